What follows belongs to an exercise in optimizing a design on an open flow for small area; a production flow would make more cautious choices. Only simulation tests tie the RTL to the original design; equivalence was not proved. The runs stand in the order in which they began. Some may have run side by side, so a run need not build on the results above it, and the first need not be the original design. The series may have gaps, and a smaller design here may also do less where the tests do not look. The flow treats the clock pin as an ideal source, which a real chip does not have.

==> flow/design.v <==
`timescale 1ps/1ps
module lcd114_test(
	input clk,  
	input resetn,
	output lcd_resetn,
	output lcd_cs,
	output lcd_rs,
	output lcd_data,
	output lcd_bl
);
assign lcd_bl =1'b1;
localparam MAX_CMDS = 69;
wire [8:0] init_cmd[MAX_CMDS:0];
assign init_cmd[ 0] = 9'h036;
assign init_cmd[ 1] = 9'h170;
assign init_cmd[ 2] = 9'h03A;
assign init_cmd[ 3] = 9'h105;
assign init_cmd[ 4] = 9'h0B2;
assign init_cmd[ 5] = 9'h10C;
assign init_cmd[ 6] = 9'h10C;
assign init_cmd[ 7] = 9'h100;
assign init_cmd[ 8] = 9'h133;
assign init_cmd[ 9] = 9'h133;
assign init_cmd[10] = 9'h0B7;
assign init_cmd[11] = 9'h135;
assign init_cmd[12] = 9'h0BB;
assign init_cmd[13] = 9'h119;
assign init_cmd[14] = 9'h0C0;
assign init_cmd[15] = 9'h12C;
assign init_cmd[16] = 9'h0C2;
assign init_cmd[17] = 9'h101;
assign init_cmd[18] = 9'h0C3;
assign init_cmd[19] = 9'h112;
assign init_cmd[20] = 9'h0C4;
assign init_cmd[21] = 9'h120;
assign init_cmd[22] = 9'h0C6;
assign init_cmd[23] = 9'h10F;
assign init_cmd[24] = 9'h0D0;
assign init_cmd[25] = 9'h1A4;
assign init_cmd[26] = 9'h1A1;
assign init_cmd[27] = 9'h0E0;
assign init_cmd[28] = 9'h1D0;
assign init_cmd[29] = 9'h104;
assign init_cmd[30] = 9'h10D;
assign init_cmd[31] = 9'h111;
assign init_cmd[32] = 9'h113;
assign init_cmd[33] = 9'h12B;
assign init_cmd[34] = 9'h13F;
assign init_cmd[35] = 9'h154;
assign init_cmd[36] = 9'h14C;
assign init_cmd[37] = 9'h118;
assign init_cmd[38] = 9'h10D;
assign init_cmd[39] = 9'h10B;
assign init_cmd[40] = 9'h11F;
assign init_cmd[41] = 9'h123;
assign init_cmd[42] = 9'h0E1;
assign init_cmd[43] = 9'h1D0;
assign init_cmd[44] = 9'h104;
assign init_cmd[45] = 9'h10C;
assign init_cmd[46] = 9'h111;
assign init_cmd[47] = 9'h113;
assign init_cmd[48] = 9'h12C;
assign init_cmd[49] = 9'h13F;
assign init_cmd[50] = 9'h144;
assign init_cmd[51] = 9'h151;
assign init_cmd[52] = 9'h12F;
assign init_cmd[53] = 9'h11F;
assign init_cmd[54] = 9'h11F;
assign init_cmd[55] = 9'h120;
assign init_cmd[56] = 9'h123;
assign init_cmd[57] = 9'h021;
assign init_cmd[58] = 9'h029;
assign init_cmd[59] = 9'h02A;  
assign init_cmd[60] = 9'h100;
assign init_cmd[61] = 9'h128;
assign init_cmd[62] = 9'h101;
assign init_cmd[63] = 9'h117;
assign init_cmd[64] = 9'h02B;  
assign init_cmd[65] = 9'h100;
assign init_cmd[66] = 9'h135;
assign init_cmd[67] = 9'h100;
assign init_cmd[68] = 9'h1BB;
assign init_cmd[69] = 9'h02C;  
localparam INIT_RESET   = 4'b0000;  
localparam INIT_PREPARE = 4'b0001;  
localparam INIT_WAKEUP  = 4'b0010;  
localparam INIT_SNOOZE  = 4'b0011;  
localparam INIT_WORKING = 4'b0100;  
localparam INIT_DONE    = 4'b0101;  
localparam CNT_100MS = 32'd27;
localparam CNT_120MS = 32'd32;
localparam CNT_200MS = 32'd54;
reg [ 3:0] init_state;
reg [ 6:0] cmd_index;
reg [31:0] clk_cnt;
reg [ 4:0] bit_loop;
reg [15:0] pixel_cnt;
reg lcd_cs_r;
reg lcd_rs_r;
reg lcd_reset_r;
reg [7:0] spi_data;
assign lcd_resetn = lcd_reset_r;
assign lcd_cs     = lcd_cs_r;
assign lcd_rs     = lcd_rs_r;
assign lcd_data   = spi_data[7];  
wire [15:0] pixel = (pixel_cnt >= 21600) ? 16'hF800 :
					(pixel_cnt >= 10800) ? 16'h07E0 : 16'h001F;
always@(posedge clk or negedge resetn) begin
	if (~resetn) begin
		clk_cnt <= 0;
		cmd_index <= 0;
		init_state <= INIT_RESET;
		lcd_cs_r <= 1;
		lcd_rs_r <= 1;
		lcd_reset_r <= 0;
		spi_data <= 8'hFF;
		bit_loop <= 0;
		pixel_cnt <= 0;
	end else begin
		case (init_state)
			INIT_RESET : begin
				if (clk_cnt == CNT_100MS) begin
					clk_cnt <= 0;
					init_state <= INIT_PREPARE;
					lcd_reset_r <= 1;
				end else begin
					clk_cnt <= clk_cnt + 1;
				end
			end
			INIT_PREPARE : begin
				if (clk_cnt == CNT_200MS) begin
					clk_cnt <= 0;
					init_state <= INIT_WAKEUP;
				end else begin
					clk_cnt <= clk_cnt + 1;
				end
			end
			INIT_WAKEUP : begin
				if (bit_loop == 0) begin
					lcd_cs_r <= 0;
					lcd_rs_r <= 0;
					spi_data <= 8'h11;  
					bit_loop <= bit_loop + 1;
				end else if (bit_loop == 8) begin
					lcd_cs_r <= 1;
					lcd_rs_r <= 1;
					bit_loop <= 0;
					init_state <= INIT_SNOOZE;
				end else begin
					spi_data <= { spi_data[6:0], 1'b1 };
					bit_loop <= bit_loop + 1;
				end
			end
			INIT_SNOOZE : begin
				if (clk_cnt == CNT_120MS) begin
					clk_cnt <= 0;
					init_state <= INIT_WORKING;
				end else begin
					clk_cnt <= clk_cnt + 1;
				end
			end
			INIT_WORKING : begin
				if (cmd_index == MAX_CMDS + 1) begin
					init_state <= INIT_DONE;
				end else begin
					if (bit_loop == 0) begin
						lcd_cs_r <= 0;
						lcd_rs_r <= init_cmd[cmd_index][8];
						spi_data <= init_cmd[cmd_index][7:0];
						bit_loop <= bit_loop + 1;
					end else if (bit_loop == 8) begin
						lcd_cs_r <= 1;
						lcd_rs_r <= 1;
						bit_loop <= 0;
						cmd_index <= cmd_index + 1;  
					end else begin
						spi_data <= { spi_data[6:0], 1'b1 };
						bit_loop <= bit_loop + 1;
					end
				end
			end
			INIT_DONE : begin
				if (pixel_cnt == 32400) begin
					;  
				end else begin
					if (bit_loop == 0) begin
						lcd_cs_r <= 0;
						lcd_rs_r <= 1;
						spi_data <= pixel[15:8];
						bit_loop <= bit_loop + 1;
					end else if (bit_loop == 8) begin
						spi_data <= pixel[7:0];
						bit_loop <= bit_loop + 1;
					end else if (bit_loop == 16) begin
						lcd_cs_r <= 1;
						lcd_rs_r <= 1;
						bit_loop <= 0;
						pixel_cnt <= pixel_cnt + 1;  
					end else begin
						spi_data <= { spi_data[6:0], 1'b1 };
						bit_loop <= bit_loop + 1;
					end
				end
			end
		endcase
	end
end
endmodule
==> flow/run.sh <==
#!/bin/bash
# synth_recipe.tcl (not shown) runs the flow's synth.tcl, then flattens the netlist and writes it again
# the make line also repeats each setting of config.mk as NAME=value (left out here)
make -C /OpenROAD-flow-scripts/flow DESIGN_CONFIG=/design/flow/config.mk WORK_HOME=/design/flow/orfs CLKGATE_MAP_FILE= SYNTH_SCRIPT=/design/flow/synth_recipe.tcl finish
==> flow/config.mk <==
export PLATFORM = sky130hd
export DESIGN_NAME = lcd114_test
export DESIGN_NICKNAME = lcd114_test
export VERILOG_FILES = /design/flow/design.v
export SDC_FILE = /design/flow/constraint.sdc
export NUM_CORES = 4
export LEC_CHECK = 0
export CAP_MARGIN = 20
export CORE_MARGIN = 2
export CORE_UTILIZATION = 40
export PLACE_DENSITY = 0.6
export SLEW_MARGIN = 20
==> flow/constraint.sdc <==
create_clock -name core_clock -period 10.0 [get_ports {clk}]
set_input_delay 2.0000 -clock core_clock [delete_from_list [all_inputs] [get_ports {clk}]]
set_output_delay 2.0000 -clock core_clock [all_outputs]
set_load 0.01 [all_outputs]
==> impl_metrics.env, run 1 <==
export IMPL_run_status="finished clean"
export IMPL_drv_slew=0
export IMPL_numCtsBuffers=9
export IMPL_min_period_ns=3.440
export IMPL_drt_iter0_markers=733
export IMPL_clock_path_buffers=2
export IMPL_crit_chain="clkdlybuf4s50_1"
export IMPL_io_buffers=5
export IMPL_ys_ff_latch=74
export IMPL_cp_arrival_ns=1.44
export IMPL_critPathMaxFanout=3
export IMPL_worstPathRequired_ns=8.00
export IMPL_drc_errors=0
export IMPL_yosys_warnings=1
export IMPL_cp_top_family="flip-flops"
export IMPL_final_nets=642
export IMPL_clk_latency_ns=0.34
export IMPL_worst_slew_pin_slew_ns=1.041
export IMPL_multiInputGateArea_sq_um=3442
export IMPL_startpoint="spi_data[7]"
export IMPL_synth_nets=668
export IMPL_ios=7
export IMPL_cp_num_buf_inv=1
export IMPL_holdWs_ns=0.4602
export IMPL_grt_overflow=0
export IMPL_final_common_cell="dfrtp_1"
export IMPL_path_clk_slew_ns=0.06
export IMPL_place_congestion=0.9686
export IMPL_max_slew_margin_pct=30.60
export IMPL_grt_max_degree=75
export IMPL_ant_nets=0
export IMPL_end_kind="output pin"
export IMPL_synthFlopType="dfrtp_1"
export IMPL_ys_seq_area_share_pct=32.94
export IMPL_syn_instance_count=654
export IMPL_drive_gt1_share_pct=9.163
export IMPL_yosysTopAreaCell="dfrtp_1"
export IMPL_layoutNonFillerInstCount=813
export IMPL_start_util_pct=40.93
export IMPL_cts_setup_buffers=0
export IMPL_ctsResizeCount=0
export IMPL_netlist_area_sq_um=5659
export IMPL_vias_per_cell=6.316
export IMPL_tns_ns=0
export IMPL_avgSynthCellArea_sq_um=8.653
export IMPL_dp_hpwl_microns=10170
export IMPL_synth_area_leaders="dfrtp_1, xnor2_1, dfstp_2, nand2_1, nand3_1"
export IMPL_timing_clock_skew_ns=0.008213
export IMPL_die_area_sq_um=15120
export IMPL_die_y_microns=122.9
export IMPL_track_usage_pct=20.47
export IMPL_crit_type="reg -> out"
export IMPL_root_buffer="clkbuf_16"
export IMPL_clock_sinks=74
export IMPL_fin_crit_sh_pct=34.40
export IMPL_wirelength_microns=14920
export IMPL_final_hold_violation_count=0
export IMPL_rows=43
export IMPL_chipWidth_microns=122.9
export IMPL_n_fill_cell=1301
export IMPL_routed_via_count=5135
export IMPL_clock_fmax_mhz=290.7
export IMPL_cap_violations=0
export IMPL_rsz0062_at_grt="no"
export IMPL_first_pass_iters=5
export IMPL_setup_violations=0
export IMPL_async_flop_share_pct=100.0
export IMPL_synth_distinct_cells=86
export IMPL_antenna_cells=0
export IMPL_cpPeakStageDelay_ns=0.56
export IMPL_dp_cells=797
export IMPL_syn2layout_area_growth_pct=6.478
export IMPL_avgRoutedWirePerCell_microns=18.36
export IMPL_reg2reg_from="cmd_index[5]"
export IMPL_core_area_sq_um=13830
export IMPL_startpoint_type="flop"
export IMPL_cts_tree="yes"
export IMPL_postCtsHoldBufs=0
export IMPL_layout_common_cells="dfrtp_1, nand2_1, nor2_1, xnor2_1, nand3_1"
export IMPL_synth_edff_count=0
export IMPL_register_area_sq_um=1864
export IMPL_slowest_stage="dfstp_2"
export IMPL_hold_start="lcd_reset_r"
export IMPL_grt_pass1_wl_microns=24700
export IMPL_grt_pass1_vias=4879
export IMPL_htreeDepth=3
export IMPL_antenna_found_initial=0
export IMPL_synth_top_area_share_pct=28.30
export IMPL_hp_class="reg -> reg"
==> worst paths after layout <==
| kind | end | slack [ns] | cells past startpoint |
|---|---|---|---|
| min reg2reg | lcd_reset_r | 0.46 | 1 |
| max in group asynchronous | clk_cnt[26] | 7.56 | 1 |
| max reg2reg | spi_data[5] | 6.85 | 6 |
| max | lcd_data | 6.56 | 1 |
| min in group asynchronous | cmd_index[3] | 1.81 | 1 |
| min | lcd_reset_r | 0.46 | 1 |
==> kinds of logic after synthesis <==
group	after synthesis	share of synthesized area (%)
XOR/XNOR	52	8.180
adder cells (fa/ha/maj)	12	2.653
AND/OR/NAND/NOR	273	28.19
flip-flops	74	32.94
AO/OA/AOI/OAI	163	20.85
multiplexers	5	0.8844
buffers and inverters	74	6.234
other	1	0.06626
==> metrics by stage <==
step / setup slack [ns] / area, sq um / util, %
floorplan: 7.463 / 5659 / -
global placement: 6.905 / 5722 / 41.38
detailed placement: 6.911 / 5722 / 41.38
CTS: 6.541 / 6026 / 43.58
global route: 6.528 / 6026 / 43.58
finish: 6.560 / 6026 / 43.58
==> registers in the layout (all words and copies together) (netlist names) <==
signal and count:
bit_loop 5, lcd_rs_r 1, init_state 3, clk_cnt 32
spi_data 8, lcd_cs_r 1, lcd_reset_r 1, cmd_index 7
pixel_cnt 16
==> cells in the mapped netlist (4+ instances only) <==
cell,n
nand4_1,21
a21oi_1,22
buf_2,20
nand3b_1,11
o21ai_0,28
xor2_1,10
inv_1,26
nor4_1,12
nand2_1,47
nor2b_1,8
nor3b_1,10
or4b_1,4
nand3_1,32
nor3_1,20
ha_1,12
buf_6,5
o211ai_1,6
and3_1,10
dfstp_2,10
a211oi_1,10
o21a_1,4
xnor2_1,41
or3b_2,5
and4_1,5
o32ai_1,4
a31oi_1,13
dfrtp_1,64
clkbuf_1,15
o22ai_1,8
o2bb2ai_1,4
nor2_1,42
mux2i_1,5
nand2b_1,14
buf_1,4
a21o_1,9
a311oi_1,5
==> layout make-up <==
cell class	count	area share, %
Tap cell	180	3.738
Timing Repair Buffer	11	1.537
Clock inverter	6	1.080
Clock buffer	10	3.966
Inverter	26	1.620
Sequential cell	74	30.94
Multi-Input combinational cell	506	57.12
==> layer usage <==
metal | up-vias | track usage (%) | share of wire, %
li1 | 2388 | - | -
met1 | 2494 | 29.32 | 47
met2 | 211 | 29.25 | 43
met3 | 42 | 4.566 | 6.4
met4 | 0 | 9.267 | 2.9
met5 | - | 0 | 0
Power of run 1 is not shown: the default activity estimate is doubtful for this run.
==> run 2: changes to the inputs <==
==> flow/design.v (replaced) <==
module lcd114_test(
	input clk,
	input resetn,
	output lcd_resetn,
	output lcd_cs,
	output lcd_rs,
	output lcd_data,
	output lcd_bl
);
assign lcd_bl = 1'b1;
reg [4:0] b;
reg [14:0] n;
wire [6:0] a = n[6:0];
reg [8:0] ent;
always @* begin
	case (a)
		7'd18: ent = 9'h036;
		7'd19: ent = 9'h170;
		7'd20: ent = 9'h03a;
		7'd21: ent = 9'h105;
		7'd22: ent = 9'h0b2;
		7'd23: ent = 9'h10c;
		7'd24: ent = 9'h10c;
		7'd25: ent = 9'h100;
		7'd26: ent = 9'h133;
		7'd27: ent = 9'h133;
		7'd28: ent = 9'h0b7;
		7'd29: ent = 9'h135;
		7'd30: ent = 9'h0bb;
		7'd31: ent = 9'h119;
		7'd32: ent = 9'h0c0;
		7'd33: ent = 9'h12c;
		7'd34: ent = 9'h0c2;
		7'd35: ent = 9'h101;
		7'd36: ent = 9'h0c3;
		7'd37: ent = 9'h112;
		7'd38: ent = 9'h0c4;
		7'd39: ent = 9'h120;
		7'd40: ent = 9'h0c6;
		7'd41: ent = 9'h10f;
		7'd42: ent = 9'h0d0;
		7'd43: ent = 9'h1a4;
		7'd44: ent = 9'h1a1;
		7'd45: ent = 9'h0e0;
		7'd46: ent = 9'h1d0;
		7'd47: ent = 9'h104;
		7'd48: ent = 9'h10d;
		7'd49: ent = 9'h111;
		7'd50: ent = 9'h113;
		7'd51: ent = 9'h12b;
		7'd52: ent = 9'h13f;
		7'd53: ent = 9'h154;
		7'd54: ent = 9'h14c;
		7'd55: ent = 9'h118;
		7'd56: ent = 9'h10d;
		7'd57: ent = 9'h10b;
		7'd58: ent = 9'h11f;
		7'd59: ent = 9'h123;
		7'd60: ent = 9'h0e1;
		7'd61: ent = 9'h1d0;
		7'd62: ent = 9'h104;
		7'd63: ent = 9'h10c;
		7'd64: ent = 9'h111;
		7'd65: ent = 9'h113;
		7'd66: ent = 9'h12c;
		7'd67: ent = 9'h13f;
		7'd68: ent = 9'h144;
		7'd69: ent = 9'h151;
		7'd70: ent = 9'h12f;
		7'd71: ent = 9'h11f;
		7'd72: ent = 9'h11f;
		7'd73: ent = 9'h120;
		7'd74: ent = 9'h123;
		7'd75: ent = 9'h021;
		7'd76: ent = 9'h029;
		7'd77: ent = 9'h02a;
		7'd78: ent = 9'h100;
		7'd79: ent = 9'h128;
		7'd80: ent = 9'h101;
		7'd81: ent = 9'h117;
		7'd82: ent = 9'h02b;
		7'd83: ent = 9'h100;
		7'd84: ent = 9'h135;
		7'd85: ent = 9'h100;
		7'd86: ent = 9'h1bb;
		7'd87: ent = 9'h02c;
		7'd13: ent = 9'h002;
		7'd14: ent = 9'h040;
		default: ent = 9'h000;
	endcase
end
wire pix = (n >= 15'd88);
wire wake = (a == 7'd13 && b >= 5'd3) || (a == 7'd14 && b <= 5'd1);
wire cmd = (a >= 7'd18) && !b[3];
wire done = (n == 15'd32488);
wire blue = (n < 15'd10888);
wire red = (n >= 15'd21688);
wire pdat = blue ? (b >= 5'd12) : red ? (b <= 5'd5) : (b >= 5'd6 && b <= 5'd11);
assign lcd_cs = pix ? (b == 5'd0 || done) : !(wake | cmd);
assign lcd_rs = pix | ent[8];
assign lcd_data = pix ? pdat : ent[~b[2:0]];
assign lcd_resetn = pix | (a > 7'd7) | (a == 7'd7 && b != 5'd0);
wire wrap = pix ? b[4] : b[3];
always @(posedge clk or negedge resetn) begin
	if (!resetn) begin
		b <= 5'd0;
		n <= 15'd4;
	end else begin
		if (wrap) b <= 5'd0;
		else b <= b + 5'd1;
		if (wrap && !done) n <= n + 15'd1;
	end
end
endmodule
==> run 2 against run 1 <==
  * Still clean on timing, DRC and antenna
  * Non-clock buffer count is 6 lower
  * Die area is 56% lower
  * Cell area down 59%
  * Sequential share of layout area down 11 points
  * Global-route usage grew 1.5 points
  * First-iteration DRC count decreased by 78%
  * Fmax is 38% lower
  * Via count down 54%
  * Sequential cell count fell by 54
  * Area after synthesis down 58%
  * Cell count fell by 54%
  * Critical path type unchanged
  * Highest routed layer unchanged
==> impl_metrics.env, run 2 <==
export IMPL_run_status="finished clean"
export IMPL_min_period_ns=5.525
export IMPL_track_usage_pct=21.98
export IMPL_final_hold_violation_count=0
export IMPL_routed_via_count=2382
export IMPL_cts_tree="yes"
export IMPL_register_area_sq_um=503.0
export IMPL_critPathMaxFanout=50
export IMPL_synthSimpleGateAreaFrac_pct=28.83
export IMPL_crit_type="reg -> out"
export IMPL_ios=7
export IMPL_ant_nets=0
export IMPL_chipWidth_microns=81.32
export IMPL_largest_register="n"
export IMPL_yosys_warnings=1
export IMPL_netlist_area_sq_um=2391
export IMPL_clk_latency_ns=0.26
export IMPL_synthMuxAreaShare_pct=5.861
export IMPL_synthMostInstantiatedCell="nand2_1"
export IMPL_fin_crit_sh_pct=55.25
export IMPL_cp_num_buf_inv=1
export IMPL_startpoint_type="flop"
export IMPL_wirelength_microns=7004
export IMPL_grt_max_degree=51
export IMPL_max_slew_margin_pct=32.32
export IMPL_crit_path_frequent_cell="a32oi_1"
export IMPL_grt_pass1_vias=2204
export IMPL_top_regs="n: 15 flops, b: 5 flops"
export IMPL_synth_top_area_share_pct=19.88
export IMPL_worstPathRequired_ns=8.00
export IMPL_synth_distinct_cells=62
export IMPL_root_buffer="clkbuf_8"
export IMPL_synth_nets=328
export IMPL_vias_per_cell=6.403
export IMPL_io_buffers=5
export IMPL_r2r_slack_ns=6.90
export IMPL_tns_ns=0
export IMPL_clock_path_buffers=2
export IMPL_place_congestion=0.9583
export IMPL_start_util_pct=40.87
export IMPL_avgSynthCellArea_sq_um=7.591
export IMPL_cap_violations=0
export IMPL_drc_errors=0
export IMPL_multiInputGateArea_sq_um=1714
export IMPL_clock_sinks=20
export IMPL_final_common_cell="nand2_1"
export IMPL_postCtsHoldBufs=0
export IMPL_synth_xor_area_share_pct=5.861
export IMPL_antenna_cells=0
export IMPL_final_nets=311
export IMPL_grt_pass1_wl_microns=11300
export IMPL_synth_area_leaders="dfrtp_1, ha_1, xnor2_1, a21oi_1, nand2b_1"
export IMPL_synthAdderAreaFrac_pct=5.756
export IMPL_ys_seq_area_share_pct=20.98
export IMPL_rows=28
export IMPL_drv_slew=0
export IMPL_end_kind="output pin"
export IMPL_ctsResizeCount=0
export IMPL_antenna_found_initial=0
export IMPL_drive_gt1_share_pct=6.734
export IMPL_die_area_sq_um=6612
export IMPL_async_flop_share_pct=100.0
export IMPL_path_clk_slew_ns=0.09
export IMPL_synth_edff_count=0
export IMPL_timing_clock_skew_ns=0.009426
export IMPL_htreeDepth=1
export IMPL_crit_chain="and3b_1 -> a2111oi_0 -> a31oi_1 -> o2111ai_1 -> a32oi_1 -> a32oi_1 -> clkdlybuf4s50_1"
export IMPL_dp_hpwl_microns=4865
export IMPL_yosysTopAreaCell="dfrtp_1"
export IMPL_numCtsBuffers=3
export IMPL_cp_top_family="compound AO/OA/AOI/OAI gates"
export IMPL_clock_fmax_mhz=181.0
export IMPL_drt_iter0_markers=164
export IMPL_ys_ff_latch=20
export IMPL_synth_top_family_by_area="simple AND/OR/NAND/NOR gates"
export IMPL_first_pass_iters=5
export IMPL_core_area_sq_um=5851
export IMPL_cp_arrival_ns=3.53
export IMPL_worst_slew_pin_slew_ns=1.015
export IMPL_synth_compound_area_share_pct=25.22
export IMPL_slowest_stage="dfstp_2"
export IMPL_syn_instance_count=315
export IMPL_yosys_top_cells_count="nand2_1, a21oi_1, nor2_1"
export IMPL_layout_common_cells="nand2_1, a21oi_1, nor2_1, dfrtp_1, nand2b_1"
export IMPL_rsz0062_at_grt="no"
export IMPL_setup_violations=0
export IMPL_n_fill_cell=569
export IMPL_synthFlopType="dfrtp_1"
export IMPL_cts_setup_buffers=0
export IMPL_avgRoutedWirePerCell_microns=18.83
export IMPL_die_y_microns=81.32
export IMPL_largest_reg_flops=15
export IMPL_syn2layout_area_growth_pct=3.925
export IMPL_grt_overflow=0
export IMPL_cpPeakStageDelay_ns=1.09
export IMPL_hp_class="reg -> reg"
[run 2: per-layer routing]
| layer | share of wire, % | wire, microns | GRT usage [%] |
|---|---|---|---|
| met4 | 2.7 | 186 | 9.831 |
| met1 | 42 | 2976 | 30.18 |
| met3 | 9.3 | 654 | 3.444 |
| met5 | 0 | 0 | 0 |
| met2 | 45 | 3186 | 33.77 |
[run 2: worst paths after layout]
check	from	cells past startpoint	endpoint
setup / recovery	n[2]	7	lcd_data
min in group asynchronous	resetn	1	n[9]
hold / removal	n[13]	1	n[13]
setup reg to reg	n[1]	8	n[3]
hold reg to reg	n[13]	1	n[13]
max in group asynchronous	resetn	1	n[3]
[run 2: area by class of cell]
cell class / count / share of cell area [%]
clock buffer: 3 / 1.662
clock inverter: 1 / 1.208
inverter: 14 / 2.115
multi-input combinational: 254 / 68.98
sequential: 20 / 20.24
tap: 75 / 3.776
timing repair buffer: 5 / 2.014
[run 2: kinds of logic (layout without fill, tap and decap cells)]
kind of cell | Yosys count | after routing
AO/OA/AOI/OAI | 88 | 88
XOR/XNOR | 16 | 16
adder cells (fa/ha/maj) | 11 | 11
buffers and inverters | 41 | 23
flip-flops | 20 | 20
multiplexers | 11 | 11
other | 1 | 1
AND/OR/NAND/NOR | 127 | 127
[run 2: stage by stage]
step                std cells  utilization, %  worst slack [ns]  instance area [sq um]  hold slack [ns]
finish                    372           42.47             4.475                   2485           0.5982
detailed placement        368           41.23             4.763                   2412           0.5879
floorplan                 315               -             5.758                   2391           0.5136
global route              372           42.47             4.327                   2485           0.6232
global placement          368           41.23             4.767                   2412           0.5695
CTS                       372           42.45             4.455                   2484           0.5985
Power of run 2 is not shown: the default activity estimate is doubtful for this run.
==> run 3: changes to the inputs <==
==> flow/design.v (replaced) <==
module lcd114_test(
	input clk,
	input resetn,
	output lcd_resetn,
	output lcd_cs,
	output lcd_rs,
	output lcd_data,
	output lcd_bl
);
assign lcd_bl = 1'b1;
reg [4:0] b;
reg [14:0] n;
wire [6:0] a = n[6:0];
reg [8:0] ent;
always @* begin
	case (a)
		7'd42: ent = 9'h036;
		7'd43: ent = 9'h170;
		7'd44: ent = 9'h03a;
		7'd45: ent = 9'h105;
		7'd46: ent = 9'h0b2;
		7'd47: ent = 9'h10c;
		7'd48: ent = 9'h10c;
		7'd49: ent = 9'h100;
		7'd50: ent = 9'h133;
		7'd51: ent = 9'h133;
		7'd52: ent = 9'h0b7;
		7'd53: ent = 9'h135;
		7'd54: ent = 9'h0bb;
		7'd55: ent = 9'h119;
		7'd56: ent = 9'h0c0;
		7'd57: ent = 9'h12c;
		7'd58: ent = 9'h0c2;
		7'd59: ent = 9'h101;
		7'd60: ent = 9'h0c3;
		7'd61: ent = 9'h112;
		7'd62: ent = 9'h0c4;
		7'd63: ent = 9'h120;
		7'd64: ent = 9'h0c6;
		7'd65: ent = 9'h10f;
		7'd66: ent = 9'h0d0;
		7'd67: ent = 9'h1a4;
		7'd68: ent = 9'h1a1;
		7'd69: ent = 9'h0e0;
		7'd70: ent = 9'h1d0;
		7'd71: ent = 9'h104;
		7'd72: ent = 9'h10d;
		7'd73: ent = 9'h111;
		7'd74: ent = 9'h113;
		7'd75: ent = 9'h12b;
		7'd76: ent = 9'h13f;
		7'd77: ent = 9'h154;
		7'd78: ent = 9'h14c;
		7'd79: ent = 9'h118;
		7'd80: ent = 9'h10d;
		7'd81: ent = 9'h10b;
		7'd82: ent = 9'h11f;
		7'd83: ent = 9'h123;
		7'd84: ent = 9'h0e1;
		7'd85: ent = 9'h1d0;
		7'd86: ent = 9'h104;
		7'd87: ent = 9'h10c;
		7'd88: ent = 9'h111;
		7'd89: ent = 9'h113;
		7'd90: ent = 9'h12c;
		7'd91: ent = 9'h13f;
		7'd92: ent = 9'h144;
		7'd93: ent = 9'h151;
		7'd94: ent = 9'h12f;
		7'd95: ent = 9'h11f;
		7'd96: ent = 9'h11f;
		7'd97: ent = 9'h120;
		7'd98: ent = 9'h123;
		7'd99: ent = 9'h021;
		7'd100: ent = 9'h029;
		7'd101: ent = 9'h02a;
		7'd102: ent = 9'h100;
		7'd103: ent = 9'h128;
		7'd104: ent = 9'h101;
		7'd105: ent = 9'h117;
		7'd106: ent = 9'h02b;
		7'd107: ent = 9'h100;
		7'd108: ent = 9'h135;
		7'd109: ent = 9'h100;
		7'd110: ent = 9'h1bb;
		7'd111: ent = 9'h02c;
		7'd37: ent = 9'h002;
		7'd38: ent = 9'h040;
		default: ent = 9'h000;
	endcase
end
wire pix = (n >= 15'd112);
wire wake = (a == 7'd37 && b >= 5'd3) || (a == 7'd38 && b <= 5'd1);
wire cmd = (a >= 7'd42) && !b[3];
wire done = (n == 15'd32512);
wire blue = (n < 15'd10912);
wire red = (n >= 15'd21712);
wire pdat = blue ? (b >= 5'd12) : red ? (b <= 5'd5) : (b >= 5'd6 && b <= 5'd11);
assign lcd_cs = pix ? (b == 5'd0 || done) : !(wake | cmd);
assign lcd_rs = pix | ent[8];
assign lcd_data = pix ? pdat : ent[~b[2:0]];
assign lcd_resetn = pix | (a > 7'd31) | (a == 7'd31 && b != 5'd0);
wire wrap = pix ? b[4] : b[3];
always @(posedge clk or negedge resetn) begin
	if (!resetn) begin
		b <= 5'd0;
		n <= 15'd28;
	end else begin
		if (wrap) b <= 5'd0;
		else b <= b + 5'd1;
		if (wrap && !done) n <= n + 15'd1;
	end
end
endmodule
==> flow/flow/run.sh (new file) <==
#!/bin/bash
# Own flow: the standard synthesis, then an area-oriented re-synthesis of the
# combinational logic only (registers kept as they are, same names and cells), then
# the standard layout from floorplan to finish.
set -euo pipefail
W=$PWD
R=$W/orfs/results/$FLOW_PLATFORM/lcd114_test/base
LIB=$FLOW_HOME/platforms/$FLOW_PLATFORM/lib/sky130_fd_sc_hd__tt_025C_1v80.lib
YOSYS=$(command -v yosys || echo $FLOW_HOME/../tools/install/yosys/bin/yosys)

bash standard.sh synth > $W/log_1_synth_std.txt 2>&1
cp $R/1_2_yosys.v $W/netlist_std.v

sed -e "s#@LIB@#$LIB#g" -e "s#@IN@#$W/netlist_std.v#" -e "s#@OUT@#$W/netlist_reopt.v#" \
    -e "s#@SCRIPT@#$W/flow/reopt.abc#" -e "s#@STAT@#$W/reopt_stat.txt#" \
    flow/reopt.ys > $W/reopt_run.ys
$YOSYS -s $W/reopt_run.ys > $W/log_1_reopt_yosys.txt 2>&1

cp $W/netlist_reopt.v $R/1_2_yosys.v
rm -f $R/1_synth.odb $R/1_synth.sdc
bash standard.sh > $W/log_2_layout.txt 2>&1
==> flow/flow/reopt.abc (new file) <==
&get -n
&st
&deepsyn -T 60
&put
dch
map -a
topo
==> flow/flow/reopt.ys (new file) <==
# comb cells become logic, registers and tie cells stay as they are
read_liberty -ignore_miss_func @LIB@
blackbox sky130_fd_sc_hd__df* sky130_fd_sc_hd__conb_1
read_verilog @IN@
hierarchy -top lcd114_test
flatten
opt_clean -purge
stat
abc -script @SCRIPT@ -liberty @LIB@ -dont_use *lpflow* -dont_use *probe* -D 10000
opt_clean -purge
splitnets
opt_clean -purge
tee -o @STAT@ stat -liberty @LIB@
check
write_verilog -noattr -nohex -nodec @OUT@
==> flow/standard.sh (new file) <==
#!/bin/bash
# synth_recipe.tcl (not shown) runs the flow's synth.tcl, then flattens the netlist and writes it again
# the make line also repeats each setting of config.mk as NAME=value (left out here)
make -C /OpenROAD-flow-scripts/flow DESIGN_CONFIG=/design/flow/config.mk WORK_HOME=/design/flow/orfs CLKGATE_MAP_FILE= SYNTH_SCRIPT=/design/flow/synth_recipe.tcl "${@:-finish}"
removed: flow/run.sh
==> run 3 against run 2 <==
  * Area after synthesis decreased by 28%
  * Worst setup slack got worse by 0.30 ns
  * Critical path depth increased by 6
  * Die area down 27%
  * Clock skew down 0.0053 ns
  * First-iteration DRC count grew 98%
  * Cell area decreased by 24%
  * Via count down 16%
  * Wire length decreased by 17%
  * Utilization grew 4.4 points
  * Critical path type unchanged
  * Critical endpoint unchanged
==> impl_metrics.env, run 3 <==
export IMPL_netlist_area_sq_um=1717
export IMPL_cp_arrival_ns=3.82
export IMPL_slowest_stage="dfstp_2"
export IMPL_routed_via_count=2009
export IMPL_final_nets=292
export IMPL_postCtsHoldBufs=0
export IMPL_hp_class="reg -> reg"
export IMPL_fin_crit_sh_pct=58.23
export IMPL_register_area_sq_um=504.2
export IMPL_cp_num_buf_inv=3
export IMPL_root_buffer="clkbuf_8"
export IMPL_syn2layout_area_growth_pct=10.71
export IMPL_grt_pass1_vias=1912
export IMPL_reg2reg_from="n[2]"
export IMPL_largest_register="n"
export IMPL_cap_violations=0
export IMPL_drv_slew=0
export IMPL_max_slew_margin_pct=43.07
export IMPL_die_area_sq_um=4832
export IMPL_min_period_ns=5.823
export IMPL_worst_slew_pin_slew_ns=0.8513
export IMPL_clk_latency_ns=0.26
export IMPL_antenna_found_initial=0
export IMPL_drive_gt1_share_pct=3.114
export IMPL_layout_common_cells="nor2_1, clkinv_1, nand2_1, nor3_1"
export IMPL_core_area_sq_um=4058
export IMPL_io_buffers=5
export IMPL_worstPathRequired_ns=8.00
export IMPL_crit_cells=13
export IMPL_place_congestion=1.022
export IMPL_end_kind="output pin"
export IMPL_synth_nets=282
export IMPL_startpoint="n[2]"
export IMPL_run_status="finished clean"
export IMPL_avgSynthCellArea_sq_um=6.131
export IMPL_grt_pass1_wl_microns=9411
export IMPL_drc_errors=0
export IMPL_crit_chain="clkinv_1 -> nor2_1 -> nor2_1 -> clkinv_1 -> nor2_1 -> a2111oi_0 -> a22oi_1 -> nor2_1 -> o2111ai_1 -> a41oi_1 -> o2111ai_1 -> a21oi_1 -> clkdlybuf4s50_1"
export IMPL_cts_setup_buffers=0
export IMPL_wirelength_microns=5781
export IMPL_critPathMaxFanout=11
export IMPL_antenna_cells=0
export IMPL_grt_overflow=0
export IMPL_setup_violations=0
export IMPL_startpoint_type="flop"
export IMPL_ant_nets=0
export IMPL_largest_reg_flops=15
export IMPL_timing_clock_skew_ns=0.004081
export IMPL_avgRoutedWirePerCell_microns=17.05
export IMPL_vias_per_cell=5.926
export IMPL_clock_fmax_mhz=171.7
export IMPL_multiInputGateArea_sq_um=1017
export IMPL_first_pass_iters=5
export IMPL_rsz0062_at_grt="no"
export IMPL_reg2reg_depth=12
export IMPL_die_y_microns=69.51
export IMPL_path_clk_slew_ns=0.08
export IMPL_cp_endpoint="lcd_data"
export IMPL_track_usage_pct=24.74
export IMPL_numCtsBuffers=3
export IMPL_start_util_pct=42.31
export IMPL_ctsResizeCount=0
export IMPL_chipWidth_microns=69.51
export IMPL_n_fill_cell=417
export IMPL_clock_path_buffers=2
export IMPL_final_common_cell="nor2_1"
export IMPL_grt_max_degree=21
export IMPL_cts_tree="yes"
export IMPL_dp_hpwl_microns=4599
export IMPL_rows=23
export IMPL_htreeDepth=1
export IMPL_top_regs="n: 15 flops, b: 5 flops"
export IMPL_final_hold_violation_count=0
export IMPL_r2r_end="n[14]"
export IMPL_syn_instance_count=280
export IMPL_crit_type="reg -> out"
export IMPL_ios=7
export IMPL_crit_path_frequent_cell="nor2_1"
export IMPL_drt_iter0_markers=325
export IMPL_cpPeakStageDelay_ns=0.67
export IMPL_clock_sinks=20
export IMPL_yosys_warnings=1
export IMPL_r2r_slack_ns=6.93
export IMPL_cp_top_family="compound AO/OA/AOI/OAI gates"
export IMPL_tns_ns=0
run 3: cell type report:
type	count	share of cell area, %
inverter	52	10.27
tap	50	3.292
multi-input combinational	208	53.52
sequential	20	26.53
clock buffer	3	2.172
timing repair buffer	5	2.633
clock inverter	1	1.580
run 3: through the flow:
step / utilization, % / setup WS, ns / instances / cell area [sq um] / hold WS, ns
3_3_place_gp: 45.08 / 4.372 / 335 / 1829 / 0.4528
6_report: 46.84 / 4.177 / 339 / 1901 / 0.4613
3_5_place_dp: 45.08 / 4.561 / 335 / 1829 / 0.4553
2_1_floorplan: - / 5.463 / 280 / 1717 / 0.4327
4_1_cts: 46.84 / 4.262 / 339 / 1901 / 0.4656
5_1_grt: 46.84 / 3.913 / 339 / 1901 / 0.4923
run 3: layer usage:
metal	vias to the layer above	part of all wire, %	GRT usage (%)	wire length (microns)
li1	969	-	-	-
met5	-	0	0	0
met2	114	48	42.41	2799
met4	0	6.8	15.90	395
met1	888	39	29.32	2236
met3	38	6.0	2.471	349
run 3: worst min path at each step:
| stage | from | to | slack (ns) | cells after the start |
|---|---|---|---|---|
| 3_3_place_gp | b[0] | b[0] | 0.45 | 1 |
| 2_1_floorplan | b[0] | b[0] | 0.43 | 1 |
| 4_1_cts | b[0] | b[0] | 0.47 | 1 |
| 6_report | b[0] | b[0] | 0.46 | 1 |
| 3_5_place_dp | b[0] | b[0] | 0.46 | 1 |
| 5_1_grt | b[0] | b[0] | 0.49 | 1 |
Power of run 3 is not shown: the default activity estimate is doubtful for this run.
==> run 4: changes to the inputs <==
--- a/flow/flow/run.sh
+++ b/flow/flow/run.sh
@@ -18,4 +18,4 @@
 
 cp $W/netlist_reopt.v $R/1_2_yosys.v
 rm -f $R/1_synth.odb $R/1_synth.sdc
-bash standard.sh > $W/log_2_layout.txt 2>&1
+bash standard.sh "BUFFER_PORTS_ARGS=-buffer_cell sky130_fd_sc_hd__buf_1" finish > $W/log_2_layout.txt 2>&1
--- a/flow/config.mk
+++ b/flow/config.mk
@@ -8,5 +8,8 @@
 export CAP_MARGIN = 20
 export CORE_MARGIN = 2
 export CORE_UTILIZATION = 40
+export CTS_BUF_LIST = sky130_fd_sc_hd__clkbuf_4
+export CTS_CLUSTER_DIAMETER = 100
+export CTS_CLUSTER_SIZE = 30
 export PLACE_DENSITY = 0.6
 export SLEW_MARGIN = 20
==> run 4 against run 3 <==
  * Area after synthesis fell by 1.4%
  * Worst setup slack got worse by 0.12 ns
  * Fmax fell by 2.0%
  * Synthesized cell count fell by 1.8%
  * Worst hold slack improved by 0.072 ns
  * Non-clock buffer count did not move
  * Sequential share of layout area rose by 1.1 points
  * Clock skew rose by 0.0010 ns
  * Critical endpoint unchanged
==> impl_metrics.env, run 4 <==
export IMPL_fin_crit_sh_pct=59.38
export IMPL_io_buffers=5
export IMPL_root_buffer="clkbuf_4"
export IMPL_grt_pass1_wl_microns=9052
export IMPL_run_status="finished clean"
export IMPL_rsz0062_at_grt="no"
export IMPL_htreeDepth=1
export IMPL_final_hold_violation_count=0
export IMPL_max_slew_margin_pct=56.40
export IMPL_avgRoutedWirePerCell_microns=15.85
export IMPL_antenna_found_initial=0
export IMPL_die_y_microns=69.06
export IMPL_chipWidth_microns=69.06
export IMPL_worstPathRequired_ns=8.00
export IMPL_r2r_slack_ns=6.93
export IMPL_routed_via_count=2032
export IMPL_clock_fmax_mhz=168.4
export IMPL_postCtsHoldBufs=0
export IMPL_cap_violations=0
export IMPL_register_area_sq_um=504.2
export IMPL_drt_iter0_markers=386
export IMPL_grt_overflow=0
export IMPL_crit_type="reg -> out"
export IMPL_end_kind="output pin"
export IMPL_largest_reg_flops=15
export IMPL_numCtsBuffers=3
export IMPL_syn_instance_count=275
export IMPL_critPathMaxFanout=14
export IMPL_first_pass_iters=6
export IMPL_cts_tree="yes"
export IMPL_cts_setup_buffers=0
export IMPL_hp_class="reg -> reg"
export IMPL_yosys_warnings=1
export IMPL_clock_path_buffers=2
export IMPL_startpoint_type="flop"
export IMPL_drv_slew=0
export IMPL_hold_start="b[0]"
export IMPL_core_area_sq_um=4029
export IMPL_cp_arrival_ns=3.94
export IMPL_syn2layout_area_growth_pct=7.982
export IMPL_min_period_ns=5.938
export IMPL_clock_sinks=20
export IMPL_final_nets=287
export IMPL_path_clk_slew_ns=0.12
export IMPL_hold_depth=1
export IMPL_avgSynthCellArea_sq_um=6.156
export IMPL_grt_pass1_vias=1924
export IMPL_r2r_end="n[14]"
export IMPL_reg2reg_from="n[1]"
export IMPL_worst_slew_pin_slew_ns=0.6497
export IMPL_synth_nets=277
export IMPL_ant_nets=0
export IMPL_track_usage_pct=23.11
export IMPL_drc_errors=0
export IMPL_rows=23
export IMPL_die_area_sq_um=4769
export IMPL_hold_end="b[0]"
export IMPL_timing_clock_skew_ns=0.005111
export IMPL_setup_violations=0
export IMPL_grt_max_degree=21
export IMPL_reg2reg_depth=15
export IMPL_clk_latency_ns=0.31
export IMPL_tns_ns=0
export IMPL_place_congestion=1.020
export IMPL_vias_per_cell=6.084
export IMPL_ios=7
export IMPL_layout_common_cells="nor2_1, clkinv_1, nand2_1, dfrtp_1, nor3_1"
export IMPL_netlist_area_sq_um=1693
export IMPL_drive_gt1_share_pct=2.817
export IMPL_largest_register="n"
export IMPL_start_util_pct=42.02
export IMPL_ctsResizeCount=0
export IMPL_top_regs="n: 15 flops, b: 5 flops"
export IMPL_antenna_cells=0
export IMPL_wirelength_microns=5293
export IMPL_multiInputGateArea_sq_um=1046
export IMPL_final_common_cell="nor2_1"
export IMPL_n_fill_cell=436
export IMPL_dp_hpwl_microns=4042
-- run 4: per-layer routing --
metal  vias to the layer above  track usage, %  wire length, microns
met1                       880           30.78                  2179
met3                        37           3.655                   550
met4                         0           15.03                   282
met2                       138           34.51                  2282
li1                        977               -                     -
met5                         -               0                     0
-- run 4: worst max-delay path, cell delays in order (launching register included) --
cell and delay (ns):
dfrtp_1 0.68, clkinv_1 0.37, nor2_1 0.29, clkinv_1 0.20
a311oi_1 0.63, nand2_1 0.18, o211a_1 0.20, o21ai_0 0.17
o2111ai_1 0.12, a32oi_1 0.21, o2111ai_1 0.12, a221oi_1 0.27
buf_1 0.19
-- run 4: how the worst max path moves through the flow --
stage                     from        to  slack (ns)
after floorplan           n[3]  lcd_data        5.25
after global placement    n[1]  lcd_data        4.46
after detailed placement  n[1]  lcd_data        4.58
after CTS                 n[1]  lcd_data        4.20
after global routing      n[1]  lcd_data        3.73
final                     n[1]  lcd_data        4.06
-- run 4: cell type report --
cell class              instances  area share (%)
clock buffers                   3           1.232
repair buffers                  5           1.095
clock inverters                 1           1.643
inverters                      38           7.803
multi-input cells             217           57.22
well taps                      50           3.422
flip-flops and latches         20           27.58
-- run 4: per-stage QoR --
| stage | utilization, % | hold WS [ns] | cells | instance area, sq um | worst slack, ns |
|---|---|---|---|---|---|
| 3_5_place_dp | 44.04 | 0.5134 | 330 | 1774 | 4.585 |
| 4_1_cts | 45.34 | 0.5308 | 334 | 1827 | 4.200 |
| 2_1_floorplan | - | 0.4725 | 275 | 1693 | 5.252 |
| 5_1_grt | 45.37 | 0.5534 | 334 | 1828 | 3.733 |
| 3_3_place_gp | 44.04 | 0.5230 | 330 | 1774 | 4.459 |
| 6_report | 45.37 | 0.5333 | 334 | 1828 | 4.062 |
Power of run 4 is not shown: the default activity estimate is doubtful for this run.
==> run 5: changes to the inputs <==
--- a/flow/flow/run.sh
+++ b/flow/flow/run.sh
@@ -18,4 +18,8 @@
 
 cp $W/netlist_reopt.v $R/1_2_yosys.v
 rm -f $R/1_synth.odb $R/1_synth.sdc
-bash standard.sh "BUFFER_PORTS_ARGS=-buffer_cell sky130_fd_sc_hd__buf_1" finish > $W/log_2_layout.txt 2>&1
+# port buffers: the smallest buffer (repair may still upsize it)
+EXTRA=("BUFFER_PORTS_ARGS=-buffer_cell sky130_fd_sc_hd__buf_1")
+# clock tree: settings in flow/cts_args.txt when present
+if [[ -s flow/cts_args.txt ]]; then EXTRA+=("CTS_ARGS=$(tr '\n' ' ' < flow/cts_args.txt)"); fi
+bash standard.sh "${EXTRA[@]}" finish > $W/log_2_layout.txt 2>&1
==> flow/flow/cts_args.txt (new file) <==
-sink_clustering_enable -repair_clock_nets -dont_use_dummy_load -sink_clustering_size 30 -sink_clustering_max_diameter 500 -root_buf sky130_fd_sc_hd__clkbuf_8 -buf_list sky130_fd_sc_hd__clkbuf_8
--- a/flow/config.mk
+++ b/flow/config.mk
@@ -8,8 +8,5 @@
 export CAP_MARGIN = 20
 export CORE_MARGIN = 2
 export CORE_UTILIZATION = 40
-export CTS_BUF_LIST = sky130_fd_sc_hd__clkbuf_4
-export CTS_CLUSTER_DIAMETER = 100
-export CTS_CLUSTER_SIZE = 30
 export PLACE_DENSITY = 0.6
 export SLEW_MARGIN = 20
==> run 5 against run 4 <==
  * Worst hold slack worse by 0.071 ns
  * Critical path depth up 1
  * First-iteration DRC count down 24%
  * Worst setup slack better by 0.43 ns
  * Register-to-register slack worse by 0.14 ns
  * Wire length up 11%
  * Still clean
  * Synthesized cell count up 1.8%
  * Cell area up 0.68%
  * Global-route usage up 1.8 points
  * Utilization about the same
==> impl_metrics.env, run 5 <==
export IMPL_io_buffers=5
export IMPL_crit_type="reg -> out"
export IMPL_rsz0062_at_grt="no"
export IMPL_syn2layout_area_growth_pct=7.216
export IMPL_timing_clock_skew_ns=0.01774
export IMPL_clock_path_buffers=2
export IMPL_final_common_cell="nor2_1"
export IMPL_ios=7
export IMPL_clock_sinks=20
export IMPL_avgSynthCellArea_sq_um=6.131
export IMPL_htreeDepth=1
export IMPL_grt_overflow=0
export IMPL_hp_class="reg -> reg"
export IMPL_yosys_warnings=1
export IMPL_clk_latency_ns=0.27
export IMPL_min_period_ns=5.505
export IMPL_fin_crit_sh_pct=55.05
export IMPL_routed_via_count=2056
export IMPL_drt_iter0_markers=294
export IMPL_core_area_sq_um=4058
export IMPL_critPathMaxFanout=11
export IMPL_path_clk_slew_ns=0.08
export IMPL_grt_max_degree=21
export IMPL_antenna_found_initial=0
export IMPL_vias_per_cell=6.083
export IMPL_setup_violations=0
export IMPL_cp_top_family="compound AO/OA/AOI/OAI gates"
export IMPL_wirelength_microns=5873
export IMPL_largest_reg_flops=15
export IMPL_cts_setup_buffers=0
export IMPL_top_regs="n: 15 flops, b: 5 flops"
export IMPL_startpoint_type="flop"
export IMPL_avgRoutedWirePerCell_microns=17.38
export IMPL_cpPeakStageDelay_ns=0.68
export IMPL_drc_errors=0
export IMPL_track_usage_pct=24.93
export IMPL_end_kind="output pin"
export IMPL_layout_common_cells="nor2_1, clkinv_1, nand2_1, nor3_1"
export IMPL_drive_gt1_share_pct=3.125
export IMPL_cp_num_buf_inv=3
export IMPL_grt_pass1_vias=2009
export IMPL_slowest_stage="dfstp_2"
export IMPL_clock_fmax_mhz=181.7
export IMPL_rows=23
export IMPL_first_pass_iters=5
export IMPL_cts_tree="yes"
export IMPL_drv_slew=0
export IMPL_die_area_sq_um=4832
export IMPL_tns_ns=0
export IMPL_worstPathRequired_ns=8.00
export IMPL_crit_chain="clkinv_1 -> nor2_1 -> nor2_1 -> clkinv_1 -> nor2_1 -> a2111oi_0 -> a22oi_1 -> nor2_1 -> o2111ai_1 -> a41oi_1 -> o2111ai_1 -> a21oi_1 -> buf_1"
export IMPL_dp_hpwl_microns=4733
export IMPL_place_congestion=0.9874
export IMPL_run_status="finished clean"
export IMPL_worst_slew_pin_slew_ns=0.6547
export IMPL_netlist_area_sq_um=1717
export IMPL_numCtsBuffers=3
export IMPL_chipWidth_microns=69.51
export IMPL_cap_violations=0
export IMPL_final_hold_violation_count=0
export IMPL_max_slew_margin_pct=55.95
export IMPL_ctsResizeCount=0
export IMPL_start_util_pct=42.31
export IMPL_syn_instance_count=280
export IMPL_die_y_microns=69.51
export IMPL_cp_arrival_ns=3.50
export IMPL_root_buffer="clkbuf_8"
export IMPL_crit_path_frequent_cell="nor2_1"
export IMPL_postCtsHoldBufs=0
export IMPL_antenna_cells=0
export IMPL_largest_register="n"
export IMPL_grt_pass1_wl_microns=9515
export IMPL_final_nets=292
export IMPL_synth_nets=282
export IMPL_ant_nets=0
run 5: path summary, 6_finish.rpt:
path / startpoint / end / slack [ns] / cells past startpoint
max: n[2] / lcd_data / 4.50 / 13
min: b[0] / b[0] / 0.46 / 1
max reg2reg: n[2] / n[14] / 6.79 / 12
min reg2reg: b[0] / b[0] / 0.46 / 1
max in group asynchronous: resetn / b[2] / 7.94 / 1
min in group asynchronous: resetn / n[8] / 1.69 / 1
run 5: stage by stage:
| step | instances | hold slack, ns | area [sq um] | util (%) | worst slack [ns] |
|---|---|---|---|---|---|
| after floorplan | 280 | 0.4327 | 1717 | - | 5.463 |
| after global placement | 335 | 0.4518 | 1798 | 44.31 | 4.745 |
| after detailed placement | 335 | 0.4544 | 1798 | 44.31 | 4.872 |
| after CTS | 338 | 0.4623 | 1839 | 45.33 | 4.565 |
| after global routing | 338 | 0.4943 | 1841 | 45.36 | 4.046 |
| final | 338 | 0.4625 | 1841 | 45.36 | 4.495 |
run 5: layer usage:
metal | GRT usage, % | vias up | routed length [microns]
li1 | - | 977 | -
met1 | 27.64 | 907 | 2207
met2 | 43.06 | 126 | 2773
met3 | 3.343 | 46 | 389
met4 | 18.74 | 0 | 503
met5 | 0 | - | 0
run 5: final cells by class:
cell class	instances	area (sq um)
fill	441	2217
multi-input combinational	208	1017
sequential	20	504.2
inverter	52	195.2
tap	50	62.56
clock buffer	3	41.29
timing repair buffer	5	20.02
run 5: worst reg2reg max path, cell delays in order, from the launching register on:
cell      delay (ns)
dfstp_2         0.68
clkinv_1        0.34
nor2_1          0.39
clkinv_1        0.15
nor2_1          0.28
nand3_1         0.19
nor2_1          0.20
nand2_1         0.10
nor2_1          0.24
nand2_1         0.12
nor2_1          0.22
a21oi_1         0.10
a21oi_1         0.11
Power of run 5 is not shown: the default activity estimate is doubtful for this run.
==> run 6: changes to the inputs <==
==> flow/flow/run.sh (replaced) <==
#!/bin/bash
# Own flow: the standard synthesis, then an area-oriented re-synthesis of the
# combinational logic only (registers kept as they are: same names, same cells),
# then the standard layout from floorplan to finish.
set -euo pipefail
W=$PWD
R=$W/orfs/results/$FLOW_PLATFORM/lcd114_test/base
LIB=$FLOW_HOME/platforms/$FLOW_PLATFORM/lib/sky130_fd_sc_hd__tt_025C_1v80.lib
YOSYS=$(command -v yosys || echo $FLOW_HOME/../tools/install/yosys/bin/yosys)
NJ=${NUM_CORES:-4}

bash standard.sh synth > $W/log_1_synth_std.txt 2>&1
cp $R/1_2_yosys.v $W/netlist_std.v

# re-synthesis: ABC's deepsyn with several seeds, keep the smallest netlist
mkdir -p $W/reopt
run_seed() {
  local s=$1
  sed -e "s#@SEED@#$s#" flow/reopt.abc > $W/reopt/s$s.abc
  sed -e "s#@LIB@#$LIB#g" -e "s#@IN@#$W/netlist_std.v#" -e "s#@OUT@#$W/reopt/s$s.v#" \
      -e "s#@SCRIPT@#$W/reopt/s$s.abc#" -e "s#@STAT@#$W/reopt/s$s.stat#" \
      flow/reopt.ys > $W/reopt/s$s.ys
  $YOSYS -s $W/reopt/s$s.ys > $W/reopt/log_yosys_s$s.txt 2>&1 || true
}
SEEDS=$(cat flow/seeds.txt)
i=0
for s in $SEEDS; do
  run_seed $s &
  i=$((i+1))
  if (( i % NJ == 0 )); then wait; fi
done
wait
best=""; barea=""
for s in $SEEDS; do
  a=$(grep -s "Chip area" $W/reopt/s$s.stat | awk '{print $NF}' || true)
  [[ -n "$a" && -s $W/reopt/s$s.v ]] || continue
  echo "seed $s area $a" >> $W/reopt/areas.txt
  if [[ -z "$best" ]] || awk "BEGIN{exit !($a < $barea)}"; then best=$s; barea=$a; fi
done
echo "best seed $best area $barea" >> $W/reopt/areas.txt
if [[ -n "$best" ]]; then
  cp $W/reopt/s$best.v $R/1_2_yosys.v
  rm -f $R/1_synth.odb $R/1_synth.sdc
fi

# port buffers: the smallest buffer (repair may still upsize it)
EXTRA=("BUFFER_PORTS_ARGS=-buffer_cell sky130_fd_sc_hd__buf_1")
# clock tree: settings in flow/cts_args.txt when present
if [[ -s flow/cts_args.txt ]]; then EXTRA+=("CTS_ARGS=$(tr '\n' ' ' < flow/cts_args.txt)"); fi
bash standard.sh "${EXTRA[@]}" finish > $W/log_2_layout.txt 2>&1
==> flow/flow/reopt.abc (replaced) <==
&get -n
&st
&deepsyn -T 60 -S @SEED@
&put
dch
map -a
topo
==> flow/flow/seeds.txt (new file) <==
0 13 21 89 7 3 42 77
==> run 6 against run 5 <==
  * Wire length is 11% lower
  * Critical path type unchanged
  * Clock skew hardly changed
  * Register-to-register slack worse by 0.76 ns
==> impl_metrics.env, run 6 <==
export IMPL_run_status="finished clean"
export IMPL_grt_max_degree=21
export IMPL_root_buffer="clkbuf_8"
export IMPL_reg2reg_depth=12
export IMPL_r2r_end="n[6]"
export IMPL_drc_errors=0
export IMPL_drt_iter0_markers=312
export IMPL_synth_nets=264
export IMPL_hold_end="n[14]"
export IMPL_grt_pass1_wl_microns=8694
export IMPL_start_util_pct=41.30
export IMPL_reg2reg_from="n[4]"
export IMPL_cap_violations=0
export IMPL_grt_overflow=0
export IMPL_clock_path_buffers=2
export IMPL_ant_nets=0
export IMPL_clock_sinks=20
export IMPL_antenna_found_initial=0
export IMPL_largest_reg_flops=15
export IMPL_largest_register="n"
export IMPL_max_slew_margin_pct=52.89
export IMPL_final_nets=274
export IMPL_vias_per_cell=6.203
export IMPL_yosys_warnings=1
export IMPL_postPlaceCellArea_sq_um=1722
export IMPL_drive_gt1_share_pct=2.593
export IMPL_hp_class="reg -> reg"
export IMPL_worst_slew_pin_slew_ns=0.7067
export IMPL_wirelength_microns=5225
export IMPL_core_area_sq_um=3971
export IMPL_place_congestion=1.070
export IMPL_grt_pass1_vias=1886
export IMPL_worstPathRequired_ns=8.00
export IMPL_hold_start="n[14]"
export IMPL_startpoint="n[4]"
export IMPL_htreeDepth=1
export IMPL_syn_instance_count=262
export IMPL_timing_clock_skew_ns=0.01802
export IMPL_avgSynthCellArea_sq_um=6.261
export IMPL_startpoint_type="flop"
export IMPL_routed_via_count=1985
export IMPL_crit_type="reg -> out"
export IMPL_r2r_slack_ns=6.03
export IMPL_cp_arrival_ns=3.26
export IMPL_setup_violations=0
export IMPL_antenna_cells=0
export IMPL_clk_latency_ns=0.26
export IMPL_track_usage_pct=24.88
export IMPL_ios=7
export IMPL_min_period_ns=5.261
export IMPL_rows=23
export IMPL_chipWidth_microns=68.04
export IMPL_path_clk_slew_ns=0.08
export IMPL_critPathMaxFanout=12
export IMPL_final_common_cell="nor2_1"
export IMPL_drv_slew=0
export IMPL_numCtsBuffers=3
export IMPL_end_kind="output pin"
export IMPL_clock_fmax_mhz=190.1
export IMPL_final_hold_violation_count=0
export IMPL_dp_hpwl_microns=4032
export IMPL_netlist_area_sq_um=1640
export IMPL_avgRoutedWirePerCell_microns=16.33
export IMPL_postCtsHoldBufs=0
export IMPL_fin_crit_sh_pct=52.61
export IMPL_first_pass_iters=5
export IMPL_layout_common_cells="nor2_1, clkinv_1, nand2_1, o21ai_0"
export IMPL_top_regs="n: 15 flops, b: 5 flops"
export IMPL_fin_area_sq_um=1764
export IMPL_cts_tree="yes"
export IMPL_holdWs_ns=0.5398
export IMPL_cts_setup_buffers=0
export IMPL_ctsResizeCount=0
export IMPL_hold_depth=1
export IMPL_rsz0062_at_grt="no"
export IMPL_die_y_microns=68.04
export IMPL_die_area_sq_um=4629
export IMPL_tns_ns=0
export IMPL_syn2layout_area_growth_pct=7.551
export IMPL_n_fill_cell=421
export IMPL_io_buffers=5
==> run 6: changes by cell type in the layout (fill, tap and decap cells not counted), moves of 3 or more <==
| cell | change |
|---|---|
| clkinv_1 | -14 |
| nand2_1 | +8 |
| nand3_1 | +3 |
| nor2_1 | -17 |
| nor4_1 | -4 |
| o21ai_0 | +7 |
==> run 6: final cells by class <==
cell class / instances / area [sq um] / share of cell area, %
tap: 50 / 62.56 / 3.546
clock buffer: 3 / 41.29 / 2.340
timing repair buffer: 5 / 20.02 / 1.135
inverter: 38 / 142.6 / 8.085
multi-input combinational: 204 / 993.5 / 56.31
sequential: 20 / 504.2 / 28.58
==> run 6: per-layer routing <==
metal / vias to the layer above / global-route usage (%) / part of all wire, %
li1: 922 / - / -
met5: - / 0 / 0
met1: 867 / 31.87 / 40
met2: 152 / 37.50 / 43
met3: 44 / 5.428 / 9.5
met4: 0 / 16.25 / 7.1
==> run 6: how the worst max path moves through the flow <==
stage                          end  slack (ns)
after floorplan           lcd_data        5.79
after global placement    lcd_data        4.92
after detailed placement  lcd_data        5.19
after CTS                 lcd_data        4.90
after global routing      lcd_data        4.50
final                     lcd_data        4.74
==> run 6: critical path, cell delays in order (launching register included) <==
cell,delay [ns]
dfstp_2,0.68
clkinv_1,0.31
nor2_1,0.53
clkinv_1,0.30
o22ai_1,0.29
o21ai_0,0.20
o211ai_1,0.12
nand2_1,0.06
o21ai_0,0.07
nand2_1,0.08
a41oi_1,0.19
buf_1,0.17
==> run 6: per-stage QoR <==
step / util (%) / worst slack (ns) / std cells
2_1_floorplan: - / 5.793 / 262
3_3_place_gp: 43.35 / 4.924 / 317
3_5_place_dp: 43.35 / 5.186 / 317
4_1_cts: 44.39 / 4.901 / 320
5_1_grt: 44.42 / 4.499 / 320
6_report: 44.42 / 4.739 / 320
Power of run 6 is not shown: the default activity estimate is doubtful for this run.
==> run 7: changes to the inputs <==
--- a/flow/flow/run.sh
+++ b/flow/flow/run.sh
@@ -45,6 +45,11 @@
 
 # port buffers: the smallest buffer (repair may still upsize it)
 EXTRA=("BUFFER_PORTS_ARGS=-buffer_cell sky130_fd_sc_hd__buf_1")
-# clock tree: settings in flow/cts_args.txt when present
-if [[ -s flow/cts_args.txt ]]; then EXTRA+=("CTS_ARGS=$(tr '\n' ' ' < flow/cts_args.txt)"); fi
+# clock tree: one clock buffer (flow/one_clkbuf.tcl, run before CTS) drives every register;
+# CTS is then given only the port's net, which has that one sink, so it adds nothing
+if [[ -s flow/one_clkbuf.tcl ]]; then
+  EXTRA+=("PRE_CTS_TCL=$W/flow/one_clkbuf.tcl" "CTS_ARGS=-clk_nets clk")
+elif [[ -s flow/cts_args.txt ]]; then
+  EXTRA+=("CTS_ARGS=$(tr '\n' ' ' < flow/cts_args.txt)")
+fi
 bash standard.sh "${EXTRA[@]}" finish > $W/log_2_layout.txt 2>&1
==> flow/flow/one_clkbuf.tcl (new file) <==
# one clock buffer between the clock port and every register clock pin
proc insert_one_clock_buffer { cell } {
  set block [ord::get_db_block]
  set clk [$block findNet clk]
  set master [[ord::get_db] findMaster $cell]
  set inst [odb::dbInst_create $block $master clkbuf_root]
  set nn [odb::dbNet_create $block clknet_root]
  $nn setSigType CLOCK
  set sx 0; set sy 0; set k 0
  foreach it [$clk getITerms] {
    set i [$it getInst]
    set loc [$i getLocation]
    set sx [expr {$sx + [lindex $loc 0]}]; set sy [expr {$sy + [lindex $loc 1]}]; incr k
    $it disconnect
    $it connect $nn
  }
  [$inst findITerm A] connect $clk
  [$inst findITerm X] connect $nn
  $inst setLocation [expr {$sx / $k}] [expr {$sy / $k}]
  $inst setPlacementStatus PLACED
  puts "inserted $cell driving $k clock pins"
}
insert_one_clock_buffer sky130_fd_sc_hd__clkbuf_16
--- a/flow/config.mk
+++ b/flow/config.mk
@@ -7,6 +7,6 @@
 export LEC_CHECK = 0
 export CAP_MARGIN = 20
 export CORE_MARGIN = 2
-export CORE_UTILIZATION = 40
+export CORE_UTILIZATION = 55
 export PLACE_DENSITY = 0.6
 export SLEW_MARGIN = 20
removed: flow/flow/cts_args.txt
==> run 7 against run 6 <==
  * Global-route usage is 4.8 points higher
  * Sequential share of layout area up 0.66 points
  * Highest routed layer unchanged
  * Critical path type unchanged
  * Sequential cell count is the same
==> impl_metrics.env, run 7 <==
export IMPL_max_slew_margin_pct=55.44
export IMPL_cp_arrival_ns=3.13
export IMPL_crit_chain="clkinv_1 -> nor2_1 -> nor3_1 -> a21oi_1 -> nand4_1 -> o21ai_0 -> a31oi_1 -> a21oi_1 -> o2111ai_1 -> a41oi_1 -> buf_1"
export IMPL_layout_common_cells="nor2_1, clkinv_1, nand2_1, o21ai_0"
export IMPL_drv_slew=0
export IMPL_ios=7
export IMPL_vias_per_cell=6.609
export IMPL_rows=19
export IMPL_syn_instance_count=262
export IMPL_cpPeakStageDelay_ns=0.67
export IMPL_grt_max_degree=21
export IMPL_fin_crit_sh_pct=51.26
export IMPL_critPathMaxFanout=15
export IMPL_track_usage_pct=29.64
export IMPL_netlist_area_sq_um=1640
export IMPL_routed_via_count=1976
export IMPL_final_common_cell="nor2_1"
export IMPL_clock_fmax_mhz=195.1
export IMPL_dp_hpwl_microns=3735
export IMPL_cp_num_buf_inv=2
export IMPL_final_nets=272
export IMPL_grt_pass1_wl_microns=8086
export IMPL_ant_nets=0
export IMPL_end_kind="output pin"
export IMPL_yosys_warnings=1
export IMPL_largest_register="n"
export IMPL_rsz0062_at_grt="no"
export IMPL_place_congestion=1.105
export IMPL_synth_nets=264
export IMPL_dp_cells=298
export IMPL_largest_reg_flops=15
export IMPL_startpoint_type="flop"
export IMPL_grt_pass1_vias=1800
export IMPL_cap_violations=0
export IMPL_worstPathRequired_ns=8.00
export IMPL_crit_type="reg -> out"
export IMPL_timing_clock_skew_ns=0.001185
export IMPL_crit_path_frequent_cell="a21oi_1"
export IMPL_min_period_ns=5.126
export IMPL_slowest_stage="dfrtp_1"
export IMPL_start_util_pct=58.47
export IMPL_drc_errors=0
export IMPL_cts_setup_buffers=0
export IMPL_final_hold_violation_count=0
export IMPL_drive_gt1_share_pct=1.866
export IMPL_die_y_microns=58.61
export IMPL_antenna_cells=0
export IMPL_avgRoutedWirePerCell_microns=16.34
export IMPL_antenna_found_initial=0
export IMPL_tns_ns=0
export IMPL_hp_class="reg -> reg"
export IMPL_path_clk_slew_ns=0.08
export IMPL_top_regs="n: 15 flops, b: 5 flops"
export IMPL_ctsResizeCount=0
export IMPL_setup_violations=0
export IMPL_run_status="finished clean"
export IMPL_drt_iter0_markers=210
export IMPL_syn2layout_area_growth_pct=5.110
export IMPL_postCtsHoldBufs=0
export IMPL_core_area_sq_um=2805
export IMPL_wirelength_microns=4887
export IMPL_die_area_sq_um=3435
export IMPL_avgSynthCellArea_sq_um=6.261
export IMPL_io_buffers=5
export IMPL_grt_overflow=0
export IMPL_layoutNonFillerInstCount=299
export IMPL_chipWidth_microns=58.61
export IMPL_worst_slew_pin_slew_ns=0.6660
export IMPL_cp_top_family="compound AO/OA/AOI/OAI gates"
export IMPL_clk_latency_ns=0.14
export IMPL_n_fill_cell=259
export IMPL_first_pass_iters=14
-- run 7: cell types whose count changed in the layout (fill, tap and decap cells not counted), sizes merged --
cell    previous run  this run
clkbuf             4         2
-- run 7: path summary, 6_finish.rpt --
kind,from,endpoint,slack (ns),depth (start not counted)
max in group asynchronous,resetn,n[2],7.86,1
min reg2reg,n[9],n[9],0.55,2
min,n[9],n[9],0.55,2
min in group asynchronous,resetn,n[5],1.80,1
max reg2reg,n[4],n[6],6.02,12
max,n[0],lcd_data,4.87,11
-- run 7: cell type report --
cell class / instances / area, sq um / share of cell area [%]
sequential: 20 / 504.2 / 29.25
multi-input combinational: 204 / 993.5 / 57.62
timing repair buffer: 5 / 20.02 / 1.161
buffer: 1 / 25.02 / 1.451
inverter: 38 / 142.6 / 8.273
tap: 31 / 38.79 / 2.250
-- run 7: through the flow --
| step | hold slack [ns] | instance area (sq um) | util (%) | worst slack (ns) |
|---|---|---|---|---|
| 3_3_place_gp | 0.5121 | 1698 | 60.53 | 5.007 |
| 6_report | 0.5455 | 1724 | 61.46 | 4.874 |
| 3_5_place_dp | 0.5247 | 1698 | 60.53 | 5.181 |
| 4_1_cts | 0.5257 | 1723 | 61.42 | 5.164 |
| 5_1_grt | 0.5839 | 1724 | 61.46 | 4.670 |
| 2_1_floorplan | 0.4936 | 1640 | - | 5.793 |
-- run 7: worst register-to-register path: stages, from the launching register on --
cell and delay [ns]:
dfstp_2 0.68, clkinv_1 0.30, nor2_1 0.60, clkinv_1 0.28, nor2_1 0.19, nor2_1 0.13
a21oi_1 0.56, nand2_1 0.15, nor2_1 0.32, clkinv_1 0.14, nor2_1 0.23, nand2_1 0.10
xor2_1 0.16
-- run 7: per-layer routing --
| metal | track usage (%) | vias up | part of all wire, % |
|---|---|---|---|
| met5 | 0 | - | 0 |
| met4 | 12.66 | 0 | 5.7 |
| met3 | 5.714 | 49 | 12 |
| met2 | 45.59 | 160 | 43 |
| met1 | 40.99 | 854 | 39 |
| li1 | - | 913 | - |
Power of run 7 is not shown: the default activity estimate is doubtful for this run.
==> run 8: changes to the inputs <==
==> flow/flow/reopt.abc (replaced) <==
&get -n
&st
&deepsyn -T 90 -S @SEED@
&put
dch
map -a
topo
--- a/flow/config.mk
+++ b/flow/config.mk
@@ -7,6 +7,6 @@
 export LEC_CHECK = 0
 export CAP_MARGIN = 20
 export CORE_MARGIN = 2
-export CORE_UTILIZATION = 55
+export CORE_UTILIZATION = 45
 export PLACE_DENSITY = 0.6
 export SLEW_MARGIN = 20
==> run 8 against run 7 <==
  * Worst setup slack got worse by 0.016 ns
  * Fmax fell by 0.31%
  * Cell area increased by 1.8%
  * Global-route usage fell by 3.5 points
  * Highest routed layer unchanged
  * Wire length increased by 6.0%
  * Sequential share of layout area fell by 0.52 points
  * Critical path depth is 2 higher
  * Die area rose by 21%
  * Via count fell by 1.1%
  * Still clean on timing, DRC and antenna
  * Critical path type unchanged
  * Clock skew increased by 0.0023 ns
  * Synthesized cell count is 0.38% higher
==> impl_metrics.env, run 8 <==
export IMPL_first_pass_iters=5
export IMPL_vias_per_cell=6.187
export IMPL_clk_latency_ns=0.15
export IMPL_cp_arrival_ns=3.14
export IMPL_final_common_cell="nor2_1"
export IMPL_antenna_cells=0
export IMPL_crit_type="reg -> out"
export IMPL_cap_violations=0
export IMPL_place_ws_ns=5.123
export IMPL_ant_nets=0
export IMPL_drive_gt1_share_pct=3.704
export IMPL_drv_slew=0
export IMPL_timing_clock_skew_ns=0.003526
export IMPL_dp_hpwl_microns=4053
export IMPL_rsz0062_at_grt="no"
export IMPL_postPlaceCellArea_sq_um=1729
export IMPL_holdWs_ns=0.5317
export IMPL_final_hold_violation_count=0
export IMPL_slowest_stage="dfstp_2"
export IMPL_hp_class="reg -> reg"
export IMPL_ctsResizeCount=0
export IMPL_grt_pass1_wl_microns=8721
export IMPL_start_util_pct=48.17
export IMPL_wl_met2_microns=2233
export IMPL_syn2layout_area_growth_pct=6.692
export IMPL_crit_path_frequent_cell="clkinv_1"
export IMPL_startpoint="n[4]"
export IMPL_fin_crit_sh_pct=51.42
export IMPL_grt_max_degree=21
export IMPL_min_period_ns=5.142
export IMPL_cp_num_buf_inv=5
export IMPL_grt_pass1_vias=1855
export IMPL_wl_met3_microns=545
export IMPL_cpPeakStageDelay_ns=0.65
export IMPL_avgRoutedWirePerCell_microns=16.40
export IMPL_tns_ns=0
export IMPL_cts_setup_buffers=0
export IMPL_final_nets=274
export IMPL_crit_chain="clkinv_1 -> a21oi_1 -> clkinv_1 -> nor2_1 -> clkinv_1 -> o22ai_1 -> clkinv_1 -> o21ai_0 -> a211oi_1 -> o2111ai_1 -> nand4_1 -> a31oi_1 -> buf_1"
export IMPL_ios=7
export IMPL_cp_top_family="compound AO/OA/AOI/OAI gates"
export IMPL_largest_register="n"
export IMPL_drc_errors=0
export IMPL_largest_reg_flops=15
export IMPL_end_kind="output pin"
export IMPL_startpoint_type="flop"
export IMPL_chipWidth_microns=64.47
export IMPL_reg2reg_from="n[4]"
export IMPL_io_buffers=5
export IMPL_setup_violations=0
export IMPL_die_y_microns=64.47
export IMPL_track_usage_pct=26.16
export IMPL_grt_overflow=0
export IMPL_place_congestion=0.9751
export IMPL_synth_nets=265
export IMPL_worstPathRequired_ns=8.00
export IMPL_yosys_warnings=1
export IMPL_syn_instance_count=263
export IMPL_layout_common_cells="nor2_1, clkinv_1, nand2_1, a21oi_1, dfrtp_1"
export IMPL_clock_fmax_mhz=194.5
export IMPL_fin_area_sq_um=1755
export IMPL_fin_ws_ns=4.858
export IMPL_met1_length_microns=2270
export IMPL_top_regs="n: 15 flops, b: 5 flops"
export IMPL_avgSynthCellArea_sq_um=6.256
export IMPL_antenna_found_initial=0
export IMPL_postCtsHoldBufs=0
export IMPL_routed_via_count=1955
export IMPL_hold_start="n[14]"
export IMPL_rows=21
export IMPL_worst_slew_pin_slew_ns=0.5642
export IMPL_drt_iter0_markers=156
export IMPL_netlist_area_sq_um=1645
export IMPL_wirelength_microns=5182
export IMPL_highest_layer="met4"
export IMPL_max_slew_margin_pct=62.24
export IMPL_core_area_sq_um=3416
export IMPL_critPathMaxFanout=10
export IMPL_path_clk_slew_ns=0.09
export IMPL_n_fill_cell=373
export IMPL_die_area_sq_um=4156
export IMPL_run_status="finished clean"
run 8: worst register-to-register path, cell delays in order, from the launching register on:
cell,delay [ns]
dfstp_2,0.65
clkinv_1,0.34
nor2_1,0.42
clkinv_1,0.23
nor2_1,0.24
nor2_1,0.15
a21oi_1,0.37
buf_4,0.23
nand2_1,0.07
clkinv_1,0.09
nand2_1,0.08
nor2_1,0.15
nor2_1,0.05
a21oi_1,0.12
run 8: final timing paths:
path	slack, ns	cells past startpoint	to
setup / recovery	4.86	13	lcd_data
hold / removal	0.53	1	n[14]
setup reg to reg	6.73	13	n[6]
hold reg to reg	0.53	1	n[14]
max in group asynchronous	7.84	1	n[4]
min in group asynchronous	1.80	1	n[1]
run 8: routing by layer:
metal  up-vias  track usage, %
li1        930               -
met1       883           36.71
met2       128           41.67
met3        14           4.340
met4         0           7.447
met5         -               0
run 8: final cells by class:
type                       instances  area, sq um  share of cell area, %
multi-input combinational        204        994.7                  56.66
sequential                        20        504.2                  28.72
inverter                          39        146.4                  8.339
tap                               46        57.56                  3.279
timing repair buffer               6        27.53                  1.568
buffer                             1        25.02                  1.426
run 8: stage by stage:
step,utilization [%],instances
after detailed placement,50.62,315
after floorplan,-,263
after global routing,51.39,316
final,51.39,316
after global placement,50.62,315
after CTS,51.36,316
Power of run 8 is not shown: the default activity estimate is doubtful for this run.
==> run 9: changes to the inputs <==
--- a/flow/flow/run.sh
+++ b/flow/flow/run.sh
@@ -15,14 +15,15 @@
 # re-synthesis: ABC's deepsyn with several seeds, keep the smallest netlist
 mkdir -p $W/reopt
 run_seed() {
-  local s=$1
-  sed -e "s#@SEED@#$s#" flow/reopt.abc > $W/reopt/s$s.abc
+  local s=$1 v=${1%%_*} seed=${1##*_}
+  sed -e "s#@SEED@#$seed#" flow/reopt_$v.abc > $W/reopt/s$s.abc
   sed -e "s#@LIB@#$LIB#g" -e "s#@IN@#$W/netlist_std.v#" -e "s#@OUT@#$W/reopt/s$s.v#" \
       -e "s#@SCRIPT@#$W/reopt/s$s.abc#" -e "s#@STAT@#$W/reopt/s$s.stat#" \
       flow/reopt.ys > $W/reopt/s$s.ys
   $YOSYS -s $W/reopt/s$s.ys > $W/reopt/log_yosys_s$s.txt 2>&1 || true
 }
-SEEDS=$(cat flow/seeds.txt)
+SEEDS=""
+for v in $(cat flow/variants.txt); do for s in $(cat flow/seeds.txt); do SEEDS="$SEEDS ${v}_$s"; done; done
 i=0
 for s in $SEEDS; do
   run_seed $s &
==> flow/flow/reopt_a.abc (new file) <==
&get -n
&st
&deepsyn -T 90 -S @SEED@
&put
dch
map -a
topo
==> flow/flow/reopt_b.abc (new file) <==
&get -n
&st
&deepsyn -T 90 -S @SEED@
&if -K 4 -a
&satlut
&st
&if -K 4 -a
&satlut
&st
&put
dch
map -a
topo
==> flow/flow/variants.txt (new file) <==
a b
removed: flow/flow/reopt.abc
==> run 9 against run 8 <==
  * Die area decreased by 1.3%
  * Register-to-register slack got worse by 0.27 ns
  * Still clean
  * Fmax decreased by 17%
  * Critical path type unchanged
  * Area after synthesis decreased by 1.4%
==> impl_metrics.env, run 9 <==
export IMPL_place_congestion=1.039
export IMPL_worst_slew_pin_slew_ns=0.8406
export IMPL_grt_overflow=0
export IMPL_die_y_microns=64.03
export IMPL_antenna_found_initial=0
export IMPL_setup_violations=0
export IMPL_cts_setup_buffers=0
export IMPL_layout_common_cells="nor2_1, clkinv_1, nand2_1, a21oi_1, dfrtp_1"
export IMPL_run_status="finished clean"
export IMPL_register_area_sq_um=504.2
export IMPL_end_kind="output pin"
export IMPL_syn2layout_area_growth_pct=6.713
export IMPL_rsz0062_at_grt="no"
export IMPL_io_buffers=5
export IMPL_syn_instance_count=249
export IMPL_avgRoutedWirePerCell_microns=15.68
export IMPL_die_area_sq_um=4100
export IMPL_n_fill_cell=337
export IMPL_critPathMaxFanout=13
export IMPL_track_usage_pct=24.40
export IMPL_start_util_pct=47.84
export IMPL_grt_pass1_wl_microns=8100
export IMPL_hp_class="reg -> reg"
export IMPL_wirelength_microns=4734
export IMPL_first_pass_iters=5
export IMPL_ant_nets=0
export IMPL_rows=21
export IMPL_yosys_warnings=1
export IMPL_fin_crit_sh_pct=61.59
export IMPL_cap_violations=0
export IMPL_crit_type="reg -> out"
export IMPL_synth_nets=251
export IMPL_path_clk_slew_ns=0.08
export IMPL_vias_per_cell=6.040
export IMPL_ios=7
export IMPL_antenna_cells=0
export IMPL_final_nets=260
export IMPL_drv_slew=0
export IMPL_dp_hpwl_microns=3579
export IMPL_fin_area_sq_um=1730
export IMPL_max_slew_margin_pct=43.44
export IMPL_largest_reg_flops=15
export IMPL_tns_ns=0
export IMPL_top_regs="n: 15 flops, b: 5 flops"
export IMPL_final_hold_violation_count=0
export IMPL_multiInputGateArea_sq_um=982.2
export IMPL_drt_iter0_markers=290
export IMPL_avgSynthCellArea_sq_um=6.512
export IMPL_startpoint_type="flop"
export IMPL_chipWidth_microns=64.03
export IMPL_core_area_sq_um=3390
export IMPL_drive_gt1_share_pct=2.734
export IMPL_grt_max_degree=21
export IMPL_largest_register="n"
export IMPL_final_common_cell="nor2_1"
export IMPL_routed_via_count=1824
export IMPL_min_period_ns=6.159
export IMPL_drc_errors=0
export IMPL_clk_latency_ns=0.15
export IMPL_timing_clock_skew_ns=0.002793
export IMPL_cp_arrival_ns=4.16
export IMPL_worstPathRequired_ns=8.00
export IMPL_ctsResizeCount=0
export IMPL_grt_pass1_vias=1644
export IMPL_netlist_area_sq_um=1622
export IMPL_postCtsHoldBufs=0
export IMPL_clock_fmax_mhz=162.4
export IMPL_postPlaceCellArea_sq_um=1705
## run 9: per-stage QoR
step	utilization (%)	setup slack, ns	hold WS [ns]	instances
after floorplan	-	4.874	0.5017	249
after global placement	50.31	4.159	0.5335	301
after detailed placement	50.31	4.161	0.5316	301
after CTS	51.05	4.121	0.5359	302
after global routing	51.05	3.476	0.5860	302
final	51.05	3.841	0.5450	302
## run 9: critical path: stages, from the launching register on
cell	delay [ns]
dfrtp_1	0.61
clkinv_1	0.38
nor2_1	0.35
clkinv_1	0.20
nor2_1	0.19
nand3_1	0.14
o21ai_0	0.11
nand2_1	0.09
clkinv_1	0.06
nand2_1	0.04
a22oi_1	0.18
nor3_1	0.09
or3_2	0.47
o21ai_0	0.25
nor3b_1	0.23
o221ai_1	0.14
nand4_1	0.11
a21oi_1	0.06
a21oi_1	0.12
buf_1	0.16
## run 9: metal layers
metal  routed length [microns]  vias to the layer above  global-route usage [%]
li1                          -                      889                       -
met1                      2091                      794                   36.67
met2                      2023                      114                   39.19
met3                       456                       27                   1.056
met4                       161                        0                   4.348
met5                         0                        -                       0
## run 9: cell type report
class,count,area share (%)
sequential,20,29.14
buffer,1,1.446
inverter,36,7.809
tap,46,3.326
multi-input combinational,193,56.76
timing repair buffer,6,1.518
## run 9: worst paths after layout
| path | startpoint | end | slack, ns | cells after the start |
|---|---|---|---|---|
| max | n[0] | lcd_data | 3.84 | 19 |
| min | n[14] | n[14] | 0.55 | 1 |
| max reg2reg | n[4] | n[6] | 6.46 | 8 |
| min reg2reg | n[14] | n[14] | 0.55 | 1 |
| max in group asynchronous | resetn | n[4] | 7.92 | 2 |
| min in group asynchronous | resetn | n[0] | 1.81 | 2 |
Power of run 9 is not shown: the default activity estimate is doubtful for this run.
==> run 10: changes to the inputs <==
==> flow/design.v (replaced) <==
module lcd114_test(
	input clk,
	input resetn,
	output lcd_resetn,
	output lcd_cs,
	output lcd_rs,
	output lcd_data,
	output lcd_bl
);
assign lcd_bl = 1'b1;
reg [4:0] b;
reg [14:0] n;
wire [6:0] a = n[6:0];
reg [8:0] ent;
always @* begin
	case (a)
		7'd14: ent = 9'h036;
		7'd15: ent = 9'h170;
		7'd16: ent = 9'h03a;
		7'd17: ent = 9'h105;
		7'd18: ent = 9'h0b2;
		7'd19: ent = 9'h10c;
		7'd20: ent = 9'h10c;
		7'd21: ent = 9'h100;
		7'd22: ent = 9'h133;
		7'd23: ent = 9'h133;
		7'd24: ent = 9'h0b7;
		7'd25: ent = 9'h135;
		7'd26: ent = 9'h0bb;
		7'd27: ent = 9'h119;
		7'd28: ent = 9'h0c0;
		7'd29: ent = 9'h12c;
		7'd30: ent = 9'h0c2;
		7'd31: ent = 9'h101;
		7'd32: ent = 9'h0c3;
		7'd33: ent = 9'h112;
		7'd34: ent = 9'h0c4;
		7'd35: ent = 9'h120;
		7'd36: ent = 9'h0c6;
		7'd37: ent = 9'h10f;
		7'd38: ent = 9'h0d0;
		7'd39: ent = 9'h1a4;
		7'd40: ent = 9'h1a1;
		7'd41: ent = 9'h0e0;
		7'd42: ent = 9'h1d0;
		7'd43: ent = 9'h104;
		7'd44: ent = 9'h10d;
		7'd45: ent = 9'h111;
		7'd46: ent = 9'h113;
		7'd47: ent = 9'h12b;
		7'd48: ent = 9'h13f;
		7'd49: ent = 9'h154;
		7'd50: ent = 9'h14c;
		7'd51: ent = 9'h118;
		7'd52: ent = 9'h10d;
		7'd53: ent = 9'h10b;
		7'd54: ent = 9'h11f;
		7'd55: ent = 9'h123;
		7'd56: ent = 9'h0e1;
		7'd57: ent = 9'h1d0;
		7'd58: ent = 9'h104;
		7'd59: ent = 9'h10c;
		7'd60: ent = 9'h111;
		7'd61: ent = 9'h113;
		7'd62: ent = 9'h12c;
		7'd63: ent = 9'h13f;
		7'd64: ent = 9'h144;
		7'd65: ent = 9'h151;
		7'd66: ent = 9'h12f;
		7'd67: ent = 9'h11f;
		7'd68: ent = 9'h11f;
		7'd69: ent = 9'h120;
		7'd70: ent = 9'h123;
		7'd71: ent = 9'h021;
		7'd72: ent = 9'h029;
		7'd73: ent = 9'h02a;
		7'd74: ent = 9'h100;
		7'd75: ent = 9'h128;
		7'd76: ent = 9'h101;
		7'd77: ent = 9'h117;
		7'd78: ent = 9'h02b;
		7'd79: ent = 9'h100;
		7'd80: ent = 9'h135;
		7'd81: ent = 9'h100;
		7'd82: ent = 9'h1bb;
		7'd83: ent = 9'h02c;
		7'd9: ent = 9'h002;
		7'd10: ent = 9'h040;
		default: ent = 9'h000;
	endcase
end
wire pix = (n >= 15'd84);
wire wake = (a == 7'd9 && b >= 5'd3) || (a == 7'd10 && b <= 5'd1);
wire cmd = (a >= 7'd14) && !b[3];
wire done = (n == 15'd32484);
wire blue = (n < 15'd10884);
wire red = (n >= 15'd21684);
wire pdat = blue ? (b >= 5'd12) : red ? (b <= 5'd5) : (b >= 5'd6 && b <= 5'd11);
assign lcd_cs = pix ? (b == 5'd0 || done) : !(wake | cmd);
assign lcd_rs = pix | ent[8];
assign lcd_data = pix ? pdat : ent[~b[2:0]];
assign lcd_resetn = pix | (a > 7'd3) | (a == 7'd3 && b != 5'd0);
wire wrap = pix ? b[4] : b[3];
always @(posedge clk or negedge resetn) begin
	if (!resetn) begin
		b <= 5'd0;
		n <= 15'd0;
	end else begin
		if (wrap) b <= 5'd0;
		else b <= b + 5'd1;
		if (wrap && !done) n <= n + 15'd1;
	end
end
endmodule
==> run 10 against run 9 <==
  * Still clean on timing, DRC and antenna
  * Sequential share of layout area fell by 0.30 points
  * Utilization fell by 0.25 points
  * Synthesized cell count rose by 2.8%
  * Worst hold slack got worse by 0.0050 ns
  * First-iteration DRC count rose by 27%
  * Register-to-register slack got worse by 0.84 ns
  * Fmax rose by 14%
  * Critical path type unchanged
==> impl_metrics.env, run 10 <==
export IMPL_run_status="finished clean"
export IMPL_min_period_ns=5.389
export IMPL_dp_hpwl_microns=3781
export IMPL_fin_crit_sh_pct=53.89
export IMPL_max_slew_margin_pct=55.21
export IMPL_n_fill_cell=358
export IMPL_final_nets=267
export IMPL_die_y_microns=64.12
export IMPL_reg2reg_from="n[2]"
export IMPL_crit_chain="clkinv_1 -> nor2_1 -> clkinv_1 -> a221oi_1 -> clkinv_1 -> a21oi_1 -> o21ai_0 -> a22oi_1 -> o31a_2 -> nor2_1 -> o41ai_1 -> buf_1"
export IMPL_syn2layout_area_growth_pct=6.692
export IMPL_ctsResizeCount=0
export IMPL_routed_via_count=1884
export IMPL_grt_pass1_vias=1764
export IMPL_critPathMaxFanout=14
export IMPL_clock_fmax_mhz=185.6
export IMPL_antenna_cells=0
export IMPL_vias_per_cell=6.097
export IMPL_drv_slew=0
export IMPL_timing_clock_skew_ns=0.005571
export IMPL_avgRoutedWirePerCell_microns=16.32
export IMPL_first_pass_iters=7
export IMPL_io_buffers=5
export IMPL_largest_register="n"
export IMPL_synth_nets=258
export IMPL_yosys_warnings=1
export IMPL_end_kind="output pin"
export IMPL_ios=7
export IMPL_drt_iter0_markers=367
export IMPL_crit_path_frequent_cell="clkinv_1"
export IMPL_antenna_found_initial=0
export IMPL_chipWidth_microns=64.12
export IMPL_cp_arrival_ns=3.39
export IMPL_ant_nets=0
export IMPL_syn_instance_count=256
export IMPL_netlist_area_sq_um=1627
export IMPL_startpoint="n[0]"
export IMPL_final_common_cell="nor2_1"
export IMPL_worstPathRequired_ns=8.00
export IMPL_drive_gt1_share_pct=1.901
export IMPL_clk_latency_ns=0.15
export IMPL_start_util_pct=47.62
export IMPL_setup_violations=0
export IMPL_drc_errors=0
export IMPL_die_area_sq_um=4111
export IMPL_track_usage_pct=25.93
export IMPL_r2r_slack_ns=5.62
export IMPL_path_clk_slew_ns=0.09
export IMPL_place_congestion=1.121
export IMPL_tns_ns=0
export IMPL_layout_common_cells="nor2_1, clkinv_1, nand2_1"
export IMPL_worst_slew_pin_slew_ns=0.6657
export IMPL_final_hold_violation_count=0
export IMPL_cp_endpoint="lcd_data"
export IMPL_r2r_end="n[14]"
export IMPL_cap_violations=0
export IMPL_wirelength_microns=5043
export IMPL_cts_setup_buffers=0
export IMPL_grt_max_degree=21
export IMPL_rows=21
export IMPL_crit_type="reg -> out"
export IMPL_top_regs="n: 15 flops, b: 5 flops"
export IMPL_reg2reg_depth=14
export IMPL_largest_reg_flops=15
export IMPL_core_area_sq_um=3416
export IMPL_startpoint_type="flop"
export IMPL_rsz0062_at_grt="no"
export IMPL_cpPeakStageDelay_ns=0.64
export IMPL_grt_overflow=0
export IMPL_slowest_stage="dfrtp_1"
export IMPL_hp_class="reg -> reg"
export IMPL_grt_pass1_wl_microns=8549
export IMPL_postCtsHoldBufs=0
export IMPL_avgSynthCellArea_sq_um=6.354
==> run 10: cell count changes in the layout (fill, tap and decap cells not counted), sizes merged, moves of 3 or more <==
cell,previous run,this run
nor2,57,63
nor3,15,20
a31oi,5,8
dfstp,3,0
a21oi,23,20
o21ai,15,18
a211oi,5,1
dfrtp,17,20
==> run 10: worst min path at each step <==
| stage | from | end | slack, ns | cells after the start |
|---|---|---|---|---|
| global route | n[8] | n[8] | 0.59 | 2 |
| detailed placement | n[8] | n[8] | 0.53 | 2 |
| global placement | n[8] | n[8] | 0.52 | 2 |
| finish | n[8] | n[8] | 0.54 | 2 |
| floorplan | n[8] | n[8] | 0.49 | 2 |
| CTS | n[8] | n[8] | 0.53 | 2 |
==> run 10: critical path: cells and delay by family (launching register included) <==
family                 cells  cell delay, ns
DFF                        1            0.64
AOI/OAI and AO/OA          6            1.33
and+or+nand+nor            2            0.35
buffers and inverters      4            0.92
==> run 10: layout make-up <==
type,instances,area [sq um],area share [%]
well taps,46,57.56,3.317
repair buffers,6,26.28,1.514
multi-input cells,201,994.7,57.32
inverters,35,131.4,7.570
flip-flops and latches,20,500.5,28.84
plain buffers,1,25.02,1.442
==> run 10: layer usage <==
layer,vias up,track usage [%],wire [microns]
met2,115,42.45,2217
met4,0,6.117,214
li1,903,-,-
met1,831,37.00,2195
met3,35,2.641,415
met5,-,0,0
==> run 10: through the flow <==
| stage | cells | setup WS (ns) | utilization [%] | area, sq um | hold WS, ns |
|---|---|---|---|---|---|
| after floorplan | 256 | 5.492 | - | 1627 | 0.4938 |
| after CTS | 309 | 4.943 | 50.81 | 1735 | 0.5322 |
| after detailed placement | 308 | 4.971 | 50.07 | 1710 | 0.5322 |
| after global placement | 308 | 4.846 | 50.07 | 1710 | 0.5182 |
| final | 309 | 4.611 | 50.81 | 1735 | 0.5400 |
| after global routing | 309 | 4.418 | 50.81 | 1735 | 0.5885 |
Power of run 10 is not shown: the default activity estimate is doubtful for this run.
==> run 11: changes to the inputs <==
==> flow/design.v: back to that of run 3 <==
--- a/flow/flow/one_clkbuf.tcl
+++ b/flow/flow/one_clkbuf.tcl
@@ -20,4 +20,4 @@
   $inst setPlacementStatus PLACED
   puts "inserted $cell driving $k clock pins"
 }
-insert_one_clock_buffer sky130_fd_sc_hd__clkbuf_16
+insert_one_clock_buffer sky130_fd_sc_hd__buf_12
==> flow/flow/reopt_a.abc (replaced) <==
&get -n
&st
&deepsyn -T 120 -S @SEED@
&put
dch
map -a
topo
==> flow/flow/seeds.txt (replaced) <==
13 7 37 26 40 33 77 3
==> flow/flow/variants.txt (replaced) <==
a
removed: flow/flow/reopt_b.abc
==> run 11 against run 10 <==
  * Global-route usage fell by 1.6 points
  * Cell area fell by 0.58%
  * Via count fell by 3.9%
  * Sequential cell count did not move
  * Sequential share of layout area rose by 0.38 points
==> impl_metrics.env, run 11 <==
export IMPL_cap_violations=0
export IMPL_syn_instance_count=249
export IMPL_antenna_found_initial=0
export IMPL_rows=21
export IMPL_min_period_ns=6.118
export IMPL_yosys_warnings=1
export IMPL_routed_via_count=1811
export IMPL_worst_slew_pin_slew_ns=0.8537
export IMPL_track_usage_pct=24.36
export IMPL_dp_cells=301
export IMPL_n_fill_cell=340
export IMPL_grt_overflow=0
export IMPL_largest_register="n"
export IMPL_netlist_area_sq_um=1622
export IMPL_drive_gt1_share_pct=2.734
export IMPL_grt_pass1_wl_microns=8086
export IMPL_clock_fmax_mhz=163.5
export IMPL_avgRoutedWirePerCell_microns=15.69
export IMPL_crit_type="reg -> out"
export IMPL_layout_common_cells="nor2_1, clkinv_1, nand2_1, a21oi_1, dfrtp_1"
export IMPL_cts_setup_buffers=0
export IMPL_place_congestion=1.039
export IMPL_end_kind="output pin"
export IMPL_clk_latency_ns=0.12
export IMPL_synth_nets=251
export IMPL_critPathMaxFanout=13
export IMPL_fin_crit_sh_pct=61.18
export IMPL_ant_nets=0
export IMPL_die_y_microns=64.03
export IMPL_startpoint_type="flop"
export IMPL_grt_pass1_vias=1644
export IMPL_avgSynthCellArea_sq_um=6.512
export IMPL_hp_class="reg -> reg"
export IMPL_drv_slew=0
export IMPL_drt_iter0_markers=293
export IMPL_run_status="finished clean"
export IMPL_setup_violations=0
export IMPL_post_route_util_pct=50.90
export IMPL_top_regs="n: 15 flops, b: 5 flops"
export IMPL_timing_clock_skew_ns=0.002597
export IMPL_largest_reg_flops=15
export IMPL_ios=7
export IMPL_wirelength_microns=4739
export IMPL_start_util_pct=47.84
export IMPL_grt_max_degree=21
export IMPL_cp_arrival_ns=4.12
export IMPL_rsz0062_at_grt="no"
export IMPL_tns_ns=0
export IMPL_core_area_sq_um=3390
export IMPL_path_clk_slew_ns=0.08
export IMPL_die_area_sq_um=4100
export IMPL_worstPathRequired_ns=8.00
export IMPL_ctsResizeCount=0
export IMPL_final_common_cell="nor2_1"
export IMPL_hold_depth=1
export IMPL_dp_hpwl_microns=3579
export IMPL_drc_errors=0
export IMPL_first_pass_iters=6
export IMPL_chipWidth_microns=64.03
export IMPL_final_hold_violation_count=0
export IMPL_reg2reg_depth=8
export IMPL_syn2layout_area_growth_pct=6.404
export IMPL_vias_per_cell=5.997
export IMPL_antenna_cells=0
export IMPL_io_buffers=5
export IMPL_layoutNonFillerInstCount=302
export IMPL_final_nets=260
export IMPL_postCtsHoldBufs=0
export IMPL_max_slew_margin_pct=42.56
[run 11: cell type report]
class,count,area (sq um),area share [%]
Tap cell,46,57.56,3.336
Sequential cell,20,504.2,29.22
Timing Repair Buffer,6,26.28,1.523
Buffer,1,20.02,1.160
Multi-Input combinational cell,193,982.2,56.93
Inverter,36,135.1,7.832
[run 11: worst max-delay path, stage by stage, from the launching register on]
cell and delay, ns:
dfrtp_1 0.59, clkinv_1 0.37, nor2_1 0.36, clkinv_1 0.20, nor2_1 0.19, nand3_1 0.15
o21ai_0 0.11, nand2_1 0.09, clkinv_1 0.06, nand2_1 0.04, a22oi_1 0.18, nor3_1 0.09
or3_2 0.47, o21ai_0 0.25, nor3b_1 0.23, o221ai_1 0.14, nand4_1 0.12, a21oi_1 0.07
a21oi_1 0.12, buf_1 0.16
[run 11: per-stage QoR]
step | setup WS (ns) | hold slack (ns) | instance area (sq um)
final | 3.882 | 0.5474 | 1725
after global routing | 3.501 | 0.5864 | 1725
after CTS | 4.121 | 0.5359 | 1725
after detailed placement | 4.161 | 0.5316 | 1705
after global placement | 4.159 | 0.5335 | 1705
after floorplan | 4.874 | 0.5017 | 1622
[run 11: path summary, 6_finish.rpt]
| kind | start | to | slack [ns] |
|---|---|---|---|
| worst max register to register | n[4] | n[6] | 6.44 |
| worst max-delay path | n[0] | lcd_data | 3.88 |
| worst min-delay path | n[14] | n[14] | 0.55 |
| max in group asynchronous | resetn | n[4] | 7.89 |
| worst min register to register | n[14] | n[14] | 0.55 |
| min in group asynchronous | resetn | n[0] | 1.84 |
[run 11: metal layers]
layer  vias to the layer above  track usage (%)  routed length (microns)
li1                        888                -                        -
met1                       802            36.56                     2100
met2                       103            39.19                     2104
met3                        18            1.056                      411
met4                         0            4.348                      122
met5                         -                0                        0
Power of run 11 is not shown: the default activity estimate is doubtful for this run.

port drivers added, routing unchanged:
Ports are ideal in the flow. The routed layouts listed here were re-timed in OpenROAD.
Step 1: set_driving_cell puts a clkbuf_16 on clk and a buf_2 on each other input, an assumption about the parent block.
Step 2 adds t to the input delays and takes it off the output delays; t is the mean of the earliest and latest rising clock arrival at the registers after step 1. Input paths then give back, and output paths get back, about the clock's delay inside the block.
a / b / c = ideal ports / drivers / drivers and shift; a / b = the first two.
run | shift t [ns] | slack for setup (ns) | worst setup path at the end | worst register clock-pin slew, ns
run 1 | 0.370 | 6.560 / 6.526 / 6.852 | register to register | 0.06 / 0.06
run 2 | 0.284 | 4.475 / 4.445 / 4.730 | register to output | 0.09 / 0.09
run 3 | 0.285 | 4.177 / 4.154 / 4.439 | register to output | 0.08 / 0.08
run 4 | 0.329 | 4.062 / 4.037 / 4.366 | register to output | 0.12 / 0.12
run 5 | 0.282 | 4.495 / 4.469 / 4.751 | register to output | 0.08 / 0.08
run 6 | 0.280 | 4.739 / 4.712 / 4.992 | register to output | 0.08 / 0.08
run 7 | 0.168 | 4.874 / 4.847 / 5.014 | register to output | 0.08 / 0.08
run 8 | 0.177 | 4.858 / 4.830 / 5.007 | register to output | 0.09 / 0.09
run 9 | 0.173 | 3.841 / 3.813 / 3.986 | register to output | 0.08 / 0.08
run 10 | 0.178 | 4.611 / 4.581 / 4.760 | register to output | 0.09 / 0.09
run 11 | 0.150 | 3.882 / 3.851 / 4.002 | register to output | 0.08 / 0.08
After both steps every run listed still meets setup and hold.
